What follows belongs to an exercise in optimizing a design on an open flow for small area; a production flow would make more cautious choices.
The RTL was checked by simulation tests, not by an equivalence proof against the original design.
Runs are listed by start time; runs that overlapped did not see each other's results, and the first one shown may already differ from the original design.
Some runs may be left out. An edit can pass the tests and still lose a function that they never use.
The flow treats the clock pin as an ideal source, which a real chip does not have.

==> design.v <==
`timescale 1ns / 1ps
module CAN_TX(
        input wire clk,
        input wire rst,
        input wire sig,  
        output reg can_tx, output reg rst_n,
        output reg led,
        output reg [14:0] crc_reg,          
        output reg [3:0] dlc,               
        output reg [10:0] id,
        output reg [3:0] current_state,
        output reg [15:0]bit_counter ,
        output reg [63:0] data,
        output reg send_frame, sending_frame,idle      
    );
parameter IDLE = 0, SOF = 1, ID_STATE = 2, RTR = 3, IDE = 4, R0 = 5, DLC_STATE = 6, 
          DATA_STATE = 7, CRC_STATE = 8, DEL1 = 9, ACK_STATE = 10, DEL2 = 11, EOF_STATE = 12;
          parameter DEBOUNCE_MAX = 100000;  
          reg [16:0] debounce_counter;
          reg btn1_stable;
          reg btn1_last;
always @(posedge clk) begin
              if (sig != btn1_last) begin
                  debounce_counter <= DEBOUNCE_MAX;
              end else if (debounce_counter > 0) begin
                  debounce_counter <= debounce_counter - 1;
              end else begin
                  btn1_stable <= sig;
              end
              btn1_last <= sig;  
          end
wire SOF_BIT = 1'b0;
reg [3:0] next_state;
always @(posedge clk)
begin
  if (rst) begin
        rst_n <= 1'b0;
        led <= 1'b0;
        data <= 64'b0;
        id <= 11'b0;
        send_frame <= 1'b0;
        dlc <= 4'b0;
  end
  else if (sig) begin
        rst_n <= 1'b1;
        data <= 64'hAABBCCDDEEFF0001;
        id <= 11'b10000000001;
        send_frame <= 1'b1;
         led <= 1'b1;
        dlc[3:0] <=4'b1000;
    end        
    else begin
        rst_n <= 1'b0;
         led <= 1'b0;
        data <= 64'b0;  
        send_frame <= 1'b0;
     end   
end 
always @ (posedge clk) begin: STATE_MEMORY
    if (rst)
        current_state <= IDLE;
    else if (!send_frame)
        current_state <= IDLE;
    else if (send_frame)
        current_state <= next_state;
end	
always @(*) 
begin: NEXT_STATE_LOGIC
    case (current_state)
        IDLE: 
                next_state = SOF;
        SOF: 
            if (send_frame && !idle)
                next_state = ID_STATE;
            else 
                next_state = SOF;
        ID_STATE: 
            if (sending_frame && bit_counter == 11)begin 
                next_state = RTR; 
                end
            else 
                next_state = ID_STATE;
        RTR: 
            if (sending_frame) 
                next_state = IDE; 
            else 
                next_state = RTR;
        IDE: 
            if (sending_frame) 
                next_state = R0; 
            else 
                next_state = IDE;
        R0:
            if (sending_frame) 
                next_state = DLC_STATE; 
            else 
                next_state = R0;
        DLC_STATE: 
            if (sending_frame && bit_counter == 4) 
                next_state = DATA_STATE; 
            else 
                next_state = DLC_STATE;
        DATA_STATE: 
            if (sending_frame && bit_counter == (dlc * 8)) 
                next_state = CRC_STATE; 
            else 
                next_state = DATA_STATE;
        CRC_STATE: 
            if (sending_frame && bit_counter == 15) 
                next_state = DEL1; 
            else 
                next_state = CRC_STATE;
        DEL1:
            if (sending_frame) 
                next_state = ACK_STATE; 
            else 
                next_state = DEL1;        
        ACK_STATE: 
            if (sending_frame) 
                next_state = DEL2; 
            else 
                next_state = ACK_STATE;
        DEL2:
            if (sending_frame) 
                next_state = EOF_STATE; 
            else 
                next_state = DEL2;
        EOF_STATE: 
            if (sending_frame && bit_counter == 6) begin
                next_state = IDLE; 
                end
            else 
                next_state = EOF_STATE;
        default: 
            next_state = IDLE;
    endcase
end	
always @ (posedge clk) 
begin: OUTPUT_LOGIC
    if (rst) begin
        can_tx <= 1'b1;
        sending_frame <= 1'b0;
        bit_counter <= 0;
        crc_reg <= 15'b0;
        idle <= 1'b1;
    end else if (!rst_n) begin
        can_tx <= 1'b1;          
        sending_frame <= 1'b0;
        bit_counter <= 0;
        crc_reg <= 15'b0;
    end else begin
        case (current_state)
            IDLE: 
                if (send_frame && !sending_frame && idle) begin
                    sending_frame <= 1'b1;
                    idle<=1'b0;
                    can_tx <= SOF_BIT;    
                     end else begin
                        can_tx <= 1'b1;        
                end
            SOF: begin 
               can_tx <= id[10 - bit_counter];
               bit_counter <= bit_counter + 1;
            end
            ID_STATE: 
              begin
                can_tx <= id[10 - bit_counter];   
                bit_counter <= bit_counter + 1;
                if (bit_counter == 11) begin
                    can_tx <= 1'b0;
                    bit_counter <= 0;
                end        
              end
            RTR: 
              begin
                    can_tx <= 1'b0;
            end
            IDE: 
            begin
                can_tx <= 1'b0;   
            end
            R0:
              begin
                can_tx <= dlc[3 - bit_counter];
                 bit_counter <= bit_counter + 1;
            end
            DLC_STATE:
               begin
                can_tx <= dlc[3 - bit_counter];   
                bit_counter <= bit_counter + 1;
                if (bit_counter == 4) begin
                    bit_counter <= 1;
                    can_tx <= data[63];
                end  
            end
            DATA_STATE:  
              begin
                can_tx <= (bit_counter <= 63) ? data[63-bit_counter] : 1'b0;   
                bit_counter <= bit_counter + 1;
                if (bit_counter == (dlc * 8))
                    bit_counter <= 0;
            end
            CRC_STATE: 
            begin
                bit_counter <= bit_counter + 1;
                if (bit_counter == 15)
                    bit_counter <= 0;
            end
            DEL1:  
             begin
                can_tx <= 1'b1; 
            end
            ACK_STATE: 
                can_tx <= 1'b1;   
            DEL2:
            begin
                can_tx <= 1'b1;  
            end
            EOF_STATE:  
            begin
                can_tx <= 1'b1;   
                bit_counter <= bit_counter + 1;
                if (bit_counter == 6) begin
                    bit_counter <= 0;
                    sending_frame <= 0;
                    idle <=1'b1;
                end
            end
            default:
            can_tx <=1;
        endcase
  end  
end
function [14:0] nextCRC;
    input new_bit;
    input [14:0] crc_in;
    begin
        nextCRC[14] = crc_in[13] ^ new_bit;
        nextCRC[13] = crc_in[12] ^ crc_in[14] ^ new_bit;
        nextCRC[12] = crc_in[11];
        nextCRC[11] = crc_in[10] ^ crc_in[14] ^ new_bit;
        nextCRC[10] = crc_in[9];
        nextCRC[9]  = crc_in[8]  ^ crc_in[14] ^ new_bit;
        nextCRC[8]  = crc_in[7];
        nextCRC[7]  = crc_in[6];
        nextCRC[6]  = crc_in[5]  ^ crc_in[14] ^ new_bit;
        nextCRC[5]  = crc_in[4];
        nextCRC[4]  = crc_in[3]  ^ crc_in[14] ^ new_bit;
        nextCRC[3]  = crc_in[2];
        nextCRC[2]  = crc_in[1];
        nextCRC[1]  = crc_in[0]  ^ crc_in[14] ^ new_bit;
        nextCRC[0]  = new_bit;
    end
endfunction
endmodule
`timescale 1ns / 1ps
module CAN_RX (
    input wire clk,
    input wire rst,
    input wire can_rx_buf, 
    output reg SOF_detected,
    output reg receiving_frame,
    output reg can_rx,
    output reg [10:0] id_rx,     
    output reg [3:0] dlc_rx,     
    output reg [63:0] crc_rx,
    output reg [63:0] data_rx,   
    output reg [3:0] current_state,
    output reg [31:0] state_ascii,
    output reg red,
    output reg green,
    output reg blue,
    output reg debug_led,
    output reg [15:0]bit_counter, 
    output reg frame_valid  
);
    reg [14:0] crc_reg;
    reg rtr;
    reg r0;
    reg sof;
    reg [4:0] next_state;
    reg rst_n;
    parameter IDLE = 0, SOF = 1, ID_STATE = 2, RTR = 3, IDE = 4, R0 = 5, DLC_STATE = 6, 
              DATA_STATE = 7, CRC_STATE = 8, DEL1 = 9, ACK_STATE = 10, DEL2=11, EOF_STATE = 12;
    reg [3:0] data_length;
always @(*) begin
        case (current_state)
            IDLE:       state_ascii = "IDLE";  
            SOF:        state_ascii = "SOF ";  
            ID_STATE:   state_ascii = "ID  ";  
            RTR:        state_ascii = "RTR ";  
            IDE:        state_ascii = "IDE ";  
            R0:         state_ascii = "R0  ";  
            DLC_STATE:  state_ascii = "DLC ";  
            DATA_STATE: state_ascii = "DATA";  
            CRC_STATE:  state_ascii = "CRC ";  
            DEL1:       state_ascii = "DEL1";  
            ACK_STATE:  state_ascii = "ACK ";  
            DEL2:       state_ascii = "DEL2";  
            EOF_STATE:  state_ascii = "EOF ";  
            default:    state_ascii = "UNK ";  
        endcase
    end
always @(posedge clk)
begin   
    if (rst) begin
    SOF_detected <= 0;
    receiving_frame <= 0;
    end
    else begin
    if (current_state == IDLE && !can_rx && !SOF_detected)begin
    SOF_detected <=1;
    receiving_frame <= 1'b1;
    end
    else begin
    if (current_state != IDLE && SOF_detected)
    SOF_detected <=1;
    end
    if (current_state == EOF_STATE && bit_counter==6 && SOF_detected)
    SOF_detected <=0;
    end
end    
always @(posedge clk)
begin   
    if (rst) begin
        current_state <= IDLE;
    end
    else if (receiving_frame) begin       
        current_state <= next_state;
    end        
    else begin
        current_state <= IDLE;
     end
end      
    always @(*) begin
        can_rx = can_rx_buf; 
    end
    always @(*)
    begin: NEXT_STATE_LOGIC
        case (current_state)
            IDLE: 
                if (SOF_detected)
                    next_state = ID_STATE; 
                else 
                    next_state = IDLE;
            SOF: 
                if (bit_counter == 1) 
                    next_state = ID_STATE; 
                else 
                    next_state = SOF;
            ID_STATE: 
                if (frame_valid && bit_counter == 10) 
                    next_state = RTR; 
                else 
                    next_state = ID_STATE;
            RTR: 
                if (frame_valid)
                    next_state = IDE; 
                else 
                    next_state = RTR;
            IDE: 
                if (frame_valid) 
                    next_state = R0; 
                else 
                    next_state = IDE;
            R0:
                if (frame_valid) 
                    next_state = DLC_STATE; 
                else 
                    next_state = R0;
            DLC_STATE: 
                if (frame_valid && bit_counter == 3) 
                    next_state = DATA_STATE; 
                else 
                    next_state = DLC_STATE;
            DATA_STATE: 
                if (frame_valid && bit_counter == (data_length * 8)) 
                    next_state = CRC_STATE; 
                else 
                    next_state = DATA_STATE;
            CRC_STATE: 
                if (frame_valid && bit_counter == 14) 
                    next_state = DEL1; 
                else 
                    next_state = CRC_STATE;
            DEL1: 
                if (frame_valid) 
                    next_state = ACK_STATE; 
                else 
                    next_state = DEL1;        
            ACK_STATE: 
                if (frame_valid)
                    next_state = DEL2; 
                else 
                    next_state = ACK_STATE;
            DEL2: 
                if (frame_valid) 
                    next_state = EOF_STATE; 
                else 
                    next_state = DEL2;        
            EOF_STATE: 
                if (frame_valid && bit_counter == 6) 
                    next_state = IDLE; 
                else 
                    next_state = EOF_STATE;
            default: 
                next_state = IDLE;
        endcase 
    end	
always @(posedge clk)
begin
  if (rst) begin
    frame_valid <= 1'b0;
    debug_led <= 1'b0;
    id_rx <= 11'b0;
    dlc_rx <= 4'b0;
    data_rx <= 64'b0;
    crc_rx <= 64'b0;
    bit_counter <= 0;
    red <= 1'b0;
    green <= 1'b0;
    blue <= 1'b0;
    data_length = 4'b0;
  end
  else
  case (current_state)
  IDLE: begin
             if (receiving_frame && !frame_valid) begin
                 frame_valid <= 1'b1;
                 debug_led <= 1'b0;
                 id_rx[10 - bit_counter] <= can_rx;   
                 bit_counter <= bit_counter + 1;
                end else begin
                end 
                end
  SOF: begin
                            red <= 1'b1;
                            green <= 1'b0; 
                            blue <= 1'b1;  
                   id_rx[10 - bit_counter] <= can_rx;          
                   bit_counter <= bit_counter + 1;  
                end
  ID_STATE:  begin
                    id_rx[10 - bit_counter] <= can_rx;
                    bit_counter <= bit_counter + 1;
                    if (bit_counter == 10) begin
                        bit_counter <= 0;
                    end
                end
   RTR:   begin
                end
                IDE:   begin                           
                end
                R0:   begin                        
                end
  DLC_STATE: begin 
                    case (bit_counter)
                        0: dlc_rx[3] <= can_rx;   
                        1: dlc_rx[2] <= can_rx;
                        2: dlc_rx[1] <= can_rx;
                        3: dlc_rx[0] <= can_rx;   
                    endcase
                    bit_counter <= bit_counter + 1;
                    if (bit_counter == 3) begin
                        bit_counter <= 1;
                        red <= 1'b1;
                         green <= 1'b1; 
                         blue <= 1'b0;  
                    end
                end
                DATA_STATE:  begin
                    case (dlc_rx)
                                    4'b0000: data_length = 0;        
                                    4'b0001: data_length = 1;        
                                    4'b0010: data_length = 2;       
                                    4'b0011: data_length = 3;       
                                    4'b0100: data_length = 4;       
                                    4'b0101: data_length = 5;       
                                    4'b0110: data_length = 6;       
                                    4'b0111: data_length = 7;       
                                    4'b1000: data_length = 8;       
                           default: data_length = 0;     
                     endcase
                    if (((data_length*8))-bit_counter <= 63)
                    data_rx[((data_length*8))-bit_counter] <= can_rx;
                    bit_counter <= bit_counter + 1;
                    if (bit_counter == (data_length * 8) ) begin
                        bit_counter <= 0;
                        red <= 1'b1;
                            green <= 1'b0; 
                            blue <= 1'b0;  
                    end
                end
                CRC_STATE:  begin
                    crc_rx[bit_counter] <= can_rx;
                    bit_counter <= bit_counter + 1;
                    if (bit_counter == 14) begin
                        bit_counter <= 0;
                    end
                end
                DEL1:  begin
                end
                ACK_STATE:   begin
                end
                DEL2:  begin
                   red <= 1'b1;
                   green <= 1'b0; 
                   blue <= 1'b0;  
                end
                EOF_STATE:  begin
                    if (can_rx == 1'b1)    
                    bit_counter <= bit_counter + 1;
                    if (bit_counter == 4) begin
                        id_rx <= 11'b00000000000;
                        dlc_rx <= 4'b0000;
                    end      
                    if (bit_counter == 6) begin
                        bit_counter <= 0;
                        frame_valid <= 1'b0;   
                        debug_led <= 1'b1;
                        red <= 1'b0;
                        green <= 1'b1; 
                        blue <= 1'b1;
                    end
   end
   endcase                 
end   
endmodule
module can_node (
    input  wire        clk,
    input  wire        rst,
    input  wire        tx_sig,
    output wire        tx_can_tx,
    output wire        tx_rst_n,
    output wire        tx_led,
    output wire [14:0] tx_crc_reg,
    output wire [3:0]  tx_dlc,
    output wire [10:0] tx_id,
    output wire [3:0]  tx_current_state,
    output wire [15:0] tx_bit_counter,
    output wire [63:0] tx_data,
    output wire        tx_send_frame,
    output wire        tx_sending_frame,
    output wire        tx_idle,
    input  wire        rx_can_rx_buf,
    output wire        rx_SOF_detected,
    output wire        rx_receiving_frame,
    output wire        rx_can_rx,
    output wire [10:0] rx_id_rx,
    output wire [3:0]  rx_dlc_rx,
    output wire [63:0] rx_crc_rx,
    output wire [63:0] rx_data_rx,
    output wire [3:0]  rx_current_state,
    output wire [31:0] rx_state_ascii,
    output wire        rx_red,
    output wire        rx_green,
    output wire        rx_blue,
    output wire        rx_debug_led,
    output wire [15:0] rx_bit_counter,
    output wire        rx_frame_valid
);
    CAN_TX u_tx (
        .clk(clk), .rst(rst), .sig(tx_sig),
        .can_tx(tx_can_tx), .rst_n(tx_rst_n), .led(tx_led),
        .crc_reg(tx_crc_reg), .dlc(tx_dlc), .id(tx_id),
        .current_state(tx_current_state), .bit_counter(tx_bit_counter),
        .data(tx_data), .send_frame(tx_send_frame),
        .sending_frame(tx_sending_frame), .idle(tx_idle)
    );
    CAN_RX u_rx (
        .clk(clk), .rst(rst), .can_rx_buf(rx_can_rx_buf),
        .SOF_detected(rx_SOF_detected), .receiving_frame(rx_receiving_frame),
        .can_rx(rx_can_rx), .id_rx(rx_id_rx), .dlc_rx(rx_dlc_rx),
        .crc_rx(rx_crc_rx), .data_rx(rx_data_rx),
        .current_state(rx_current_state), .state_ascii(rx_state_ascii),
        .red(rx_red), .green(rx_green), .blue(rx_blue),
        .debug_led(rx_debug_led), .bit_counter(rx_bit_counter),
        .frame_valid(rx_frame_valid)
    );
endmodule
==> run.sh <==
#!/bin/bash
# synth_recipe.tcl (not shown) runs the flow's synth.tcl, then flattens the netlist and writes it again
# the make line also repeats each setting of config.mk as NAME=value (left out here)
make -C /OpenROAD-flow-scripts/flow DESIGN_CONFIG=/design/flow/config.mk WORK_HOME=/design/flow/orfs CLKGATE_MAP_FILE= SYNTH_SCRIPT=/design/flow/synth_recipe.tcl finish
==> config.mk <==
export PLATFORM = sky130hd
export DESIGN_NAME = can_node
export DESIGN_NICKNAME = can_node
export VERILOG_FILES = /design/flow/design.v
export SDC_FILE = /design/flow/constraint.sdc
export NUM_CORES = 4
export LEC_CHECK = 0
export CAP_MARGIN = 20
export CORE_MARGIN = 2
export CORE_UTILIZATION = 40
export SLEW_MARGIN = 20
==> constraint.sdc <==
create_clock -name core_clock -period 7.0 [get_ports {clk}]
set_input_delay 1.4000 -clock core_clock [delete_from_list [all_inputs] [get_ports {clk}]]
set_output_delay 1.4000 -clock core_clock [all_outputs]
set_load 0.01 [all_outputs]
==> impl_metrics.tcl, run 1 <==
set metrics [dict create \
    outcome "no timing/DRC/antenna violations" \
    hold_class "reg2reg" \
    drc_errors 0 \
    critPathRequiredTime_ns 7.39 \
    ys_seq_area_share_pct 32.77 \
    grt_max_degree 83 \
    grt_pass1_wl_um 70280 \
    path_max_fanout 24 \
    fmax_mhz 177.7 \
    via_per_inst 5.578 \
    tightestPinTransition_ns 1.072 \
    crit_chain "inv_1, ha_1, nor2b_1, maj3_2, xnor2_1, nand2_1, or4b_1, nor3_1, o211a_1, ha_1, nor4bb_1, a32oi_1, buf_4, or4_1, o21ai_2, a21oi_1" \
    drt_pass1_iterations 8 \
    postRouteAntennaNets 0 \
    ios 327 \
    final_cell_mix "clkdlybuf4s50_1, nand2_1, dfxtp_1" \
    htree_levels 1 \
    n_fill_cell 3341 \
    fin_tns_setup_ns 0 \
    drive_gt1_share_pct 5.383 \
    synth.distinct_cells 90 \
    initial_core_util_pct 40.71 \
    first_global_vias 12620 \
    cts_setup_buffers 0 \
    cpMostUsedCell "ha_1" \
    cp-start-kind "flop" \
    wire_per_inst_um 18.47 \
    grt_antenna_before_repair 0 \
    clk_pin_slew_ns 0.06 \
    cts_resized 0 \
    core_um2 33620 \
    ctsRootBufferMaster "clkbuf_16" \
    cts_buffer_depth 3 \
    cp.arrival_ns 6.02 \
    vias 13480 \
    synth_ff_type "dfxtp_1" \
    rows 67 \
    fin_skew_ns 0.01974 \
    synthesis.area_um2 13680 \
    chipWidth_um 189.0 \
    mostFrequentLayoutCell "clkdlybuf4s50_1" \
    portBuffers 263 \
    cp_slowest_cell "dfxtp_1" \
    setup_viol 0 \
    synth_seq_cells 224 \
    slew_headroom_pct 28.01 \
    nets 1983 \
    totalWireLength_um 44640 \
    rsz0062_at_grt "false" \
    clk_latency_ns 0.54 \
    die_y_um 189.0 \
    ys_warn_count 2 \
    clock-sinks 224 \
    dieArea_um2 35710 \
    maxCapViolCount 0 \
    fin_util_pct 50.07 \
    critPathCaptureType "flop" \
    drtIter0Drc 984 \
    slew_violations 0 \
    overflow 0 \
    fin_area_um2 16830 \
    avgSynthCellArea_um2 7.619 \
    hold_ws_ns 0.4543 \
    synth_edf_count 0 \
    cpPeakStageDelay_ns 0.90 \
    period_minus_slack_ns 5.629 \
    finalHoldViolCount 0 \
    cts_hold_buf 0 \
    placed_area_um2 15960 \
    critical_path_class "reg2reg" \
    place.gp.congestion 0.9245 \
    post-route-period-util_pct 80.41 \
    area_growth_pct 23.00 \
    diodes 0 \
    tritoncts "done" \
    async_reset_ff_share_pct 0 \
    dpl.hpwl_um 32360 \
    cts_buffers 27 \
    grt_use_total_pct 24.03 \
    r2r_slack_ns 1.37 \
    syn_inst 1796 \
]
==> layer usage <==
metal | track usage (%) | vias to the layer above | wire length [um]
li1 | - | 6476 | -
met1 | 31.14 | 6352 | 19100
met2 | 39.49 | 569 | 20650
met3 | 5.561 | 86 | 3555
met4 | 7.602 | 0 | 1339
met5 | 0 | - | 0
==> worst max-delay path: cells and delay by family, from the launching register on <==
kind / cells / cell delay (ns)
buffers and inverters: 2 / 0.49
adders and majority gates: 3 / 0.95
AOI/OAI and AO/OA: 4 / 0.62
and+or+nand+nor: 6 / 2.24
DFF: 1 / 0.90
xor gates and xnor gates: 1 / 0.29
==> path summary, 6_finish.rpt <==
kind / from / end / cells after the start
worst max-delay path: u_rx.bit_counter[0] / u_rx.data_rx[9] / 16
worst min-delay path: u_rx.crc_rx[33] / u_rx.crc_rx[33] / 2
worst max register to register: u_rx.bit_counter[0] / u_rx.data_rx[9] / 16
worst min register to register: u_rx.crc_rx[33] / u_rx.crc_rx[33] / 2
==> through the flow <==
stage          setup WS [ns]  std cells
2_1_floorplan          1.943       1857
3_3_place_gp           1.645       2369
3_5_place_dp           1.457       2369
4_1_cts                1.442       2416
5_1_grt               0.9921       2417
6_report               1.371       2417
==> final cells by class <==
class                   count  area, um^2  area share (%)
inverters                  40       150.1          0.8921
clock inverters            10       81.33          0.4832
multi-input cells        1380        8044           47.79
well taps                 448       560.5           3.330
flip-flops and latches    224        4484           26.64
repair buffers            278        2738           16.27
clock buffers              37       773.2           4.594
==> logic make-up after synthesis <==
family | share of synthesized area [%]
XOR/XNOR | 5.303
flip-flops | 32.77
buffers and inverters | 10.22
other | 0.05488
AND/OR/NAND/NOR | 28.15
adder cells (fa/ha/maj) | 2.642
multiplexers | 3.054
AO/OA/AOI/OAI | 17.80
==> flip-flops by register name, summed over array words and instances (netlist names) <==
register,cells
u_rx.current_state,4
u_rx.debug_led,1
u_rx.frame_valid,1
u_rx.crc_rx,64
u_tx.id,1
u_rx.data_length,4
u_rx.receiving_frame,1
u_rx.SOF_detected,1
u_rx.dlc_rx,4
u_tx.idle,1
u_tx.current_state,4
u_rx.blue,1
u_tx.bit_counter,16
u_rx.data_rx,64
u_tx.data,1
u_tx.can_tx,1
u_rx.bit_counter,16
u_rx.red,1
rx_state_ascii,25
u_rx.id_rx,11
u_rx.green,1
u_tx.sending_frame,1
==> synthesized netlist by cell type (all sizes together) (4+ instances only) <==
cell	number	area [um^2]
a2111oi	6	77.57
a211oi	15	112.6
a21o	13	97.59
a21oi	154	774.5
a22o	4	35.03
a22oi	12	90.09
a31o	4	35.04
a31oi	11	68.82
and2	11	68.82
and3	14	87.58
buf	126	922.1
clkbuf	87	326.6
dfxtp	224	4484
ha	28	350.3
inv	39	146.4
mux2i	38	380.4
nand2	241	904.6
nand2b	32	200.2
nand3	139	695.7
nand4	30	187.7
nand4b	4	35.03
nor2	164	618.1
nor2b	16	102.6
nor3	57	324.1
nor3b	7	52.55
nor4	24	190.2
o211a	4	40.04
o211ai	6	45.04
o21a	5	37.54
o21ai	77	415.4
o221ai	6	52.55
o22ai	7	43.79
o31a	7	61.31
o31ai	7	52.55
o32ai	4	35.03
o41ai	16	147.7
or2	13	81.33
or3	12	75.07
or4	9	78.82
xnor2	44	392.9
xor2	32	287.8
Power of run 1 is not shown: the default activity estimate is doubtful for this run.
==> run 2: changes to the inputs <==
==> design.v (replaced) <==
module can_node (
    input  wire        clk,
    input  wire        rst,
    input  wire        tx_sig,
    output wire        tx_can_tx,
    output wire        tx_rst_n,
    output wire        tx_led,
    output wire [14:0] tx_crc_reg,
    output wire [3:0]  tx_dlc,
    output wire [10:0] tx_id,
    output wire [3:0]  tx_current_state,
    output wire [15:0] tx_bit_counter,
    output wire [63:0] tx_data,
    output wire        tx_send_frame,
    output wire        tx_sending_frame,
    output wire        tx_idle,
    input  wire        rx_can_rx_buf,
    output wire        rx_SOF_detected,
    output wire        rx_receiving_frame,
    output wire        rx_can_rx,
    output wire [10:0] rx_id_rx,
    output wire [3:0]  rx_dlc_rx,
    output wire [63:0] rx_crc_rx,
    output wire [63:0] rx_data_rx,
    output wire [3:0]  rx_current_state,
    output wire [31:0] rx_state_ascii,
    output wire        rx_red,
    output wire        rx_green,
    output wire        rx_blue,
    output wire        rx_debug_led,
    output wire [15:0] rx_bit_counter,
    output wire        rx_frame_valid
);
    localparam [3:0] IDLE = 0, SOF = 1, ID_STATE = 2, RTR = 3, IDE = 4, R0 = 5,
                     DLC_STATE = 6, DATA_STATE = 7, CRC_STATE = 8, DEL1 = 9,
                     ACK_STATE = 10, DEL2 = 11, EOF_STATE = 12;
    localparam [63:0] DATA_C = 64'hAABBCCDDEEFF0001;
    reg       tx_sf_q;      
    reg       tx_idv;       
    reg [3:0] tx_st;
    reg [6:0] tx_bc;
    reg       tx_sending;
    reg       tx_idle_q;
    assign tx_rst_n = tx_sf_q;
    assign tx_led = tx_sf_q;
    assign tx_send_frame = tx_sf_q;
    assign tx_data = tx_sf_q ? DATA_C : 64'd0;
    assign tx_id = {tx_idv, 9'd0, tx_idv};
    assign tx_dlc = {tx_idv, 3'd0};
    assign tx_crc_reg = 15'd0;
    assign tx_current_state = tx_st;
    assign tx_bit_counter = {9'd0, tx_bc};
    assign tx_sending_frame = tx_sending;
    assign tx_idle = tx_idle_q;
    always @(posedge clk) begin
        tx_sf_q <= ~rst & tx_sig;
        tx_idv <= ~rst & (tx_sig | tx_idv);
    end
    wire tx_s_idle = (tx_st == IDLE);
    wire tx_s_id   = (tx_st == ID_STATE);
    wire tx_s_r0   = (tx_st == R0);
    wire tx_s_dlc  = (tx_st == DLC_STATE);
    wire tx_s_data = (tx_st == DATA_STATE);
    wire tx_s_crc  = (tx_st == CRC_STATE);
    wire tx_s_eof  = (tx_st == EOF_STATE);
    wire tx_end_eof = tx_s_eof & tx_bc[2] & tx_bc[1];
    wire tx_end = (tx_s_id & tx_bc[3] & tx_bc[1] & tx_bc[0]) |
                  (tx_s_dlc & tx_bc[2]) |
                  (tx_s_data & tx_bc[6]) |
                  (tx_s_crc & (&tx_bc[3:0])) |
                  tx_end_eof;
    wire tx_wait = tx_s_id | tx_s_dlc | tx_s_data | tx_s_crc | tx_s_eof;
    wire tx_count = tx_wait | (tx_st == SOF) | tx_s_r0;
    wire tx_adv = ~tx_wait | (tx_end & (tx_sending | ~tx_s_id));
    wire tx_run = ~rst & tx_sf_q;
    wire tx_start = tx_s_idle & tx_idle_q;    
    wire tx_inc = tx_run & tx_count & ~tx_end;
    wire [6:0] tx_bc1 = tx_bc + 7'd1;
    always @(posedge clk) begin
        if (~tx_run)
            tx_st <= IDLE;
        else if (tx_adv)
            tx_st <= tx_s_eof ? IDLE : tx_st + 4'd1;
        tx_bc <= tx_inc ? tx_bc1 : {6'd0, tx_run & tx_s_dlc & tx_end};
        tx_sending <= tx_run & (tx_start | (tx_sending & ~tx_end_eof));
        tx_idle_q <= rst | (tx_sf_q ? ((tx_idle_q & ~tx_s_idle) | tx_end_eof) : tx_idle_q);
    end
    reg tx_bit;
    always @(*) begin
        case (tx_st)
            SOF:        tx_bit = ~tx_sending;
            ID_STATE:   tx_bit = (tx_bc == 7'd1) | (tx_bc == 7'd11);
            DLC_STATE:  tx_bit = (tx_bc == 7'd1);
            DATA_STATE: tx_bit = DATA_C[6'd0 - tx_bc[5:0]];
            RTR, IDE, R0, CRC_STATE, DEL1: tx_bit = 1'b0;
            default:    tx_bit = 1'b1;
        endcase
    end
    assign tx_can_tx = tx_bit;
    reg [3:0]  rx_st;
    reg [15:0] rx_bc;
    reg        rx_sof_q;
    reg        rx_fv;
    reg        rx_done;      
    reg [14:0] rx_crc_q;
    reg [10:0] rx_id_q;
    reg [3:0]  rx_dlc_q;
    reg [63:0] rx_data_q;
    assign rx_id_rx = rx_id_q;
    assign rx_dlc_rx = rx_dlc_q;
    assign rx_data_rx = rx_data_q;
    assign rx_can_rx = rx_can_rx_buf;
    assign rx_current_state = rx_st;
    assign rx_bit_counter = rx_bc;
    assign rx_SOF_detected = rx_sof_q;
    assign rx_frame_valid = rx_fv;
    assign rx_receiving_frame = rx_sof_q | rx_done;
    assign rx_crc_rx = {49'd0, rx_crc_q};
    wire rx_late = rx_st[3] | (rx_st[2] & rx_st[1] & rx_st[0]);    
    assign rx_red = rx_late;
    assign rx_blue = rx_done & ~rx_late;
    assign rx_green = (rx_st == DATA_STATE) | rx_blue;
    assign rx_debug_led = rx_done & ~rx_fv;
    assign rx_state_ascii[0] = ~((rx_st[3] & ~rx_st[0]) | (~rx_st[2] & rx_st[1]) | (rx_st[2] & ~rx_st[1]) | (rx_st[2] & ~rx_st[0]));
    assign rx_state_ascii[1] = (rx_st[3] & rx_st[1] & rx_st[0]);
    assign rx_state_ascii[2] = (~rx_st[3] & ~rx_st[2] & ~rx_st[1]);
    assign rx_state_ascii[3] = 1'b0;
    assign rx_state_ascii[4] = (rx_st[3] & rx_st[0]);
    assign rx_state_ascii[5] = ~((~rx_st[3] & ~rx_st[2] & ~rx_st[1]) | (rx_st[2] & rx_st[1] & rx_st[0]));
    assign rx_state_ascii[6] = (~rx_st[3] & ~rx_st[2] & ~rx_st[1]) | (rx_st[2] & rx_st[1] & rx_st[0]);
    assign rx_state_ascii[7] = 1'b0;
    assign rx_state_ascii[8] = ~((~rx_st[3] & ~rx_st[2]) | (rx_st[3] & rx_st[2]) | (rx_st[0]));
    assign rx_state_ascii[9] = (~rx_st[3] & ~rx_st[2] & rx_st[0]) | (rx_st[3] & ~rx_st[0]) | (rx_st[2] & rx_st[1] & ~rx_st[0]);
    assign rx_state_ascii[10] = (~rx_st[3] & ~rx_st[1] & ~rx_st[0]) | (rx_st[3] & rx_st[2]) | (rx_st[3] & rx_st[0]) | (rx_st[2] & rx_st[1] & rx_st[0]);
    assign rx_state_ascii[11] = ~((~rx_st[3] & rx_st[1]) | (rx_st[3] & ~rx_st[1] & ~rx_st[0]) | (rx_st[2]));
    assign rx_state_ascii[12] = (~rx_st[3] & rx_st[1] & rx_st[0]);
    assign rx_state_ascii[13] = (~rx_st[3] & ~rx_st[2] & rx_st[1] & ~rx_st[0]) | (~rx_st[3] & ~rx_st[1] & rx_st[0]);
    assign rx_state_ascii[14] = (rx_st[3]) | (~rx_st[2] & ~rx_st[1]) | (rx_st[2] & ~rx_st[0]) | (rx_st[1] & rx_st[0]);
    assign rx_state_ascii[15] = 1'b0;
    assign rx_state_ascii[16] = (rx_st[3] & rx_st[2]) | (rx_st[3] & rx_st[1]) | (rx_st[3] & rx_st[0]) | (rx_st[2] & rx_st[1] & rx_st[0]);
    assign rx_state_ascii[17] = (rx_st[3] & ~rx_st[0]);
    assign rx_state_ascii[18] = ~((rx_st[3] & ~rx_st[2] & ~rx_st[0]) | (rx_st[2] & rx_st[0]));
    assign rx_state_ascii[19] = ~((~rx_st[3] & ~rx_st[1]) | (~rx_st[2]) | (rx_st[0]));
    assign rx_state_ascii[20] = (~rx_st[3] & ~rx_st[2] & rx_st[0]) | (~rx_st[3] & ~rx_st[1] & rx_st[0]) | (rx_st[3] & ~rx_st[2] & ~rx_st[1] & ~rx_st[0]);
    assign rx_state_ascii[21] = (~rx_st[3] & ~rx_st[1] & rx_st[0]);
    assign rx_state_ascii[22] = (rx_st[3]) | (rx_st[1]) | (~rx_st[0]);
    assign rx_state_ascii[23] = 1'b0;
    assign rx_state_ascii[24] = ~((rx_st[2] & rx_st[1]) | (rx_st[0]));
    assign rx_state_ascii[25] = (~rx_st[3] & ~rx_st[2] & rx_st[0]) | (~rx_st[3] & ~rx_st[1] & rx_st[0]) | (rx_st[3] & ~rx_st[2] & ~rx_st[1] & ~rx_st[0]);
    assign rx_state_ascii[26] = (rx_st[3] & rx_st[2]) | (rx_st[3] & rx_st[0]) | (rx_st[2] & rx_st[1]);
    assign rx_state_ascii[27] = ~((rx_st[3]) | (rx_st[2] & rx_st[1]) | (rx_st[0]));
    assign rx_state_ascii[28] = ~((rx_st[3]) | (rx_st[2] & rx_st[1]) | (~rx_st[0]));
    assign rx_state_ascii[29] = 1'b0;
    assign rx_state_ascii[30] = 1'b1;
    assign rx_state_ascii[31] = 1'b0;
    wire rx_s_idle = (rx_st == IDLE);
    wire rx_s_id   = (rx_st == ID_STATE);
    wire rx_s_dlc  = (rx_st == DLC_STATE);
    wire rx_s_data = (rx_st == DATA_STATE);
    wire rx_s_crc  = (rx_st == CRC_STATE);
    wire rx_s_eof  = (rx_st == EOF_STATE);
    wire rx_dl_nz = rx_dlc_q[3] ? (rx_dlc_q[2:0] == 3'd0) : (rx_dlc_q[2:0] != 3'd0);
    wire [2:0] rx_dl3 = rx_dlc_q[3] ? 3'd0 : rx_dlc_q[2:0];    
    wire [5:0] rx_didx = {rx_dl3, 3'd0} - rx_bc[5:0];
    wire rx_d_wr = rx_s_data & (rx_dl_nz | (rx_bc == 16'd0));
    wire rx_end_data = rx_d_wr & (rx_didx == 6'd0);
    wire rx_end_dlc = rx_s_dlc & rx_bc[1] & rx_bc[0];
    wire rx_end_eof = rx_s_eof & rx_bc[2] & rx_bc[1];
    wire rx_end = (rx_s_id & rx_bc[3] & rx_bc[1]) | rx_end_dlc | rx_end_data |
                  (rx_s_crc & rx_bc[3] & rx_bc[2] & rx_bc[1]) | rx_end_eof;
    wire rx_wait = rx_s_id | rx_s_dlc | rx_s_data | rx_s_crc | rx_s_eof;
    wire rx_adv = (rx_s_idle & rx_sof_q) | (~rx_s_idle & ~rx_wait) | rx_end;
    wire rx_idle_cap = rx_s_idle & (rx_sof_q | rx_done) & ~rx_fv;
    wire rx_inc = ~rst & ((rx_wait & ~rx_end & (rx_can_rx_buf | ~rx_s_eof)) | rx_idle_cap);
    wire rx_hold = ~rst & ((rx_s_eof & ~rx_end & ~rx_can_rx_buf) | (rx_s_idle & ~rx_idle_cap));
    wire [15:0] rx_bc1 = rx_bc + 16'd1;
    always @(posedge clk) begin
        if (rst)
            rx_st <= IDLE;
        else if (rx_adv)
            rx_st <= rx_s_idle ? ID_STATE : rx_s_eof ? IDLE : rx_st + 4'd1;
        rx_bc <= ({16{rx_inc}} & rx_bc1) | ({16{rx_hold}} & rx_bc) |
                 {15'd0, ~rst & rx_end_dlc};
        rx_sof_q <= ~rst & ((rx_s_idle & ~rx_can_rx_buf) | (rx_sof_q & ~rx_end_eof));
        rx_fv <= ~rst & ((rx_fv & ~rx_end_eof) | rx_idle_cap);
        rx_done <= ~rst & (rx_done | rx_end_eof);
    end
    wire rx_eof_clr = rx_s_eof & rx_bc[2] & ~rx_bc[1] & ~rx_bc[0];
    wire rx_clr = rst | rx_eof_clr;
    wire rx_x_rst = rx_can_rx_buf & ~rst;
    wire rx_x_clr = rx_can_rx_buf & ~rx_clr;
    genvar g;
    wire [3:0] rx_bc_hi, rx_bc_lo;        
    generate
        for (g = 0; g < 4; g = g + 1) begin : g_pre
            assign rx_bc_hi[g] = (rx_bc[3:2] == g);
            assign rx_bc_lo[g] = (rx_bc[1:0] == g);
        end
    endgenerate
    wire [3:0] rx_id_hi = {4{rx_clr}} | ({4{rx_s_id}} & rx_bc_hi);
    wire [3:0] rx_id_lo = {4{rx_clr}} | rx_bc_lo;
    wire [3:0] rx_crc_hi = {4{rst}} | ({4{rx_s_crc}} & rx_bc_hi);
    wire [3:0] rx_crc_lo = {4{rst}} | rx_bc_lo;
    wire [10:0] rx_id_en;
    assign rx_id_en[10] = rx_clr | rx_idle_cap;
    generate
        for (g = 0; g < 10; g = g + 1) begin : g_id
            assign rx_id_en[g] = rx_id_hi[(10 - g) / 4] & rx_id_lo[(10 - g) % 4];
        end
    endgenerate
    wire [3:0] rx_dlc_en;
    generate
        for (g = 0; g < 4; g = g + 1) begin : g_dlc
            assign rx_dlc_en[g] = rx_clr | (rx_s_dlc & rx_bc_lo[3 - g]);
        end
    endgenerate
    wire [7:0] rx_d_hi, rx_d_lo;
    generate
        for (g = 0; g < 8; g = g + 1) begin : g_dpre
            assign rx_d_hi[g] = rst | (rx_d_wr & (rx_didx[5:3] == g));
            assign rx_d_lo[g] = rst | (rx_didx[2:0] == g);
        end
    endgenerate
    wire [63:0] rx_d_en;
    generate
        for (g = 0; g < 64; g = g + 1) begin : g_den
            assign rx_d_en[g] = rx_d_hi[g / 8] & rx_d_lo[g % 8];
        end
    endgenerate
    wire [14:0] rx_crc_en;
    generate
        for (g = 0; g < 15; g = g + 1) begin : g_crc
            assign rx_crc_en[g] = rx_crc_hi[g / 4] & rx_crc_lo[g % 4];
        end
    endgenerate
    integer i;
    always @(posedge clk) begin
        for (i = 0; i < 11; i = i + 1)
            if (rx_id_en[i]) rx_id_q[i] <= rx_x_clr;
        for (i = 0; i < 4; i = i + 1)
            if (rx_dlc_en[i]) rx_dlc_q[i] <= rx_x_clr;
        for (i = 0; i < 64; i = i + 1)
            if (rx_d_en[i]) rx_data_q[i] <= rx_x_rst;
        for (i = 0; i < 15; i = i + 1)
            if (rx_crc_en[i]) rx_crc_q[i] <= rx_x_rst;
    end
endmodule
==> flow/run.sh (new file) <==
#!/bin/bash
# Layout flow: the standard ORFS flow (standard.sh) with
#  * the standard synthesis's combinational logic re-mapped by ABC for area
#    (registers untouched: same instances, names and cell types),
#  * buf_1 port buffers,
#  * a clock tree of clkbuf_8 without dummy loads,
#  * the constant outputs buffered from a few shared tie cells.
# Logs: flow_make_synth.log / flow_make.log (make), flow_reabc.log (Yosys),
# and each ORFS step's own log under orfs/logs/.
set -euo pipefail
here=$(pwd)
res=$here/orfs/results/$FLOW_PLATFORM/can_node/base

bash standard.sh synth > flow_make_synth.log 2>&1

cp $res/1_2_yosys.v $here/flow_synth_standard.v
REABC_LIB=$FLOW_HOME/platforms/$FLOW_PLATFORM/lib/sky130_fd_sc_hd__tt_025C_1v80.lib \
REABC_IN=$here/flow_synth_standard.v \
REABC_OUT=$here/flow_synth_reabc.v \
REABC_SCRIPT=$here/flow/reabc.abc \
REABC_STAT=$here/flow_reabc_stat.txt \
  yosys -c $here/flow/reabc.tcl > flow_reabc.log 2>&1
cp $here/flow_synth_reabc.v $res/1_2_yosys.v
rm -f $res/1_synth.odb

export BUFFER_PORTS_ARGS="-buffer_cell sky130_fd_sc_hd__buf_1"
export CTS_ARGS="-sink_clustering_enable -repair_clock_nets -buf_list sky130_fd_sc_hd__clkbuf_8 -dont_use_dummy_load"
export POST_GLOBAL_PLACE_TCL=$here/flow/ties.tcl
bash standard.sh > flow_make.log 2>&1
==> flow/reabc.abc (new file) <==
strash
dch
map -a
topo
==> flow/reabc.tcl (new file) <==
# Re-map the standard synthesis's combinational logic for area.  The
# registers (and tie cells) are kept exactly as the standard synthesis made
# them: same instances, names and cell types.  Reads REABC_IN, writes
# REABC_OUT; REABC_LIB is the liberty file, REABC_SCRIPT the ABC script.
yosys -import
set lib $::env(REABC_LIB)
read_liberty -ignore_miss_func $lib
# sequential cells and tie cells stay black boxes
set fh [open $lib]
set cells {}
foreach {all c} [regexp -all -inline {cell \("(\w+)"\)} [read $fh]] { lappend cells $c }
close $fh
foreach m $cells {
  if {[regexp {__(df|edf|sdf|dl|sdl|conb)} $m]} { catch { setattr -mod -set blackbox 1 $m } }
}
read_verilog $::env(REABC_IN)
hierarchy -top $::env(FLOW_TOP)
setattr -set keep 1 t:sky130_fd_sc_hd__df* t:sky130_fd_sc_hd__edf* t:sky130_fd_sc_hd__conb*
flatten
hierarchy -top $::env(FLOW_TOP)
opt_clean -purge
set dont_use {}
foreach m $cells {
  if {[regexp {lpflow|probe} $m]} { lappend dont_use -dont_use $m }
}
abc -liberty $lib {*}$dont_use -script $::env(REABC_SCRIPT)
opt_clean -purge
splitnets
opt_clean -purge
insbuf -buf sky130_fd_sc_hd__buf_4 A X
hilomap -singleton -hicell sky130_fd_sc_hd__conb_1 HI -locell sky130_fd_sc_hd__conb_1 LO
tee -o $::env(REABC_STAT) stat -liberty $lib
check
write_verilog -noattr -nohex -nodec $::env(REABC_OUT)
==> flow/ties.tcl (new file) <==
# POST_GLOBAL_PLACE hook: the constant outputs.  The standard flow gives each
# constant output port its own tie cell and no buffer.  Here each such port
# gets a buf_1 port buffer instead (in the tie cell's place), and the buffers
# of up to TIE_GROUP neighbouring ports share one tie cell.
set tie_group 16
set block [ord::get_db_block]
set db [ord::get_db]
set buf_master [$db findMaster sky130_fd_sc_hd__buf_1]
set tie_master [$db findMaster sky130_fd_sc_hd__conb_1]
set die [$block getDieArea]
set W [expr {[$die xMax] - [$die xMin]}]
set H [expr {[$die yMax] - [$die yMin]}]

# constant output ports: port net driven by a conb_1 pin that drives nothing else
set consts {}
foreach bterm [$block getBTerms] {
  if {[$bterm getIoType] ne "OUTPUT"} continue
  set net [$bterm getNet]
  if {$net eq "NULL" || [$net getSigType] ne "SIGNAL"} continue
  set its [$net getITerms]
  if {[llength $its] != 1 || [llength [$net getBTerms]] != 1} continue
  set it [lindex $its 0]
  set inst [$it getInst]
  if {[[$inst getMaster] getName] ne "sky130_fd_sc_hd__conb_1"} continue
  set bb [$bterm getBBox]
  set x [expr {([$bb xMin] + [$bb xMax]) / 2}]
  set y [expr {([$bb yMin] + [$bb yMax]) / 2}]
  # position along the die's edge, counter-clockwise from the lower left
  if {$y <= [$die yMin] + 1000} {
    set t $x
  } elseif {$x >= [$die xMax] - 1000} {
    set t [expr {$W + $y}]
  } elseif {$y >= [$die yMax] - 1000} {
    set t [expr {$W + $H + ($W - $x)}]
  } else {
    set t [expr {2 * $W + $H + ($H - $y)}]
  }
  lappend consts [list $t [[$it getMTerm] getName] $bterm $net $inst]
}
puts "ties.tcl: [llength $consts] constant output ports"

set n_tie 0
set n_buf 0
foreach value {LO HI} {
  set ports {}
  foreach c [lsort -integer -index 0 $consts] {
    if {[lindex $c 1] eq $value} { lappend ports $c }
  }
  set ngroups [expr {([llength $ports] + $tie_group - 1) / $tie_group}]
  for {set g 0} {$g < $ngroups} {incr g} {
    # spread the ports evenly over the groups
    set lo [expr {$g * [llength $ports] / $ngroups}]
    set hi [expr {($g + 1) * [llength $ports] / $ngroups - 1}]
    set tnet [odb::dbNet_create $block "tie_${value}_net_$g"]
    set tie [odb::dbInst_create $block $tie_master "tie_${value}_$g"]
    [$tie findITerm $value] connect $tnet
    set sx 0
    set sy 0
    set k 0
    foreach c [lrange $ports $lo $hi] {
      lassign $c t v bterm net old
      lassign [$old getLocation] ox oy
      [$old findITerm $value] disconnect
      odb::dbInst_destroy $old
      set b [odb::dbInst_create $block $buf_master "tiebuf_${value}_${g}_$k"]
      [$b findITerm A] connect $tnet
      [$b findITerm X] connect $net
      $b setLocation $ox $oy
      $b setPlacementStatus PLACED
      set sx [expr {$sx + $ox}]
      set sy [expr {$sy + $oy}]
      incr k
      incr n_buf
    }
    $tie setLocation [expr {$sx / $k}] [expr {$sy / $k}]
    $tie setPlacementStatus PLACED
    incr n_tie
  }
}
puts "ties.tcl: $n_buf port buffers on $n_tie shared tie cells"
==> standard.sh (new file) <==
#!/bin/bash
# synth_recipe.tcl (not shown) runs the flow's synth.tcl, then flattens the netlist and writes it again
# the make line also repeats each setting of config.mk as NAME=value (left out here)
make -C /OpenROAD-flow-scripts/flow DESIGN_CONFIG=/design/flow/config.mk WORK_HOME=/design/flow/orfs CLKGATE_MAP_FILE= SYNTH_SCRIPT=/design/flow/synth_recipe.tcl "${@:-finish}"
removed: run.sh
==> run 2 against run 1 <==
Maximum frequency up 45%. Synthesized cell count down 55%. Global-route usage down 6.7 points. Highest routed layer unchanged.
==> impl_metrics.tcl, run 2 <==
set metrics [dict create \
    largest_register "rx_data_q" \
    rsz0062_at_grt "false" \
    cts_setup_buffers 0 \
    dp_cells 1162 \
    critPathCaptureType "output port" \
    cts_buffers 17 \
    hold_class "reg2reg" \
    ctsRootBufferMaster "clkbuf_8" \
    period_minus_slack_ns 3.882 \
    synthesis.area_um2 7132 \
    drive_gt1_share_pct 2.306 \
    nets 960 \
    slew_violations 0 \
    fin_util_pct 42.83 \
    post-route-period-util_pct 55.46 \
    critPathRequiredTime_ns 5.60 \
    finalHoldViolCount 0 \
    fin_tns_setup_ns 0 \
    grt_max_degree 80 \
    outcome "no timing/DRC/antenna violations" \
    wire_per_inst_um 14.55 \
    fmax_mhz 257.6 \
    maxCapViolCount 0 \
    grt_pass1_wl_um 24890 \
    htree_levels 4 \
    drt_pass1_iterations 5 \
    dpl.hpwl_um 13130 \
    area_growth_pct 4.246 \
    dieArea_um2 18910 \
    critical_path_class "reg2out" \
    tritoncts "done" \
    totalWireLength_um 17160 \
    stdcell_count 1179 \
    slew_headroom_pct 34.81 \
    path_max_fanout 5 \
    fin_skew_ns 0.04410 \
    portBuffers 205 \
    final_cell_mix "buf_1, nor2_1, edfxtp_1" \
    ys_warn_count 1 \
    clk_latency_ns 0.45 \
    diodes 0 \
    die_y_um 137.5 \
    route.met2.wl_um 8102 \
    mostFrequentLayoutCell "buf_1" \
    initial_core_util_pct 41.09 \
    rows 48 \
    first_global_vias 4676 \
    cts_hold_buf 0 \
    drtIter0Drc 281 \
    postRouteAntennaNets 0 \
    core_um2 17360 \
    drc_errors 0 \
    pre_cts_ws_ns 3.444 \
    cp_slowest_cell "o311ai_0" \
    setup_viol 0 \
    overflow 0 \
    cts_buffer_depth 2 \
    path_buf_inv 3 \
    chipWidth_um 137.5 \
    largest_register_ffs 64 \
    tightestPinTransition_ns 0.9733 \
    cpPeakStageDelay_ns 0.35 \
    via_per_inst 4.685 \
    cts_resized 0 \
    cpMostUsedCell "nor2_1" \
    ios 327 \
    worst_slack_ns 3.118 \
    top_layer "met4" \
    clock-sinks 132 \
    grt_antenna_before_repair 0 \
    avgSynthCellArea_um2 8.915 \
    met1_length_um 7374 \
    crit_chain "nor2_1, clkinv_1, nor3_1, clkinv_1, nor2_1, nor2_1, o21ai_0, a21oi_1, o311ai_0, o2111ai_1, buf_1" \
    cp.arrival_ns 2.48 \
    vias 5524 \
    wl_met3_um 1524 \
    grt_use_total_pct 17.36 \
    syn_inst 800 \
    cp-start-kind "flop" \
    cpLargestDelayFamily "compound AO/OA/AOI/OAI gates" \
    clk_pin_slew_ns 0.07 \
]
## run 2: cell type report
cell class                      instances  area [um^2]
Buffer                                121        454.2
Inverter                               84        315.3
Tap cell                              225        281.5
Sequential cell                       132         3583
Fill cell                            1829         9922
Clock buffer                           17        234.0
Multi-Input combinational cell        393         1780
Timing Repair Buffer                  207        785.8
## run 2: worst register-to-register path, cell delays in order (launching register included)
cell,delay (ns)
dfxtp_1,0.38
nor2_1,0.38
clkinv_1,0.25
nor2_1,0.24
clkinv_1,0.09
nor2_1,0.20
clkinv_1,0.14
a21oi_1,0.18
nand2_1,0.06
nand2_1,0.11
clkinv_1,0.11
nand3_1,0.12
nand3_1,0.10
o21ai_0,0.18
clkinv_1,0.11
nor2_1,0.40
clkinv_1,0.29
o32ai_1,0.17
## run 2: path summary, 6_finish.rpt
check	startpoint	to	slack, ns	cells after the start
worst min register to register	rx_done	rx_done	0.48	2
worst max-delay path	tx_bc[0]	tx_can_tx	3.12	11
worst max register to register	rx_bc[1]	rx_bc[4]	3.41	17
worst min-delay path	rx_done	rx_done	0.48	2
## run 2: per-layer routing
| layer | vias up | global-route usage (%) |
|---|---|---|
| met5 | - | 0 |
| met4 | 0 | 4.467 |
| met3 | 14 | 5.335 |
| met2 | 230 | 28.14 |
| met1 | 2526 | 22.63 |
| li1 | 2754 | - |
## run 2: metrics by stage
stage / hold WS [ns] / cell area, um^2
final: 0.4765 / 7435
after global placement: 0.4564 / 7167
after CTS: 0.4834 / 7435
after detailed placement: 0.4671 / 7201
after floorplan: 0.4485 / 7579
after global routing: 0.5039 / 7435
Power of run 2 is not shown: the default activity estimate is doubtful for this run.
==> run 3: changes to the inputs <==
--- a/design.v
+++ b/design.v
@@ -41,4 +41,3 @@
     reg [6:0] tx_bc;
-    reg       tx_sending;
-    reg       tx_idle_q;
+    reg       tx_stuck;
     assign tx_rst_n = tx_sf_q;
@@ -52,4 +51,5 @@
     assign tx_bit_counter = {9'd0, tx_bc};
-    assign tx_sending_frame = tx_sending;
-    assign tx_idle = tx_idle_q;
+    wire tx_s_idle = (tx_st == IDLE);
+    assign tx_sending_frame = ~tx_s_idle & ~tx_stuck;
+    assign tx_idle = tx_s_idle & ~tx_stuck;
     always @(posedge clk) begin
@@ -58,3 +58,2 @@
     end
-    wire tx_s_idle = (tx_st == IDLE);
     wire tx_s_id   = (tx_st == ID_STATE);
@@ -73,5 +72,4 @@
     wire tx_count = tx_wait | (tx_st == SOF) | tx_s_r0;
-    wire tx_adv = ~tx_wait | (tx_end & (tx_sending | ~tx_s_id));
+    wire tx_adv = ~tx_wait | (tx_end & (~tx_stuck | ~tx_s_id));
     wire tx_run = ~rst & tx_sf_q;
-    wire tx_start = tx_s_idle & tx_idle_q;    
     wire tx_inc = tx_run & tx_count & ~tx_end;
@@ -84,4 +82,3 @@
         tx_bc <= tx_inc ? tx_bc1 : {6'd0, tx_run & tx_s_dlc & tx_end};
-        tx_sending <= tx_run & (tx_start | (tx_sending & ~tx_end_eof));
-        tx_idle_q <= rst | (tx_sf_q ? ((tx_idle_q & ~tx_s_idle) | tx_end_eof) : tx_idle_q);
+        tx_stuck <= ~rst & (tx_stuck | (~tx_sf_q & ~tx_s_idle));
     end
@@ -90,3 +87,3 @@
         case (tx_st)
-            SOF:        tx_bit = ~tx_sending;
+            SOF:        tx_bit = tx_stuck;
             ID_STATE:   tx_bit = (tx_bc == 7'd1) | (tx_bc == 7'd11);
@@ -102,3 +99,2 @@
     reg        rx_sof_q;
-    reg        rx_fv;
     reg        rx_done;      
@@ -115,2 +111,3 @@
     assign rx_SOF_detected = rx_sof_q;
+    wire rx_fv = (rx_st != IDLE) | rx_bc[0];
     assign rx_frame_valid = rx_fv;
@@ -181,6 +178,5 @@
             rx_st <= rx_s_idle ? ID_STATE : rx_s_eof ? IDLE : rx_st + 4'd1;
-        rx_bc <= ({16{rx_inc}} & rx_bc1) | ({16{rx_hold}} & rx_bc) |
+        rx_bc <= ({16{rx_inc}} & rx_bc1) | {13'd0, {3{rx_hold}} & rx_bc[2:0]} |
                  {15'd0, ~rst & rx_end_dlc};
         rx_sof_q <= ~rst & ((rx_s_idle & ~rx_can_rx_buf) | (rx_sof_q & ~rx_end_eof));
-        rx_fv <= ~rst & ((rx_fv & ~rx_end_eof) | rx_idle_cap);
         rx_done <= ~rst & (rx_done | rx_end_eof);
--- a/flow/run.sh
+++ b/flow/run.sh
@@ -26,3 +26,3 @@
 export BUFFER_PORTS_ARGS="-buffer_cell sky130_fd_sc_hd__buf_1"
-export CTS_ARGS="-sink_clustering_enable -repair_clock_nets -buf_list sky130_fd_sc_hd__clkbuf_8 -dont_use_dummy_load"
+export CTS_ARGS="-sink_clustering_enable -repair_clock_nets -buf_list sky130_fd_sc_hd__${MY_CTS_BUF:-clkbuf_8} -dont_use_dummy_load"
 export POST_GLOBAL_PLACE_TCL=$here/flow/ties.tcl
==> flow/reabc.abc (replaced) <==
strash
balance
rewrite
refactor
balance
rewrite
rewrite -z
balance
refactor -z
rewrite -z
balance
strash
balance
rewrite
refactor
balance
rewrite
rewrite -z
balance
refactor -z
rewrite -z
balance
dch -f
map -a
==> run 3 against run 2 <==
Still clean. Maximum frequency grew 1.5%. Cell count shrank 2.1%. Global-route usage grew 0.49 points. Clock skew shrank 0.014 ns. Wire length is 0.59% lower. Non-clock buffer count is the same. Die area fell by 1.8%.
==> impl_metrics.tcl, run 3 <==
set metrics [dict create \
    drc_errors 0 \
    overflow 0 \
    cts_resized 0 \
    totalWireLength_um 17060 \
    cts_hold_buf 0 \
    clk_pin_slew_ns 0.05 \
    first_global_vias 4596 \
    syn_inst 775 \
    outcome "no timing/DRC/antenna violations" \
    ctsRootBufferMaster "clkbuf_8" \
    drive_gt1_share_pct 2.476 \
    finalHoldViolCount 0 \
    r2r_slack_ns 3.66 \
    final_cell_mix "buf_1, nor2_1, edfxtp_1" \
    path_max_fanout 10 \
    postRouteAntennaNets 0 \
    slew_headroom_pct 36.35 \
    post-route-period-util_pct 54.64 \
    cpPeakStageDelay_ns 0.40 \
    dieArea_um2 18580 \
    rr_startpoint "rx_bc[0]" \
    grt_use_total_pct 17.85 \
    ios 327 \
    rsz0062_at_grt "false" \
    clk_latency_ns 0.43 \
    grt_util_met3_pct 3.729 \
    rows 48 \
    hold_ws_ns 0.5039 \
    critical_path_class "reg2out" \
    period_minus_slack_ns 3.825 \
    cp.arrival_ns 2.42 \
    nets 935 \
    synthesis.area_um2 7000 \
    initial_core_util_pct 40.76 \
    hold_class "reg2reg" \
    htree_levels 4 \
    fin_tns_setup_ns 0 \
    mostFrequentLayoutCell "buf_1" \
    cp_slowest_cell "dfxtp_1" \
    chipWidth_um 136.3 \
    portBuffers 205 \
    vias 5465 \
    grt_max_degree 80 \
    stdcell_count 1154 \
    dpl.hpwl_um 12850 \
    min_from "rx_bc[15]" \
    setup_viol 0 \
    tritoncts "done" \
    critPathCaptureType "output port" \
    drt_pass1_iterations 5 \
    core_um2 17180 \
    busiest_layer "met2" \
    diodes 0 \
    tightestPinTransition_ns 0.9534 \
    cpMostUsedCell "nor2_1" \
    drtIter0Drc 466 \
    fmax_mhz 261.5 \
    critPathRequiredTime_ns 5.60 \
    avgSynthCellArea_um2 9.033 \
    dp_cells 1137 \
    gr-usage-met1_pct 22.99 \
    grt_pass1_wl_um 25010 \
    clock-sinks 130 \
    wire_per_inst_um 14.78 \
    fin_skew_ns 0.02970 \
    grt_use_met2_pct 29.54 \
    cts_buffers 17 \
    startpoint "rx_st[0]" \
    largest_register "rx_data_q" \
    via_per_inst 4.736 \
    grt_antenna_before_repair 0 \
    maxCapViolCount 0 \
    cts_buffer_depth 2 \
    die_y_um 136.3 \
    cts_setup_buffers 0 \
    cp-start-kind "flop" \
    slew_violations 0 \
    largest_register_ffs 64 \
    crit_chain "nor2_1, clkinv_1, nor2_1, clkinv_1, nor2_1, clkinv_1, nor2_1, buf_1" \
    ys_warn_count 1 \
    area_growth_pct 4.307 \
]
==> run 3: final timing paths <==
kind | to | cells past startpoint
worst min-delay path | rx_bc[15] | 1
worst min register to register | rx_bc[15] | 1
worst max-delay path | rx_debug_led | 8
worst max register to register | rx_bc[15] | 22
==> run 3: layer usage <==
| layer | wire, um | vias to the layer above |
|---|---|---|
| li1 | - | 2673 |
| met4 | 331 | 0 |
| met2 | 8162 | 269 |
| met3 | 1306 | 22 |
| met1 | 7259 | 2501 |
| met5 | 0 | - |
==> run 3: metrics by stage <==
| step | utilization, % | cell area [um^2] | setup WS [ns] |
|---|---|---|---|
| 2_1_floorplan | - | 7447 | 3.088 |
| 3_3_place_gp | 40.95 | 7034 | 3.610 |
| 3_5_place_dp | 41.15 | 7068 | 3.548 |
| 6_report | 42.51 | 7302 | 3.175 |
| 4_1_cts | 42.51 | 7302 | 3.211 |
| 5_1_grt | 42.51 | 7302 | 2.912 |
==> run 3: critical path: cells and delay by family (launching register included) <==
family / cells / cell delay (ns)
buf+inv: 4 / 0.66
flops: 1 / 0.40
simple gates: 4 / 0.95
==> run 3: area by class of cell <==
type	count	area (um^2)
clock buffers	17	234.0
flip-flops and latches	130	3543
repair buffers	207	784.5
plain buffers	121	454.2
inverters	78	292.8
fillers	1843	9874
well taps	225	281.5
multi-input cells	376	1712
Power of run 3 is not shown: the default activity estimate is doubtful for this run.
==> run 4: changes to the inputs <==
==> flow/run.sh (replaced) <==
#!/bin/bash
# Layout flow: the standard ORFS flow (standard.sh) with
#  * the standard synthesis's combinational logic re-mapped by ABC for area
#    (registers untouched: same instances, names and cell types); the
#    re-mapped netlist is used only if Yosys proves it equivalent to the
#    standard one,
#  * buf_1 port buffers,
#  * a clock tree of clkbuf_4 (about 8 flip-flops each), no dummy loads,
#  * the constant outputs buffered from a few shared tie cells.
# Logs: flow_make_synth.log / flow_make.log (make), flow_reabc.log and
# flow_eqcheck.log (Yosys), and each ORFS step's own log under orfs/logs/.
set -euo pipefail
here=$(pwd)
res=$here/orfs/results/$FLOW_PLATFORM/can_node/base
lib=$FLOW_HOME/platforms/$FLOW_PLATFORM/lib/sky130_fd_sc_hd__tt_025C_1v80.lib

bash standard.sh synth > flow_make_synth.log 2>&1

cp $res/1_2_yosys.v $here/flow_synth_standard.v
if REABC_LIB=$lib \
   REABC_IN=$here/flow_synth_standard.v \
   REABC_OUT=$here/flow_synth_reabc.v \
   REABC_SCRIPT=$here/flow/reabc.abc \
   REABC_STAT=$here/flow_reabc_stat.txt \
     timeout 900 yosys -c $here/flow/reabc.tcl > flow_reabc.log 2>&1; then
  sed -e "s#@LIB@#$lib#" -e "s#@A@#$here/flow_synth_standard.v#" \
      -e "s#@B@#$here/flow_synth_reabc.v#" -e "s#@TOP@#$FLOW_TOP#" \
      $here/flow/eqcheck.ys.in > $here/flow_eqcheck.ys
  if timeout 900 yosys $here/flow_eqcheck.ys > flow_eqcheck.log 2>&1; then
    echo "re-mapped netlist proven equivalent: using it" >> flow_eqcheck.log
    cp $here/flow_synth_reabc.v $res/1_2_yosys.v
    rm -f $res/1_synth.odb
  else
    echo "equivalence not proven: keeping the standard netlist" >> flow_eqcheck.log
  fi
fi

export BUFFER_PORTS_ARGS="-buffer_cell sky130_fd_sc_hd__buf_1"
export CTS_ARGS="-sink_clustering_enable -repair_clock_nets -buf_list sky130_fd_sc_hd__${MY_CTS_BUF:-clkbuf_4} -dont_use_dummy_load"
export PRE_CTS_TCL=$here/flow/cts_pre.tcl
export POST_CTS_TCL=$here/flow/cts_post.tcl
export POST_GLOBAL_PLACE_TCL=$here/flow/ties.tcl
bash standard.sh > flow_make.log 2>&1
==> flow/cts_post.tcl (new file) <==
# POST_CTS hook: lift the fanout limit again before the constraints are saved
set_max_fanout 10000 [current_design]
==> flow/cts_pre.tcl (new file) <==
# PRE_CTS hook: a fanout limit makes the clock tree's H-tree use more,
# smaller leaf clusters (about 8 flip-flops per clkbuf_4)
set_max_fanout 12 [current_design]
==> flow/eqcheck.ys.in (new file) <==
read_liberty -ignore_miss_func @LIB@
read_verilog @A@
rename @TOP@ gold
read_verilog @B@
rename @TOP@ gate
proc
flatten gold gate
opt_clean
equiv_make gold gate equiv
hierarchy -top equiv
equiv_simple -seq 2
equiv_induct -seq 2
equiv_status -assert
==> flow/reabc.abc (replaced) <==
&get -n
&st
&deepsyn -T 60
&put
dch -f
amap
--- a/config.mk
+++ b/config.mk
@@ -9,3 +9,3 @@
 export CORE_MARGIN = 2
-export CORE_UTILIZATION = 40
+export CORE_UTILIZATION = 65
 export SLEW_MARGIN = 20
==> run 4 against run 3 <==
Still clean. First-iteration DRC count up 6.0%. Register-to-register slack worse by 0.59 ns. Sequential share of layout area up 2.9 points. Global-route usage up 9.2 points. Clock skew down 0.0098 ns. Synthesized cell count down 7.9%. Design area down 5.7%. Worst setup slack worse by 0.13 ns. Cell count down 13%. Largest cell class unchanged. Highest routed layer unchanged.
==> impl_metrics.tcl, run 4 <==
set metrics [dict create \
    cp.arrival_ns 2.55 \
    path_max_fanout 8 \
    r2r_end "rx_bc[1]" \
    totalWireLength_um 15980 \
    grt_use_total_pct 27.09 \
    largest_register_ffs 64 \
    cpPeakStageDelay_ns 0.51 \
    wire_per_inst_um 15.88 \
    critPathCaptureType "output port" \
    synthesis.area_um2 6783 \
    finalHoldViolCount 0 \
    rsz0062_at_grt "false" \
    initial_core_util_pct 66.30 \
    ios 327 \
    crit_chain "clkinv_1, nor2_1, nand2_1, clkinv_1, nor2_1, clkinv_1, nor2_1, a21oi_1, buf_1" \
    slew_violations 0 \
    setup_viol 0 \
    slew_headroom_pct 27.93 \
    critical_path_class "reg2out" \
    busiest_layer "met2" \
    fmax_mhz 252.8 \
    outcome "no timing/DRC/antenna violations" \
    gr-usage-met1_pct 40.22 \
    maxCapViolCount 0 \
    drc_errors 0 \
    period_minus_slack_ns 3.955 \
    dpl.hpwl_um 12220 \
    grt_max_degree 80 \
    clk_latency_ns 0.49 \
    clock-sinks 130 \
    cp_slowest_cell "dfxtp_1" \
    clk_pin_slew_ns 0.10 \
    diodes 0 \
    drt_pass1_iterations 7 \
    overflow 0 \
    syn_inst 714 \
    fin_tns_setup_ns 0 \
    mostFrequentLayoutCell "buf_1" \
    grt_pass1_wl_um 23160 \
    via_per_inst 5.203 \
    fin_skew_ns 0.01992 \
    r2r_slack_ns 3.07 \
    tightestPinTransition_ns 1.081 \
    rows 37 \
    avgSynthCellArea_um2 9.500 \
    area_growth_pct 1.531 \
    dieArea_um2 11270 \
    cp-start-kind "flop" \
    largest_register "rx_data_q" \
    grt_use_met2_pct 41.30 \
    r2r_cells 18 \
    post-route-period-util_pct 56.50 \
    tritoncts "done" \
    postRouteAntennaNets 0 \
    critPathRequiredTime_ns 5.60 \
    rr_startpoint "rx_bc[0]" \
    drive_gt1_share_pct 2.759 \
    portBuffers 205 \
    die_y_um 106.2 \
    vias 5234 \
    grt_antenna_before_repair 0 \
    startpoint "rx_st[2]" \
    first_global_vias 4186 \
    crit_end "rx_state_ascii[10]" \
    drtIter0Drc 494 \
    core_um2 10230 \
    grt_util_met3_pct 4.966 \
    nets 876 \
    final_cell_mix "buf_1, nor2_1, edfxtp_1" \
    min_from "rx_bc[9]" \
    hold_class "reg2reg" \
    chipWidth_um 106.2 \
    ys_warn_count 1 \
]
==> run 4: metrics by stage <==
step                hold slack [ns]  util, %  cells  worst slack, ns  cell area (um^2)
floorplan                    0.4485        -    833            3.107              7229
global placement             0.4681    65.68    980            3.324              6720
detailed placement           0.4701    66.05    989            3.146              6758
global route                 0.5150    67.31   1006            2.571              6887
finish                       0.4881    67.31   1006            3.045              6887
==> run 4: routing by layer <==
layer,up-vias,share of wire (%)
li1,2507,-
met1,2419,43
met2,287,47
met3,21,8.7
met4,0,1.5
met5,-,0
==> run 4: critical path, delay by kind of cell (launching register included) <==
kind                   cells  cell delay [ns]
AND/OR/NAND/NOR            4             0.67
buffers and inverters      4             0.65
flip-flops                 1             0.51
AO/OA/AOI/OAI              1             0.23
==> run 4: final cells by class, clock buffers not listed <==
cell class	instances	area [um^2]
fill	866	3344
timing repair buffer	209	799.5
inverter	58	217.7
tap	136	170.2
buffer	121	454.2
multi-input combinational	335	1573
sequential	130	3545
==> run 4: worst min-delay path by stage <==
| stage | end | slack, ns | cells past startpoint |
|---|---|---|---|
| after global placement | rx_done | 0.47 | 2 |
| after floorplan | rx_done | 0.45 | 2 |
| after global routing | rx_bc[9] | 0.52 | 2 |
| final | rx_bc[9] | 0.49 | 2 |
| after detailed placement | rx_bc[9] | 0.47 | 2 |
Power of run 4 is not shown: the default activity estimate is doubtful for this run.
==> run 5: changes to the inputs <==
--- a/design.v
+++ b/design.v
@@ -59,7 +59,7 @@
     wire tx_s_id   = (tx_st == ID_STATE);
-    wire tx_s_r0   = (tx_st == R0);
-    wire tx_s_dlc  = (tx_st == DLC_STATE);
-    wire tx_s_data = (tx_st == DATA_STATE);
+    wire tx_s_r0   = tx_st[2] & ~tx_st[1] & tx_st[0];
+    wire tx_s_dlc  = tx_st[2] & tx_st[1] & ~tx_st[0];
+    wire tx_s_data = tx_st[2] & tx_st[1] & tx_st[0];
     wire tx_s_crc  = (tx_st == CRC_STATE);
-    wire tx_s_eof  = (tx_st == EOF_STATE);
+    wire tx_s_eof  = tx_st[3] & tx_st[2];
     wire tx_end_eof = tx_s_eof & tx_bc[2] & tx_bc[1];
@@ -111,3 +111,3 @@
     assign rx_SOF_detected = rx_sof_q;
-    wire rx_fv = (rx_st != IDLE) | rx_bc[0];
+    wire rx_fv = rx_st[3] | rx_st[2] | rx_st[1] | rx_bc[0];
     assign rx_frame_valid = rx_fv;
@@ -118,5 +118,5 @@
     assign rx_blue = rx_done & ~rx_late;
-    assign rx_green = (rx_st == DATA_STATE) | rx_blue;
+    assign rx_green = (rx_st[2] & rx_st[1] & rx_st[0]) | rx_blue;
     assign rx_debug_led = rx_done & ~rx_fv;
-    assign rx_state_ascii[0] = ~((rx_st[3] & ~rx_st[0]) | (~rx_st[2] & rx_st[1]) | (rx_st[2] & ~rx_st[1]) | (rx_st[2] & ~rx_st[0]));
+    assign rx_state_ascii[0] = (~rx_st[3] & ~rx_st[2] & ~rx_st[1]) | (~rx_st[3] & rx_st[2] & rx_st[1] & rx_st[0]) | (rx_st[3] & ~rx_st[1] & rx_st[0]);
     assign rx_state_ascii[1] = (rx_st[3] & rx_st[1] & rx_st[0]);
@@ -131,6 +131,6 @@
     assign rx_state_ascii[10] = (~rx_st[3] & ~rx_st[1] & ~rx_st[0]) | (rx_st[3] & rx_st[2]) | (rx_st[3] & rx_st[0]) | (rx_st[2] & rx_st[1] & rx_st[0]);
-    assign rx_state_ascii[11] = ~((~rx_st[3] & rx_st[1]) | (rx_st[3] & ~rx_st[1] & ~rx_st[0]) | (rx_st[2]));
+    assign rx_state_ascii[11] = (~rx_st[3] & ~rx_st[2] & ~rx_st[1] & ~rx_st[0]) | (rx_st[3] & rx_st[1]) | (rx_st[3] & rx_st[0]);
     assign rx_state_ascii[12] = (~rx_st[3] & rx_st[1] & rx_st[0]);
     assign rx_state_ascii[13] = (~rx_st[3] & ~rx_st[2] & rx_st[1] & ~rx_st[0]) | (~rx_st[3] & ~rx_st[1] & rx_st[0]);
-    assign rx_state_ascii[14] = (rx_st[3]) | (~rx_st[2] & ~rx_st[1]) | (rx_st[2] & ~rx_st[0]) | (rx_st[1] & rx_st[0]);
+    assign rx_state_ascii[14] = (rx_st[3]) | (rx_st[2] & rx_st[1]) | (~rx_st[1] & ~rx_st[0]) | (rx_st[1] & rx_st[0]);
     assign rx_state_ascii[15] = 1'b0;
@@ -152,8 +152,8 @@
     assign rx_state_ascii[31] = 1'b0;
-    wire rx_s_idle = (rx_st == IDLE);
+    wire rx_s_idle = ~rx_st[3] & ~rx_st[2] & ~rx_st[1];
     wire rx_s_id   = (rx_st == ID_STATE);
-    wire rx_s_dlc  = (rx_st == DLC_STATE);
-    wire rx_s_data = (rx_st == DATA_STATE);
+    wire rx_s_dlc  = rx_st[2] & rx_st[1] & ~rx_st[0];
+    wire rx_s_data = rx_st[2] & rx_st[1] & rx_st[0];
     wire rx_s_crc  = (rx_st == CRC_STATE);
-    wire rx_s_eof  = (rx_st == EOF_STATE);
+    wire rx_s_eof  = rx_st[3] & rx_st[2];
     wire rx_dl_nz = rx_dlc_q[3] ? (rx_dlc_q[2:0] == 3'd0) : (rx_dlc_q[2:0] != 3'd0);
==> flow/run.sh (replaced) <==
#!/bin/bash
# Layout flow: the standard ORFS flow (standard.sh) with
#  * the standard synthesis's combinational logic re-mapped by ABC for area
#    (registers untouched: same instances, names and cell types): four ABC
#    runs with different seeds, and the smallest result that Yosys proves
#    equivalent to the standard netlist is used (else the standard netlist),
#  * buf_1 port buffers,
#  * a clock tree of clkbuf_4 (about 8 flip-flops each), no dummy loads,
#  * the constant outputs buffered from a few shared tie cells.
# Logs: flow_make_synth.log / flow_make.log (make), flow_reabc_N.log and
# flow_eqcheck_N.log (Yosys), and each ORFS step's own log under orfs/logs/.
set -euo pipefail
here=$(pwd)
res=$here/orfs/results/$FLOW_PLATFORM/can_node/base
lib=$FLOW_HOME/platforms/$FLOW_PLATFORM/lib/sky130_fd_sc_hd__tt_025C_1v80.lib

bash standard.sh synth > flow_make_synth.log 2>&1
cp $res/1_2_yosys.v $here/flow_synth_standard.v

for n in 1 2 3 4; do
  ( REABC_LIB=$lib \
    REABC_IN=$here/flow_synth_standard.v \
    REABC_OUT=$here/flow_synth_reabc_$n.v \
    REABC_SCRIPT=$here/flow/reabc_$n.abc \
    REABC_STAT=$here/flow_reabc_stat_$n.txt \
      timeout 900 yosys -c $here/flow/reabc.tcl > flow_reabc_$n.log 2>&1 || true ) &
done
wait

# candidates, smallest first
cands=$(for n in 1 2 3 4; do
  a=$(grep -s "Chip area" $here/flow_reabc_stat_$n.txt | awk '{print $NF}')
  [[ -n "$a" && -s $here/flow_synth_reabc_$n.v ]] && echo "$a $n"
done | sort -g | awk '{print $2}')
echo "candidates (smallest first): $cands" > flow_reabc_choice.log
for n in $cands; do
  sed -e "s#@LIB@#$lib#" -e "s#@A@#$here/flow_synth_standard.v#" \
      -e "s#@B@#$here/flow_synth_reabc_$n.v#" -e "s#@TOP@#$FLOW_TOP#" \
      $here/flow/eqcheck.ys.in > $here/flow_eqcheck_$n.ys
  if timeout 900 yosys $here/flow_eqcheck_$n.ys > flow_eqcheck_$n.log 2>&1; then
    echo "using re-mapped netlist $n (proven equivalent)" >> flow_reabc_choice.log
    cp $here/flow_synth_reabc_$n.v $res/1_2_yosys.v
    rm -f $res/1_synth.odb
    break
  fi
  echo "netlist $n: equivalence not proven" >> flow_reabc_choice.log
done

export BUFFER_PORTS_ARGS="-buffer_cell sky130_fd_sc_hd__buf_1"
export CTS_ARGS="-sink_clustering_enable -repair_clock_nets -buf_list sky130_fd_sc_hd__${MY_CTS_BUF:-clkbuf_4} -dont_use_dummy_load"
export PRE_CTS_TCL=$here/flow/cts_pre.tcl
export POST_CTS_TCL=$here/flow/cts_post.tcl
export POST_GLOBAL_PLACE_TCL=$here/flow/ties.tcl
bash standard.sh > flow_make.log 2>&1
==> flow/cts_post.tcl (replaced) <==
# POST_CTS hook: lift the fanout limit again before the constraints are
# saved, and give the clock buffers whose loads see the slowest clock edges
# (placement estimate above 95 ps) a stronger clkbuf_8.
set_max_fanout 10000 [current_design]
set_propagated_clock [all_clocks]
estimate_parasitics -placement
set upsized 0
foreach inst [get_cells *] {
  if {[get_property $inst ref_name] ne "sky130_fd_sc_hd__clkbuf_4"} continue
  set worst 0
  foreach opin [get_pins -of_objects $inst -filter "direction == output"] {
    foreach p [get_pins -of_objects [get_nets -of_objects $opin] -filter "direction == input"] {
      foreach e {rise fall} {
        set s [get_property $p slew_max_$e]
        if {$s > $worst} { set worst $s }
      }
    }
  }
  if {$worst > 0.095} {
    replace_cell $inst sky130_fd_sc_hd__clkbuf_8
    incr upsized
  }
}
puts "cts_post.tcl: $upsized clock buffers upsized to clkbuf_8"
if {$upsized} {
  detailed_placement
  estimate_parasitics -placement
}
==> flow/reabc_1.abc (new file) <==
&get -n
&st
&deepsyn -T 60 -S 1
&put
dch -f
amap
==> flow/reabc_2.abc (new file) <==
&get -n
&st
&deepsyn -T 60 -S 2
&put
dch -f
amap
==> flow/reabc_3.abc (new file) <==
&get -n
&st
&deepsyn -T 60 -S 3
&put
dch -f
amap
==> flow/reabc_4.abc (new file) <==
&get -n
&st
&deepsyn -T 60 -S 4
&put
dch -f
amap
removed: flow/reabc.abc
==> run 5 against run 4 <==
Worst setup slack got worse by 0.078 ns. Design area increased by 0.40%. Wire length decreased by 6.9%. Die area about the same. Flip-flop and latch count unchanged. Worst hold slack got worse by 0.0053 ns. Largest cell class unchanged.
==> impl_metrics.tcl, run 5 <==
set metrics [dict create \
    grt_antenna_before_repair 0 \
    drtIter0Drc 310 \
    portBuffers 205 \
    rows 37 \
    ys_warn_count 1 \
    initial_core_util_pct 66.25 \
    chipWidth_um 106.1 \
    drc_errors 0 \
    tritoncts "done" \
    area_growth_pct 2.012 \
    final_cell_mix "buf_1, nor2_1, edfxtp_1" \
    cp-start-kind "flop" \
    first_global_vias 4126 \
    vias 5142 \
    path_max_fanout 16 \
    worstHoldPathCells 2 \
    finalHoldViolCount 0 \
    grt_use_total_pct 25.47 \
    core_um2 10230 \
    ios 327 \
    fmax_mhz 248.0 \
    r2r_slack_ns 2.97 \
    grt_max_degree 80 \
    clock-sinks 130 \
    path_buf_inv 3 \
    multiInputGateArea_um2 1600 \
    cpLargestDelayFamily "simple AND/OR/NAND/NOR gates" \
    hold_class "reg2reg" \
    slew_headroom_pct 34.22 \
    fin_skew_ns 0.03277 \
    outcome "no timing/DRC/antenna violations" \
    cpPeakStageDelay_ns 0.72 \
    drive_gt1_share_pct 2.641 \
    maxCapViolCount 0 \
    rr_startpoint "rx_bc[0]" \
    largest_register "rx_data_q" \
    period_minus_slack_ns 4.033 \
    overflow 0 \
    grt_pass1_wl_um 21910 \
    rsz0062_at_grt "false" \
    totalWireLength_um 14880 \
    syn_inst 715 \
    dpl.hpwl_um 11110 \
    crit_chain "clkinv_1, nand2_1, nor2_1, clkinv_1, nor2_1, clkinv_1, or4_1, nor4_1, o21ai_0, nor2_1, nand3_1, o311a_1, a31oi_1, or2_0, nor2_1, o21a_1" \
    cp.arrival_ns 4.30 \
    r2r_cells 16 \
    post-route-period-util_pct 57.61 \
    critPathRequiredTime_ns 7.27 \
    drt_pass1_iterations 5 \
    setup_viol 0 \
    largest_register_ffs 64 \
    fin_tns_setup_ns 0 \
    min_from "rx_bc[12]" \
    synthesis.area_um2 6778 \
    mostFrequentLayoutCell "buf_1" \
    clk_pin_slew_ns 0.06 \
    diodes 0 \
    slew_violations 0 \
    cp_slowest_cell "or2_0" \
    cpMostUsedCell "nor2_1" \
    nets 877 \
    hold_path_end "rx_bc[12]" \
    critical_path_class "reg2reg" \
    startpoint "rx_bc[0]" \
    clk_latency_ns 0.40 \
    via_per_inst 5.106 \
    ff_latch_area_um2 3543 \
    n_fill_cell 892 \
    avgSynthCellArea_um2 9.479 \
    r2r_end "rx_bc[1]" \
    die_y_um 106.1 \
    critPathCaptureType "flop" \
    wire_per_inst_um 14.77 \
    postRouteAntennaNets 0 \
    dieArea_um2 11260 \
    tightestPinTransition_ns 0.9831 \
]
run 5: changes by cell type in the layout (fill, tap and decap cells not counted), moves of 5 or more:
cell      delta
o22ai_1      -8
clkbuf_8     +5
nor2_1      +12
clkinv_1     -8
clkbuf_4     -5
run 5: through the flow:
| step | hold slack (ns) | setup slack (ns) | std cells | cell area, um^2 | util, % |
|---|---|---|---|---|---|
| finish | 0.4829 | 2.967 | 1007 | 6914 | 67.58 |
| global placement | 0.4653 | 3.347 | 981 | 6715 | 65.64 |
| detailed placement | 0.4719 | 3.061 | 990 | 6755 | 66.03 |
| global route | 0.5076 | 2.521 | 1007 | 6914 | 67.58 |
| floorplan | 0.4485 | 3.106 | 834 | 7224 | - |
run 5: metal layers:
metal  wire length (um)  track usage [%]
met3               1370            6.193
met4                331            9.586
met5                  0                0
met1               6010            34.18
met2               7164            40.34
run 5: final cells by class, clock buffers not listed:
class / count / area share [%]
timing repair buffer: 209 / 11.56
multi-input combinational: 344 / 23.15
buffer: 121 / 6.569
sequential: 130 / 51.25
inverter: 50 / 2.714
tap: 136 / 2.461
run 5: worst reg2reg max path: stages (launching register included):
cell      delay (ns)
dfxtp_1         0.35
clkinv_1        0.14
nand2_1         0.08
nor2_1          0.22
clkinv_1        0.13
nor2_1          0.16
clkinv_1        0.11
or4_1           0.40
nor4_1          0.23
o21ai_0         0.19
nor2_1          0.31
nand3_1         0.18
o311a_1         0.16
a31oi_1         0.23
or2_0           0.72
nor2_1          0.12
o21a_1          0.20
run 5: how the worst max path moves through the flow:
stage	endpoint	cells after the start
after floorplan	rx_crc_q[0]	2
after global placement	rx_bc[1]	16
after detailed placement	rx_bc[1]	16
after global routing	rx_bc[1]	16
final	rx_bc[1]	16
Power of run 5 is not shown: the default activity estimate is doubtful for this run.
==> run 6: changes to the inputs <==
--- a/design.v
+++ b/design.v
@@ -40,3 +40,3 @@
     reg [3:0] tx_st;
-    reg [6:0] tx_bc;
+    reg [5:0] tx_bc;        
     reg       tx_stuck;
@@ -50,3 +50,2 @@
     assign tx_current_state = tx_st;
-    assign tx_bit_counter = {9'd0, tx_bc};
     wire tx_s_idle = (tx_st == IDLE);
@@ -64,2 +63,4 @@
     wire tx_s_eof  = tx_st[3] & tx_st[2];
+    wire tx_bc6 = tx_s_data & (tx_bc == 6'd0);
+    assign tx_bit_counter = {9'd0, tx_bc6, tx_bc};
     wire tx_end_eof = tx_s_eof & tx_bc[2] & tx_bc[1];
@@ -67,3 +68,3 @@
                   (tx_s_dlc & tx_bc[2]) |
-                  (tx_s_data & tx_bc[6]) |
+                  tx_bc6 |
                   (tx_s_crc & (&tx_bc[3:0])) |
@@ -75,3 +76,3 @@
     wire tx_inc = tx_run & tx_count & ~tx_end;
-    wire [6:0] tx_bc1 = tx_bc + 7'd1;
+    wire [5:0] tx_bc1 = tx_bc + 6'd1;
     always @(posedge clk) begin
@@ -81,3 +82,3 @@
             tx_st <= tx_s_eof ? IDLE : tx_st + 4'd1;
-        tx_bc <= tx_inc ? tx_bc1 : {6'd0, tx_run & tx_s_dlc & tx_end};
+        tx_bc <= tx_inc ? tx_bc1 : {5'd0, tx_run & tx_s_dlc & tx_end};
         tx_stuck <= ~rst & (tx_stuck | (~tx_sf_q & ~tx_s_idle));
@@ -88,5 +89,5 @@
             SOF:        tx_bit = tx_stuck;
-            ID_STATE:   tx_bit = (tx_bc == 7'd1) | (tx_bc == 7'd11);
-            DLC_STATE:  tx_bit = (tx_bc == 7'd1);
-            DATA_STATE: tx_bit = DATA_C[6'd0 - tx_bc[5:0]];
+            ID_STATE:   tx_bit = (tx_bc == 6'd1) | (tx_bc == 6'd11);
+            DLC_STATE:  tx_bit = (tx_bc == 6'd1);
+            DATA_STATE: tx_bit = DATA_C[6'd0 - tx_bc];
             RTR, IDE, R0, CRC_STATE, DEL1: tx_bit = 1'b0;
@@ -185,3 +186,2 @@
     wire rx_clr = rst | rx_eof_clr;
-    wire rx_x_rst = rx_can_rx_buf & ~rst;
     wire rx_x_clr = rx_can_rx_buf & ~rx_clr;
@@ -198,3 +198,3 @@
     wire [3:0] rx_crc_hi = {4{rst}} | ({4{rx_s_crc}} & rx_bc_hi);
-    wire [3:0] rx_crc_lo = {4{rst}} | rx_bc_lo;
+    wire [3:0] rx_crc_lo = rx_id_lo;
     wire [10:0] rx_id_en;
@@ -209,3 +209,3 @@
         for (g = 0; g < 4; g = g + 1) begin : g_dlc
-            assign rx_dlc_en[g] = rx_clr | (rx_s_dlc & rx_bc_lo[3 - g]);
+            assign rx_dlc_en[g] = (rx_clr | rx_s_dlc) & rx_id_lo[3 - g];
         end
@@ -238,5 +238,5 @@
         for (i = 0; i < 64; i = i + 1)
-            if (rx_d_en[i]) rx_data_q[i] <= rx_x_rst;
+            if (rx_d_en[i]) rx_data_q[i] <= rx_x_clr;
         for (i = 0; i < 15; i = i + 1)
-            if (rx_crc_en[i]) rx_crc_q[i] <= rx_x_rst;
+            if (rx_crc_en[i]) rx_crc_q[i] <= rx_x_clr;
     end
--- a/flow/run.sh
+++ b/flow/run.sh
@@ -3,3 +3,3 @@
 #  * the standard synthesis's combinational logic re-mapped by ABC for area
-#    (registers untouched: same instances, names and cell types): four ABC
+#    (registers untouched: same instances, names and cell types): eight ABC
 #    runs with different seeds, and the smallest result that Yosys proves
@@ -8,3 +8,6 @@
 #  * a clock tree of clkbuf_4 (about 8 flip-flops each), no dummy loads,
-#  * the constant outputs buffered from a few shared tie cells.
+#  * the constant outputs buffered from a few shared tie cells,
+#  * placement not timing-driven (the clock has slack to spare), so the
+#    buffers it would add are not needed; the buffer removal it does first
+#    is done by a hook.
 # Logs: flow_make_synth.log / flow_make.log (make), flow_reabc_N.log and
@@ -19,3 +22,3 @@
 
-for n in 1 2 3 4; do
+for n in 1 2 3 4 5 6 7 8; do
   ( REABC_LIB=$lib \
@@ -26,2 +29,4 @@
       timeout 900 yosys -c $here/flow/reabc.tcl > flow_reabc_$n.log 2>&1 || true ) &
+  # four at a time (the flow has four CPUs)
+  if [[ $n == 4 ]]; then wait; fi
 done
@@ -30,3 +35,3 @@
 # candidates, smallest first
-cands=$(for n in 1 2 3 4; do
+cands=$(for n in 1 2 3 4 5 6 7 8; do
   a=$(grep -s "Chip area" $here/flow_reabc_stat_$n.txt | awk '{print $NF}')
@@ -52,2 +57,3 @@
 export POST_CTS_TCL=$here/flow/cts_post.tcl
+export PRE_GLOBAL_PLACE_TCL=$here/flow/gpl_pre.tcl
 export POST_GLOBAL_PLACE_TCL=$here/flow/ties.tcl
--- a/flow/cts_post.tcl
+++ b/flow/cts_post.tcl
@@ -2,3 +2,3 @@
 # saved, and give the clock buffers whose loads see the slowest clock edges
-# (placement estimate above 95 ps) a stronger clkbuf_8.
+# (placement estimate above 100 ps) a stronger clkbuf_8.
 set_max_fanout 10000 [current_design]
@@ -18,3 +18,3 @@
   }
-  if {$worst > 0.095} {
+  if {$worst > 0.100} {
     replace_cell $inst sky130_fd_sc_hd__clkbuf_8
==> flow/gpl_pre.tcl (new file) <==
remove_buffers
==> flow/reabc_5.abc (new file) <==
&get -n
&st
&deepsyn -T 60 -S 5
&put
dch -f
amap
==> flow/reabc_6.abc (new file) <==
&get -n
&st
&deepsyn -T 60 -S 6
&put
dch -f
amap
==> flow/reabc_7.abc (new file) <==
&get -n
&st
&deepsyn -T 60 -S 7
&put
dch -f
amap
==> flow/reabc_8.abc (new file) <==
&get -n
&st
&deepsyn -T 60 -S 8
&put
dch -f
amap
--- a/config.mk
+++ b/config.mk
@@ -9,3 +9,4 @@
 export CORE_MARGIN = 2
-export CORE_UTILIZATION = 65
+export CORE_UTILIZATION = 75
+export GPL_TIMING_DRIVEN = 0
 export SLEW_MARGIN = 20
==> run 6 against run 5 <==
Wire length increased by 7.8%. First-iteration DRC count rose by 32%. Clock skew down 0.0094 ns. Design area is 0.71% lower. Critical path type is now reg2out.
==> impl_metrics.tcl, run 6 <==
set metrics [dict create \
    syn_inst 711 \
    postRouteAntennaNets 0 \
    diodes 0 \
    drtIter0Drc 408 \
    dpl.hpwl_um 12120 \
    maxCapViolCount 0 \
    placed_area_um2 6719 \
    ys_warn_count 1 \
    finalHoldViolCount 0 \
    ios 327 \
    hold_class "reg2reg" \
    clock-sinks 129 \
    vias 5285 \
    slew_headroom_pct 29.53 \
    n_fill_cell 621 \
    critPathCaptureType "output port" \
    area_growth_pct 1.800 \
    nets 872 \
    critical_path_class "reg2out" \
    grt_max_degree 48 \
    overflow 0 \
    setup_viol 0 \
    portBuffers 205 \
    chipWidth_um 98.83 \
    mostFrequentLayoutCell "buf_1" \
    dieArea_um2 9766 \
    slew_violations 0 \
    rows 34 \
    avgSynthCellArea_um2 9.485 \
    fmax_mhz 253.9 \
    initial_core_util_pct 77.33 \
    final_cell_mix "buf_1, nor2_1, edfxtp_1" \
    totalWireLength_um 16040 \
    grt_use_total_pct 31.22 \
    tritoncts "done" \
    grt_pass1_wl_um 23510 \
    largest_register_ffs 64 \
    clk_pin_slew_ns 0.09 \
    rsz0062_at_grt "false" \
    die_y_um 98.83 \
    largest_register "rx_data_q" \
    drt_pass1_iterations 6 \
    cp-start-kind "flop" \
    wire_per_inst_um 16.47 \
    drive_gt1_share_pct 2.771 \
    core_um2 8721 \
    critPathRequiredTime_ns 5.60 \
    synthesis.area_um2 6744 \
    fin_skew_ns 0.02336 \
    path_max_fanout 7 \
    via_per_inst 5.426 \
    period_minus_slack_ns 3.938 \
    clk_latency_ns 0.40 \
    grt_antenna_before_repair 0 \
    tightestPinTransition_ns 1.057 \
    outcome "no timing/DRC/antenna violations" \
    drc_errors 0 \
    post-route-period-util_pct 56.26 \
    cp.arrival_ns 2.54 \
    first_global_vias 4548 \
    fin_area_um2 6865 \
]
run 6: cell count changes in the layout (fill, tap and decap cells not counted), sizes merged, moves of 4 or more:
cell | previous run | this run
o21ai | 28 | 37
nor2 | 176 | 169
o22ai | 3 | 8
a21oi | 22 | 18
run 6: layout make-up, clock buffers not listed:
class | instances | area (um^2) | share of cell area [%]
well taps | 108 | 135.1 | 1.968
multi-input cells | 339 | 1595 | 23.24
flip-flops and latches | 129 | 3523 | 51.32
repair buffers | 207 | 818.3 | 11.92
plain buffers | 121 | 454.2 | 6.616
inverters | 53 | 198.9 | 2.898
run 6: worst paths after layout:
check / from / to / slack, ns / depth (start not counted)
worst max-delay path: rx_st[2] / rx_state_ascii[10] / 3.06 / 10
worst min-delay path: rx_bc[9] / rx_bc[9] / 0.50 / 2
worst max register to register: rx_bc[1] / rx_bc[15] / 3.30 / 18
worst min register to register: rx_bc[9] / rx_bc[9] / 0.50 / 2
run 6: per-stage QoR:
step	setup TNS [ns]	cells	hold slack, ns	setup WS (ns)	utilization, %
2_1_floorplan	0	830	0.4432	1.862	-
3_3_place_gp	-45.95	946	0.4651	-0.4913	75.87
3_5_place_dp	0	957	0.4801	3.260	77.04
5_1_grt	0	974	0.5261	2.877	78.72
6_report	0	974	0.5010	3.062	78.72
run 6: worst max-delay path: stages (launching register included):
cell and delay, ns:
dfxtp_1 0.45, clkinv_1 0.24, nor2_1 0.35, nand2_1 0.13
clkinv_1 0.12, nor2_1 0.06, clkinv_1 0.09, nor2_1 0.05
or2_0 0.27, a21oi_1 0.16, buf_1 0.22
run 6: layer usage:
| layer | track usage [%] | wire (um) |
|---|---|---|
| met3 | 7.305 | 1829 |
| met5 | 0 | 0 |
| met2 | 53.22 | 8153 |
| met1 | 39.52 | 5779 |
| met4 | 10.43 | 277 |
Power of run 6 is not shown: the default activity estimate is doubtful for this run.
==> run 7: changes to the inputs <==
--- a/flow/cts_post.tcl
+++ b/flow/cts_post.tcl
@@ -2,3 +2,3 @@
 # saved, and give the clock buffers whose loads see the slowest clock edges
-# (placement estimate above 100 ps) a stronger clkbuf_8.
+# (placement estimate above 105 ps) a stronger clkbuf_8.
 set_max_fanout 10000 [current_design]
@@ -18,3 +18,3 @@
   }
-  if {$worst > 0.100} {
+  if {$worst > 0.105} {
     replace_cell $inst sky130_fd_sc_hd__clkbuf_8
--- a/flow/ties.tcl
+++ b/flow/ties.tcl
@@ -3,4 +3,4 @@
 # gets a buf_1 port buffer instead (in the tie cell's place), and the buffers
-# of up to TIE_GROUP neighbouring ports share one tie cell.
-set tie_group 16
+# of up to tie_group neighbouring ports share one tie cell.
+set tie_group 40
 set block [ord::get_db_block]
--- a/config.mk
+++ b/config.mk
@@ -7,3 +7,3 @@
 export LEC_CHECK = 0
-export CAP_MARGIN = 20
+export CAP_MARGIN = 0
 export CORE_MARGIN = 2
@@ -11,2 +11,2 @@
 export GPL_TIMING_DRIVEN = 0
-export SLEW_MARGIN = 20
+export SLEW_MARGIN = 0
==> run 7 against run 6 <==
Flip-flop and latch count stayed put. Sequential share of layout area increased by 0.54 points. Clock skew fell by 0.0042 ns. Design area is 1.0% lower. Utilization decreased by 0.82 points. Synthesized cell count did not move. Die area did not move. Register-to-register slack about the same. First-iteration DRC count is 0.25% higher. Wire length hardly changed. Critical path depth shrank 5. Critical path type unchanged. Highest routed layer unchanged.
==> impl_metrics.tcl, run 7 <==
set metrics [dict create \
    clock-sinks 129 \
    critPathCaptureType "output port" \
    cpLargestDelayFamily "simple AND/OR/NAND/NOR gates" \
    fmax_mhz 250.5 \
    clk_pin_slew_ns 0.09 \
    first_global_vias 4595 \
    tightestPinTransition_ns 1.296 \
    area_growth_pct 0.7422 \
    grt_antenna_before_repair 0 \
    final_cell_mix "buf_1, nor2_1, edfxtp_1" \
    mostFrequentLayoutCell "buf_1" \
    cp_slowest_cell "nor4_1" \
    largest_register "rx_data_q" \
    die_y_um 98.83 \
    fin_skew_ns 0.01912 \
    grt_max_degree 49 \
    maxCapViolCount 0 \
    period_minus_slack_ns 3.993 \
    path_max_fanout 10 \
    grt_pass1_wl_um 23520 \
    ys_warn_count 1 \
    critPathRequiredTime_ns 5.60 \
    cpPeakStageDelay_ns 0.95 \
    clk_latency_ns 0.40 \
    dpl.hpwl_um 11980 \
    fin_tns_setup_ns 0 \
    drc_errors 0 \
    nets 866 \
    vias 5304 \
    core_um2 8721 \
    largest_register_ffs 64 \
    drt_pass1_iterations 7 \
    grt_use_total_pct 31.09 \
    drtIter0Drc 409 \
    critical_path_class "reg2out" \
    wire_per_inst_um 16.57 \
    totalWireLength_um 16040 \
    tritoncts "done" \
    path_buf_inv 2 \
    synthesis.area_um2 6744 \
    drive_gt1_share_pct 2.326 \
    setup_viol 0 \
    syn_inst 711 \
    via_per_inst 5.479 \
    cp-start-kind "flop" \
    avgSynthCellArea_um2 9.485 \
    initial_core_util_pct 77.33 \
    ios 327 \
    crit_chain "clkinv_1, nor4_1, or2_0, a21oi_1, buf_1" \
    overflow 0 \
    postRouteAntennaNets 0 \
    dieArea_um2 9766 \
    cp.arrival_ns 2.59 \
    diodes 0 \
    finalHoldViolCount 0 \
    rsz0062_at_grt "false" \
    slew_violations 0 \
    hold_class "reg2reg" \
    chipWidth_um 98.83 \
    outcome "no timing/DRC/antenna violations" \
    post-route-period-util_pct 57.04 \
    portBuffers 205 \
    slew_headroom_pct 13.19 \
    rows 34 \
]
[run 7: worst paths after layout]
kind                                      endpoint  cells past startpoint  slack, ns      from
worst max-delay path            rx_state_ascii[10]                      5       3.01  rx_st[3]
worst min-delay path                       rx_done                      2       0.50   rx_done
worst max register to register           rx_bc[15]                     18       3.30  rx_bc[0]
worst min register to register             rx_done                      2       0.50   rx_done
[run 7: final cells by class, clock buffers not listed]
| class | count | area (um^2) |
|---|---|---|
| Sequential cell | 129 | 3523 |
| Multi-Input combinational cell | 334 | 1558 |
| Fill cell | 635 | 1927 |
| Tap cell | 108 | 135.1 |
| Buffer | 121 | 454.2 |
| Timing Repair Buffer | 206 | 790.8 |
| Inverter | 53 | 198.9 |
[run 7: per-layer routing]
metal | global-route usage (%) | vias up | part of all wire, %
met1 | 39.29 | 2440 | 36
met2 | 54.37 | 350 | 51
met5 | 0 | - | 0
li1 | - | 2488 | -
met3 | 7.518 | 26 | 11
met4 | 7.482 | 0 | 1.5
[run 7: tightest hold or removal path, cell delays in order, from the launching register on]
cell and delay, ns:
dfxtp_1 0.34, nor2_1 0.05, nor2_1 0.07
[run 7: metrics by stage]
stage	hold slack, ns	util (%)	instance area (um^2)	cells	setup slack [ns]
final	0.4990	77.91	6794	968	3.007
after global routing	0.5261	77.91	6794	968	2.758
after detailed placement	0.4770	76.36	6659	951	2.189
after global placement	0.4651	75.87	6616	946	-0.4913
after floorplan	0.4432	-	7191	830	1.862
Power of run 7 is not shown: the default activity estimate is doubtful for this run.
==> run 8: changes to the inputs <==
--- a/design.v
+++ b/design.v
@@ -179,3 +179,4 @@
             rx_st <= rx_s_idle ? ID_STATE : rx_s_eof ? IDLE : rx_st + 4'd1;
-        rx_bc <= ({16{rx_inc}} & rx_bc1) | {13'd0, {3{rx_hold}} & rx_bc[2:0]} |
+        rx_bc <= {{9{~rst}} & rx_bc1[15:7], {7{rx_inc}} & rx_bc1[6:0]} |
+                 {13'd0, {3{rx_hold}} & rx_bc[2:0]} |
                  {15'd0, ~rst & rx_end_dlc};
@@ -216,3 +217,3 @@
             assign rx_d_hi[g] = rst | (rx_d_wr & (rx_didx[5:3] == g));
-            assign rx_d_lo[g] = rst | (rx_didx[2:0] == g);
+            assign rx_d_lo[g] = (rst | (rx_bc[2] == ((((8 - g) % 8) >> 2) & 1))) & rx_id_lo[((8 - g) % 8) & 3];
         end
--- a/flow/run.sh
+++ b/flow/run.sh
@@ -3,4 +3,5 @@
 #  * the standard synthesis's combinational logic re-mapped by ABC for area
-#    (registers untouched: same instances, names and cell types): eight ABC
-#    runs with different seeds, and the smallest result that Yosys proves
+#    (registers untouched: same instances, names and cell types): sixteen ABC
+#    runs (deep synthesis with different seeds and pre-passes), and the
+#    smallest result that Yosys proves
 #    equivalent to the standard netlist is used (else the standard netlist),
@@ -22,3 +23,3 @@
 
-for n in 1 2 3 4 5 6 7 8; do
+for n in $(seq 1 16); do
   ( REABC_LIB=$lib \
@@ -30,3 +31,3 @@
   # four at a time (the flow has four CPUs)
-  if [[ $n == 4 ]]; then wait; fi
+  if (( n % 4 == 0 )); then wait; fi
 done
@@ -35,3 +36,3 @@
 # candidates, smallest first
-cands=$(for n in 1 2 3 4 5 6 7 8; do
+cands=$(for n in $(seq 1 16); do
   a=$(grep -s "Chip area" $here/flow_reabc_stat_$n.txt | awk '{print $NF}')
==> flow/reabc_10.abc (new file) <==
&get -n
&st
&synch2
&deepsyn -T 60 -S 2
&put
dch -f
amap
==> flow/reabc_11.abc (new file) <==
&get -n
&st
&synch2
&deepsyn -T 60 -S 3
&put
dch -f
amap
==> flow/reabc_12.abc (new file) <==
&get -n
&st
&synch2
&deepsyn -T 60 -S 4
&put
dch -f
amap
==> flow/reabc_13.abc (new file) <==
&get -n
&st
&syn3
&deepsyn -T 60 -S 1
&put
dch -f
amap
==> flow/reabc_14.abc (new file) <==
&get -n
&st
&syn3
&deepsyn -T 60 -S 2
&put
dch -f
amap
==> flow/reabc_15.abc (new file) <==
&get -n
&st
&syn3
&deepsyn -T 60 -S 3
&put
dch -f
amap
==> flow/reabc_16.abc (new file) <==
&get -n
&st
&syn3
&deepsyn -T 60 -S 4
&put
dch -f
amap
==> flow/reabc_9.abc (new file) <==
&get -n
&st
&synch2
&deepsyn -T 60 -S 1
&put
dch -f
amap
--- a/config.mk
+++ b/config.mk
@@ -7,3 +7,3 @@
 export LEC_CHECK = 0
-export CAP_MARGIN = 0
+export CAP_MARGIN = 10
 export CORE_MARGIN = 2
@@ -11,2 +11,2 @@
 export GPL_TIMING_DRIVEN = 0
-export SLEW_MARGIN = 0
+export SLEW_MARGIN = 10
==> run 8 against run 7 <==
Still clean on timing, DRC and antenna. Register-to-register slack worse by 0.45 ns. Worst hold slack worse by 0.011 ns. Area after synthesis down 0.43%. Clock skew increased by 0.0048 ns. Largest cell class unchanged.
==> impl_metrics.tcl, run 8 <==
set metrics [dict create \
    mostFrequentLayoutCell "buf_1" \
    clk_pin_slew_ns 0.09 \
    tritoncts "done" \
    totalWireLength_um 15270 \
    first_global_vias 4426 \
    rr_startpoint "rx_bc[0]" \
    cp_slowest_cell "o21ai_0" \
    n_fill_cell 637 \
    largest_register "rx_data_q" \
    area_growth_pct 0.8384 \
    vias 5187 \
    min_from "rx_bc[8]" \
    r2r_end "rx_bc[2]" \
    dpl.hpwl_um 11560 \
    r2r_slack_ns 2.85 \
    cpPeakStageDelay_ns 0.58 \
    pre_cts_ws_ns 2.841 \
    hold_path_end "rx_bc[8]" \
    overflow 0 \
    portBuffers 205 \
    avgSynthCellArea_um2 9.552 \
    via_per_inst 5.403 \
    hold_class "reg2reg" \
    rsz0062_at_grt "false" \
    drc_errors 0 \
    cp-start-kind "flop" \
    synthesis.area_um2 6715 \
    grt_use_total_pct 30.50 \
    grt_pass1_wl_um 23320 \
    drt_pass1_iterations 6 \
    critPathCaptureType "flop" \
    initial_core_util_pct 77.00 \
    fin_tns_setup_ns 0 \
    chipWidth_um 98.63 \
    ys_warn_count 1 \
    outcome "no timing/DRC/antenna violations" \
    largest_register_ffs 64 \
    worstHoldPathCells 2 \
    fin_skew_ns 0.02392 \
    r2r_cells 19 \
    nets 858 \
    drtIter0Drc 372 \
    drive_gt1_share_pct 2.347 \
    clock-sinks 129 \
    tightestPinTransition_ns 1.104 \
    syn_inst 703 \
    post-route-period-util_pct 59.22 \
    slew_violations 0 \
    maxCapViolCount 0 \
    grt_antenna_before_repair 0 \
    cpMostUsedCell "nor2_1" \
    worst_slack_ns 2.855 \
    path_max_fanout 8 \
    final_cell_mix "buf_1, nor2_1, edfxtp_1" \
    fmax_mhz 241.2 \
    core_um2 8721 \
    die_y_um 98.63 \
    cp.arrival_ns 4.39 \
    diodes 0 \
    postRouteAntennaNets 0 \
    path_buf_inv 3 \
    critPathRequiredTime_ns 7.24 \
    wire_per_inst_um 15.91 \
    ios 327 \
    dieArea_um2 9727 \
    clk_latency_ns 0.40 \
    period_minus_slack_ns 4.145 \
    grt_max_degree 54 \
    finalHoldViolCount 0 \
    setup_viol 0 \
    slew_headroom_pct 26.11 \
    crit_chain "clkinv_1, nand2_1, nor2_1, clkinv_1, nor2_1, o22ai_1, o21ai_0, nor2_1, a21oi_1, nand2_1, o21ai_0, clkinv_1, nor2_1, nand3_1, a22oi_1, a31o_1, a211oi_1, o21ai_0, o22ai_1" \
    rows 34 \
    hold_ws_ns 0.4885 \
    cpLargestDelayFamily "compound AO/OA/AOI/OAI gates" \
    critical_path_class "reg2reg" \
]
run 8: area by class of cell, clock buffers not listed:
type	instances	area [um^2]	area share (%)
multi-input combinational	332	1551	22.91
inverter	47	176.4	2.605
timing repair buffer	206	790.8	11.68
buffer	121	454.2	6.707
tap	108	135.1	1.996
sequential	129	3523	52.03
run 8: worst max path at each step:
stage | cells after the start | to | start | slack [ns]
after detailed placement | 7 | rx_data_q[34] | rst | 2.84
after global placement | 6 | rx_crc_q[10] | rst | -0.42
after global routing | 21 | rx_bc[2] | rx_bc[0] | 2.58
final | 19 | rx_bc[2] | rx_bc[0] | 2.85
after floorplan | 5 | rx_crc_q[0] | rst | 2.04
run 8: per-stage QoR:
step           util, %  cells  instance area, um^2
3_3_place_gp     75.54    938                 6588
5_1_grt          77.65    960                 6771
3_5_place_dp     76.04    943                 6631
2_1_floorplan        -    822                 7162
6_report         77.65    960                 6771
run 8: worst register-to-register path: stages (launching register included):
cell and delay (ns):
dfxtp_1 0.34, clkinv_1 0.15, nand2_1 0.13, nor2_1 0.24, clkinv_1 0.16, nor2_1 0.27, o22ai_1 0.15, o21ai_0 0.28
nor2_1 0.08, a21oi_1 0.16, nand2_1 0.06, o21ai_0 0.14, clkinv_1 0.15, nor2_1 0.24, nand3_1 0.20, a22oi_1 0.22
a31o_1 0.18, a211oi_1 0.08, o21ai_0 0.58, o22ai_1 0.18
run 8: routing by layer:
| layer | share of wire [%] | global-route usage, % |
|---|---|---|
| met4 | 1.8 | 11.28 |
| met3 | 10 | 5.745 |
| met5 | 0 | 0 |
| met2 | 50 | 49.50 |
| met1 | 39 | 41.55 |
Power of run 8 is not shown: the default activity estimate is doubtful for this run.

-- port drivers added, routing unchanged --
The flow's constraints put no driver on any port. The routed layouts listed below were extracted and timed again, unchanged, in two steps. Step 1 assumes that a clkbuf_16 drives the clock port and a buf_2 every other input. Step 2 times the ports against the registers' clock, not the clock port: input delays grow and output delays shrink by t, the midpoint of the rising clock arrivals with the driver on. Three values: no drivers, after step 1, after step 2; two values: the first two.
run	t, ns	setup WS [ns]	latest minus earliest clock arrival (ns)	worst data-port slew with drivers (ns)	pins driven straight from the clock port
run 1	0.589	1.371 / 1.371 / 1.371	0.020 / 0.021	0.03	1
run 2	0.459	3.118 / 3.082 / 3.409	0.047 / 0.048	0.07	1
run 3	0.456	3.175 / 3.139 / 3.513	0.030 / 0.030	0.03	1
run 4	0.509	3.045 / 3.015 / 3.067	0.020 / 0.020	0.05	1
run 5	0.419	2.967 / 2.967 / 2.967	0.034 / 0.034	0.03	1
run 6	0.418	3.062 / 3.030 / 3.201	0.024 / 0.024	0.04	1
run 7	0.416	3.007 / 2.977 / 2.741	0.020 / 0.019	0.05	1
run 8	0.414	2.855 / 2.855 / 2.778	0.024 / 0.024	0.03	1
After both steps every run listed still meets setup and hold. The setup slack of run 7, which loses most, moves by -0.030 ns with the drivers and by -0.266 ns with both steps.
